What follows belongs to an exercise in optimizing a design on an open flow for small area and few clock cycles; a production flow would make more cautious choices. The RTL was checked by simulation tests, not by an equivalence proof against the original design. Runs are listed by start time; runs that overlapped did not see each other's results, and the first one shown may already differ from the original design. The series may have gaps, and a smaller design here may also do less where the tests do not look.

==> design/flow/config.mk <==
export PLATFORM = sky130hd
export DESIGN_NAME = CHIP
export DESIGN_NICKNAME = CHIP
export VERILOG_FILES = /design/flow/design.v
export SDC_FILE = /design/flow/constraint.sdc
export NUM_CORES = 4
export LEC_CHECK = 0
export CAP_MARGIN = 20
export CORE_MARGIN = 2
export CORE_UTILIZATION = 40
export SLEW_MARGIN = 20
==> design/flow/constraint.sdc <==
create_clock -name core_clock -period 11.0 [get_ports {clk}]
set_input_delay 2.2000 -clock core_clock [delete_from_list [all_inputs] [get_ports {clk}]]
set_output_delay 2.2000 -clock core_clock [all_outputs]
set_load 0.01 [all_outputs]
==> design/flow/design.v <==
module CHIP (	clk,
				rst_n,
				mem_read_D,
				mem_write_D,
				mem_addr_D,
				mem_wdata_D,
				mem_rdata_D,
				mem_ready_D,
				mem_read_I,
				mem_write_I,
				mem_addr_I,
				mem_wdata_I,
				mem_rdata_I,
				mem_ready_I,
				DCACHE_addr, 
				DCACHE_wdata,
				DCACHE_wen,
				pipe_stall
			);
input			clk, rst_n;
output			mem_read_D;
output			mem_write_D;
output	[31:4]	mem_addr_D;
output	[127:0]	mem_wdata_D;
input	[127:0]	mem_rdata_D;
input			mem_ready_D;
output			mem_read_I;
output			mem_write_I;
output	[31:4]	mem_addr_I;
output	[127:0]	mem_wdata_I;
input	[127:0]	mem_rdata_I;
input			mem_ready_I;
output	[29:0]	DCACHE_addr;
output	[31:0]	DCACHE_wdata;
output			DCACHE_wen;
output			pipe_stall;
wire        ICACHE_ren;
wire        ICACHE_wen;
wire [29:0] ICACHE_addr;
wire [31:0] ICACHE_wdata;
wire        ICACHE_stall;
wire [31:0] ICACHE_rdata;
wire        DCACHE_ren;
wire        DCACHE_wen;
wire [29:0] DCACHE_addr;
wire [31:0] DCACHE_wdata;
wire        DCACHE_stall;
wire [31:0] DCACHE_rdata;
wire [127:0] ICACHE_mem_wdata;
assign pipe_stall = ICACHE_stall | DCACHE_stall;
	MIPS_Pipeline i_MIPS(
		clk, 
		rst_n,
		ICACHE_ren,
		ICACHE_wen,
		ICACHE_addr,
		ICACHE_wdata,
		ICACHE_stall,
		ICACHE_rdata,
		DCACHE_ren,
		DCACHE_wen,
		DCACHE_addr,
		DCACHE_wdata,
		DCACHE_stall,
		DCACHE_rdata
	);
	cache D_cache(
		clk,
		~rst_n,
		DCACHE_ren,
		DCACHE_wen,
		DCACHE_addr,
		DCACHE_wdata,
		DCACHE_stall,
		DCACHE_rdata,
		mem_read_D,
		mem_write_D,
		mem_addr_D,
		mem_rdata_D,
		mem_wdata_D,
		mem_ready_D
	);
	cache I_cache(
		clk,
		~rst_n,
		ICACHE_ren,
		ICACHE_wen,
		ICACHE_addr,
		ICACHE_wdata,
		ICACHE_stall,
		ICACHE_rdata,
		mem_read_I,
		mem_write_I,
		mem_addr_I,
		mem_rdata_I,
		ICACHE_mem_wdata,
		mem_ready_I
	);
	assign mem_wdata_I = 128'd0;
endmodule
module cache(
    clk,
    proc_reset,
    proc_read,
    proc_write,
    proc_addr,
    proc_wdata,
    proc_stall,
    proc_rdata,
    mem_read,
    mem_write,
    mem_addr,
    mem_rdata,
    mem_wdata,
    mem_ready
);
    input          clk;
    input          proc_reset;
    input          proc_read, proc_write;
    input   [29:0] proc_addr;
    input   [31:0] proc_wdata;
    output   reg   proc_stall;
    output  [31:0] proc_rdata;
    input  [127:0] mem_rdata;
    input          mem_ready;
    output   reg   mem_read, mem_write;
    output  reg [27:0] mem_addr;
    output [127:0] mem_wdata;
    parameter IDLE          = 2'b00;
    parameter WRITE_BACK    = 2'b01;
    parameter READ_FROM_MEM = 2'b10;
    reg [1:0] state, state_next;
    reg [153:0] blocks[7:0];
    reg [153:0] blocks_next[7:0];
    wire [24:0] proc_tag;
    wire [2:0]  proc_index;
    wire [1:0]  offset;
    wire [153:0] block_match;
    wire valid,hit;
    wire [24:0] cache_tag;
    integer i;
    assign proc_tag = proc_addr[29:5];
    assign proc_index = proc_addr[4:2];
    assign offset = proc_addr[1:0];
    assign block_match = blocks[proc_index];
    assign proc_rdata = (offset == 2'b00)? block_match[31:0]:
                        (offset == 2'b01)? block_match[63:32]:
                        (offset == 2'b10)? block_match[95:64]: block_match[127:96];
    assign valid  = block_match[153];
    assign hit = (proc_tag == cache_tag) ? 1'b1: 1'b0;
    assign cache_tag = block_match[152:128];
    assign mem_wdata = block_match[127:0];
    always@(*)begin    
        case(state)
            IDLE:
            begin
                mem_read = 1'b0;
                mem_write= 1'b0;
                mem_addr = 28'b0;
            end
            WRITE_BACK:
            begin
                mem_read = 1'b0;
                mem_write= 1'b1;
                mem_addr = {cache_tag,proc_index};
            end
            READ_FROM_MEM:
            begin
                mem_read = 1'b1;
                mem_write= 1'b0;
                mem_addr = {proc_tag,proc_index};
            end
            default:
            begin
                mem_read = 1'b0;
                mem_write= 1'b0;
                mem_addr = 28'b0;
            end
        endcase
    end
    always@(*)begin
        for(i = 0;i<8; i=i+1)begin
            blocks_next[i] = blocks[i];
        end
        proc_stall = 1'b0;
        case(state)
            IDLE:
            begin
                if(proc_read && ~proc_write)begin                
                    if(hit) begin
                        proc_stall = 1'b0;
                        state_next = IDLE;
                    end else begin
                        proc_stall = 1'b1;
                        if(valid) state_next = READ_FROM_MEM;
                        else      state_next = WRITE_BACK;
                    end
                end else if(~proc_read && proc_write)begin       
                    if(hit)begin
                        proc_stall = 1'b0;
                        state_next = IDLE;
                        blocks_next[proc_index][153] = 1'b0;     
                        if     (offset == 2'b00)blocks_next[proc_index][31:0] = proc_wdata;
                        else if(offset == 2'b01)blocks_next[proc_index][63:32] = proc_wdata;
                        else if(offset == 2'b10)blocks_next[proc_index][95:64] = proc_wdata;
                        else                    blocks_next[proc_index][127:96] = proc_wdata;
                    end else begin
                        proc_stall = 1'b1;
                        if(valid) state_next = READ_FROM_MEM;
                        else      state_next = WRITE_BACK;
                    end
                end else state_next = IDLE;
            end
            WRITE_BACK:
            begin
                proc_stall = 1'b1;
                if(~mem_ready) state_next = WRITE_BACK;
                else           state_next = READ_FROM_MEM;
            end
            READ_FROM_MEM:
            begin
                proc_stall = 1'b1;
                if(~mem_ready) state_next = READ_FROM_MEM;
                else begin
                    blocks_next[proc_index] = {1'b1,proc_tag,mem_rdata};
                    state_next = IDLE;
                end
            end
            default:
            begin
                state_next = IDLE;
            end
        endcase
    end
always@( posedge clk or posedge proc_reset ) begin
    if( proc_reset ) begin
        state <= 2'b00;
        for(i = 0;i<8;i=i+1)begin
            blocks[i] <= {1'b1,{153{1'b1}}};
        end 
    end
    else begin
        state <= state_next;
        for (i = 0; i<8; i=i+1)begin
            blocks[i] <= blocks_next[i];
        end
    end
end
endmodule
module MIPS_Pipeline(
		clk, 
		rst_n,
		ICACHE_ren,
		ICACHE_wen,
		ICACHE_addr,
		ICACHE_wdata,
		ICACHE_stall,
		ICACHE_rdata,
		DCACHE_ren,
		DCACHE_wen,
		DCACHE_addr,
		DCACHE_wdata,
		DCACHE_stall,
		DCACHE_rdata
	);
	input clk, rst_n;
	output ICACHE_ren, ICACHE_wen;
	output [29:0] ICACHE_addr;
	output [31:0] ICACHE_wdata;	 
	input  ICACHE_stall;
	input  [31:0] ICACHE_rdata;
	output DCACHE_ren, DCACHE_wen;
	output [29:0] DCACHE_addr;
	output [31:0] DCACHE_wdata;
	input  DCACHE_stall;
	input  [31:0] DCACHE_rdata;
	wire Zero;
	wire mem_stall;
	wire stall;
	wire [31:0] PC4;
	wire [31:0] PC_w;
	reg  [31:0] PC_r;
	wire [31:0] IFID_PC4_w;
	wire [31:0] IFID_instruction_w;
	reg  [31:0] IFID_PC4_r;
	reg  [31:0] IFID_instruction_r;
	wire  [5:0] instruction;
	wire  [4:0] if_id_rs_r,if_id_rt_r,id_ex_rt_r; 
	wire  [5:0] func_ctrl;
	wire	jump_out;			 
	wire	jr_pcaddr_out;		 
	wire	branch_out;			 
	wire	flush_out;			 
	wire    [1:0]aluop_out;		 
	wire	alusrc_out;			 
	wire	regwrite_ex_out;	 
	wire	stall_for_lw_out;	
	wire	jal_addr_ex_out;   
	wire	jal_data_ex_out;
	wire	memread_out;		 
	wire	memwrite_out;		 
	wire	regwrite_mem_out;	 
	wire	jal_addr_mem_out;  
	wire  jal_data_mem_out;
	wire	memtoreg_out;		 
	wire	regwrite_wb_out;	 
	wire	jal_addr_out;		 
	wire	jal_data_out;		 
	wire	regdst_out;  		 
	reg [2:0] id_ex_ex_r,id_ex_ex_w;		 
	reg [1:0]id_ex_m_r,id_ex_m_w;
	reg [4:0]id_ex_wb_r,id_ex_wb_w;
	reg [1:0]ex_mem_m_r,ex_mem_m_w;		 
	reg [4:0]ex_mem_wb_r,ex_mem_wb_w;
	reg [4:0]mem_wb_wb_r,mem_wb_wb_w;	 
	reg	[1:0] ForwardC,ForwardD;
	wire [4:0] wb_addr_alu_true;
	wire [4:0] wb_addr_mem_true;
	wire [4:0] wb_addr_wb_true;
	wire [5:0] IFID_inst_31_26;
	wire [31:0] IFID_Rs_data;
	wire [31:0] IFID_Rt_data;
	wire [15:0] IFID_inst_15_0;
	wire [4:0] IFID_Rs_addr;
	wire [4:0] IFID_Rt_addr;
	wire [4:0] IFID_Rd_addr;
	reg [31:0] register_w[31:0];
	reg [31:0] register_r[31:0];
	wire [31:0] ReadData_Rs, ReadData_Rt;
	integer i ;
	wire [4:0] Reg_Write_addr;
	wire [31:0] Reg_Write_data;
	wire [31:0] inst_sign_extend;
	wire [31:0] beq_addr;
	wire [31:0] jump_addr;
	wire [31:0] jr_addr;
	wire [31:0] IDEX_PC4_w;
	wire [5:0]  IDEX_inst31_26_w;
	wire [31:0] IDEX_Rs_data_w;
	wire [31:0] IDEX_Rt_data_w;
	wire [15:0] IDEX_inst15_0_w;
	wire [4:0]  IDEX_Rt_addr_w;
	wire [4:0]  IDEX_Rd_addr_w;
	reg [31:0] IDEX_PC4_r;
	reg [5:0]  IDEX_inst31_26_r;
	reg [31:0] IDEX_Rs_data_r;
	reg [31:0] IDEX_Rt_data_r;
	reg [15:0] IDEX_inst15_0_r;
	reg [4:0]  IDEX_Rt_addr_r;
	reg [4:0]  IDEX_Rd_addr_r;
	wire  [31:0] ALUin1;
	reg   [31:0] ALUin2;
	wire  [31:0] ALUadd;
	wire  [31:0] ALUsub;
	wire  [31:0] ALUand;
	wire  [31:0] ALUor;
	wire  [31:0] ALUxor;
	wire  [31:0] data2_forward;
	wire [31:0] addr_in_zero;
	wire [31:0] addr_in_sign;
	wire [4:0] shamt;
	wire [5:0] func;
	reg [31:0] ALUout;
	wire [4:0] IDEX_R;
	wire [31:0] EXMEM_data_w;	 
	wire [31:0] EXMEM_Rt_data_w;
	wire [4:0] EXMEM_R_w;
	reg  [31:0] EXMEM_data_r;
	reg  [31:0] EXMEM_Rt_data_r;
	reg  [4:0] EXMEM_R_r;
	wire [31:0] MEMWB_data_w;
	wire [4:0]  MEMWB_R_w;
	reg  [31:0] MEMWB_data_r;
	reg  [4:0]  MEMWB_R_r;
		wire [31:0] EXMEM_memout;
	assign ICACHE_ren=1'b1;
	assign ICACHE_wen=1'b0;
	assign ICACHE_wdata=32'd0;
	assign mem_stall = ICACHE_stall | DCACHE_stall;
	assign PC4 = PC_r+32'd4;
	assign ICACHE_addr = PC_r[31:2];
	assign jump_addr = {IFID_PC4_w[31:28], IFID_instruction_w[25:0],2'b0 };
	assign jump_out = (IFID_instruction_w[31:26]==6'b000010 || IFID_instruction_w[31:26]==6'b000011);
	assign PC_w = (stall) ? PC_r :
		   (jump_out==1'b1 && jr_pcaddr_out==1'b0 && branch_out==1'b0) ? jump_addr : 
		   (jump_out==1'b0 && jr_pcaddr_out==1'b1 && branch_out==1'b0) ? jr_addr :
		   (jump_out==1'b0 && jr_pcaddr_out==1'b0 && branch_out==1'b1) ? beq_addr : PC4;
	assign IFID_instruction_w = (stall) ? IFID_instruction_r : 
								(flush_out) ? 32'd0 : ICACHE_rdata;
	assign IFID_PC4_w = (stall) ? IFID_PC4_r :
						(flush_out) ? 32'd0 : PC4;
	assign  instruction = IFID_instruction_r[31:26];
	assign  if_id_rs_r = IFID_instruction_r[25:21];
	assign  if_id_rt_r = IFID_instruction_r[20:16];
	assign  id_ex_rt_r = IDEX_Rt_addr_r;
	assign  func_ctrl = IFID_instruction_r[5:0];
	assign	jr_pcaddr_out=(instruction==6'b000000)&&(func_ctrl==6'b001000 || func_ctrl==6'b001001);		 
	assign	branch_out=(instruction==6'b000100)&&(Zero);									 
	assign	flush_out=   ((instruction==6'b000000)&&(func_ctrl==6'b001000 || func_ctrl==6'b001001))||
						 ((instruction==6'b000100)&&(Zero));									 
	assign aluop_out=id_ex_ex_r[2:1];																								 
	assign alusrc_out=id_ex_ex_r[0];																									 
	assign regwrite_ex_out=id_ex_wb_r[3];																							 
	assign stall_for_lw_out=id_ex_m_r[1] &&(if_id_rs_r==id_ex_rt_r || if_id_rt_r==id_ex_rt_r)&& (id_ex_rt_r!=5'b00000); 
	assign jal_addr_ex_out=id_ex_wb_r[2];																							 
	assign jal_data_ex_out=id_ex_wb_r[1];
	assign memread_out=ex_mem_m_r[1];			 
	assign memwrite_out=	ex_mem_m_r[0];			 
	assign regwrite_mem_out=ex_mem_wb_r[3]; 	 
	assign jal_addr_mem_out=ex_mem_wb_r[2];	 
	assign jal_data_mem_out=ex_mem_wb_r[1];
	assign memtoreg_out=ex_mem_wb_r[4];		 
	assign regwrite_wb_out=mem_wb_wb_r[3];		 
	assign jal_addr_out=mem_wb_wb_r[2];			 
	assign jal_data_out=mem_wb_wb_r[1];			 
	assign regdst_out=id_ex_wb_r[0];  			 
	always@(*)begin
		if (mem_stall)begin																				 
			id_ex_ex_w=id_ex_ex_r;
			id_ex_m_w=id_ex_m_r;
			id_ex_wb_w=id_ex_wb_r;
			ex_mem_m_w=ex_mem_m_r;
			ex_mem_wb_w=ex_mem_wb_r;
			mem_wb_wb_w=mem_wb_wb_r;
		end
		else if (id_ex_m_r[1] &&(if_id_rs_r==id_ex_rt_r || if_id_rt_r==id_ex_rt_r)&& (id_ex_rt_r!=5'b00000))begin 		 
			id_ex_ex_w=3'b110;
			id_ex_m_w=2'b00;
			id_ex_wb_w=5'b00000;
			ex_mem_m_w=id_ex_m_r;
			ex_mem_wb_w=id_ex_wb_r;
			mem_wb_wb_w=ex_mem_wb_r;
		end
		else begin
			if(instruction==6'b000000)begin						 
				id_ex_ex_w=3'b100;
				id_ex_m_w=2'b00;
				id_ex_wb_w=(func_ctrl==6'b001001)?5'b01011:5'b01001;		 
			end
			else if(instruction==6'b001000 || 					 
					instruction==6'b001100 || 					 
					instruction==6'b001101 || 					 
					instruction==6'b001110 ||					 
					instruction==6'b001010)begin				 
				id_ex_ex_w=3'b001;
				id_ex_m_w=2'b00;
				id_ex_wb_w=5'b01000;
			end
			else if(instruction==6'b100011)begin				 
				id_ex_ex_w=3'b001;
				id_ex_m_w=2'b10;
				id_ex_wb_w=5'b11000;
			end
			else if(instruction==6'b101011)begin				 
				id_ex_ex_w=3'b001;
				id_ex_m_w=2'b01;
				id_ex_wb_w=5'b00000;
			end
			else if(instruction==6'b000100)begin				 
				id_ex_ex_w=3'b010;
				id_ex_m_w=2'b00;
				id_ex_wb_w=5'b00000;
			end
			else if(instruction==6'b000010)begin				 
				id_ex_ex_w=3'b110;
				id_ex_m_w=2'b00;
				id_ex_wb_w=5'b00000;
			end
			else if(instruction==6'b000011)begin				 
				id_ex_ex_w=3'b110;
				id_ex_m_w=2'b00;
				id_ex_wb_w=5'b01110;
			end
			else begin			 
				id_ex_ex_w=3'b110;
				id_ex_m_w=2'b00;
				id_ex_wb_w=5'b00000;
			end
			ex_mem_m_w=id_ex_m_r;
			ex_mem_wb_w=id_ex_wb_r;
			mem_wb_wb_w=ex_mem_wb_r;
		end
	end
	assign DCACHE_ren=memread_out;
	assign DCACHE_wen=memwrite_out;
	assign DCACHE_addr=EXMEM_data_r[31:2];
	assign DCACHE_wdata=EXMEM_Rt_data_r;
	assign stall = mem_stall | stall_for_lw_out;
	assign wb_addr_alu_true=jal_addr_ex_out?5'b11111:IDEX_R;
	assign wb_addr_mem_true=jal_addr_mem_out?5'b11111:EXMEM_R_r;
	assign wb_addr_wb_true=jal_addr_out?5'b11111:MEMWB_R_r;
	always@(*)begin
		if(wb_addr_alu_true==IFID_Rs_addr && regwrite_ex_out && wb_addr_alu_true!=5'b00000)begin
			ForwardC=2'b01;
		end
		else if(wb_addr_mem_true==IFID_Rs_addr && regwrite_mem_out && wb_addr_mem_true!=5'b00000)begin
			ForwardC=2'b10;
		end
		else if(wb_addr_wb_true==IFID_Rs_addr && regwrite_wb_out && wb_addr_wb_true!=5'b00000)begin
			ForwardC=2'b11;
		end
		else begin
			ForwardC=2'b00;
		end
	end
	always@(*)begin
		if(wb_addr_alu_true==IFID_Rt_addr && regwrite_ex_out && wb_addr_alu_true!=5'b00000)begin
			ForwardD=2'b01;
		end
		else if(wb_addr_mem_true==IFID_Rt_addr && regwrite_mem_out && wb_addr_mem_true!=5'b00000)begin
			ForwardD=2'b10;
		end
		else if(wb_addr_wb_true==IFID_Rt_addr && regwrite_wb_out && wb_addr_wb_true!=5'b00000)begin
			ForwardD=2'b11;
		end
		else begin
			ForwardD=2'b00;
		end
	end
	assign IFID_inst_31_26 = IFID_instruction_r[31:26];
	assign IFID_inst_15_0 = IFID_instruction_r[15:0];
	assign Reg_Write_addr = (jal_addr_out) ? 5'd31 : MEMWB_R_r;
	assign Reg_Write_data = MEMWB_data_r;
	assign ReadData_Rs = register_r[IFID_instruction_r[25:21]];
	assign ReadData_Rt = register_r[IFID_instruction_r[20:16]];
	assign IFID_Rs_data = (ForwardC==2'b01) ? EXMEM_data_w : 
						  (ForwardC==2'b10) ? MEMWB_data_w :
						  (ForwardC==2'b11) ? MEMWB_data_r : ReadData_Rs;
	assign IFID_Rt_data = (ForwardD==2'b01) ? EXMEM_data_w :
						  (ForwardD==2'b10) ? MEMWB_data_w :
						  (ForwardD==2'b11) ? MEMWB_data_r : ReadData_Rt;			  
	assign Zero = (IFID_Rs_data==IFID_Rt_data) ? 1'b1 : 1'b0;
	assign IFID_Rs_addr = IFID_instruction_r[25:21];
	assign IFID_Rt_addr = IFID_instruction_r[20:16];
	assign IFID_Rd_addr = IFID_instruction_r[15:11];
	assign inst_sign_extend = {{16{IFID_instruction_r[15]}}, IFID_inst_15_0};
	assign beq_addr = (inst_sign_extend << 2) + IFID_PC4_r;
	always @(*) begin
		register_w[0]=32'd0;
		for (i=1; i<32; i=i+1) begin
			register_w[i] = register_r[i];
		end
		if(regwrite_wb_out && Reg_Write_addr!=5'b00000) begin
			register_w[Reg_Write_addr] = Reg_Write_data;
		end
		else ;
	end
	assign jr_addr = IFID_Rs_data;
	assign IDEX_PC4_w = (mem_stall) ? IDEX_PC4_r : IFID_PC4_r;
	assign IDEX_inst31_26_w = (mem_stall) ? IDEX_inst31_26_r : IFID_inst_31_26;
	assign IDEX_Rs_data_w = (mem_stall) ? IDEX_Rs_data_r : IFID_Rs_data;
	assign IDEX_Rt_data_w = (mem_stall) ? IDEX_Rt_data_r : IFID_Rt_data;
	assign IDEX_inst15_0_w = (mem_stall) ? IDEX_inst15_0_r : IFID_inst_15_0;
	assign IDEX_Rt_addr_w = (mem_stall) ? IDEX_Rt_addr_r : IFID_Rt_addr;
	assign IDEX_Rd_addr_w = (mem_stall) ? IDEX_Rd_addr_r : IFID_Rd_addr;
	assign addr_in_zero = {16'b0, IDEX_inst15_0_r};
	assign addr_in_sign = {{16{IDEX_inst15_0_r[15]}}, IDEX_inst15_0_r};
	assign shamt = IDEX_inst15_0_r[10:6];
	assign func = IDEX_inst15_0_r[5:0];
	assign IDEX_R = (regdst_out) ? IDEX_Rd_addr_r : IDEX_Rt_addr_r ;
	assign ALUin1=IDEX_Rs_data_r;
	assign data2_forward=IDEX_Rt_data_r;
	always@(*)begin
		case(aluop_out)
		2'b00: begin	 
			if((IDEX_inst31_26_r==6'b001100)||(IDEX_inst31_26_r==6'b001101)||(IDEX_inst31_26_r==6'b001110)) begin	 
				ALUin2 = addr_in_zero;
			end
			else begin	 
				ALUin2 = addr_in_sign;
			end
		end
		2'b10: begin	 
			if((func==6'b100000)||(func==6'b100010)||(func==6'b100100)||(func==6'b100101)||(func==6'b100110)||(func==6'b101010))	begin	 
				ALUin2 = data2_forward;
			end
			else begin	 
				ALUin2 = data2_forward;
			end
		end
		default : begin 
				ALUin2 = 32'd0;	
		end
		endcase	
	end
	assign	ALUadd = ALUin1 + ALUin2;
	assign	ALUsub = ALUin1 - ALUin2;
	assign	ALUand = ALUin1 & ALUin2;
	assign	ALUor  = ALUin1 | ALUin2;
	assign	ALUxor = ALUin1 ^ ALUin2;
	always@(*) begin
		case(aluop_out)
		2'b00: begin	 
			if(IDEX_inst31_26_r==6'b001000) begin	 
				ALUout = ALUadd;
				end
			else if(IDEX_inst31_26_r==6'b001100) begin	 
				ALUout = ALUand;
				end
			else if(IDEX_inst31_26_r==6'b001101) begin	 
				ALUout = ALUor;
				end
			else if(IDEX_inst31_26_r==6'b001110) begin	 
				ALUout = ALUxor;
				end
			else if(IDEX_inst31_26_r==6'b001010) begin	 
				ALUout = ALUsub[31] ? 32'd1 : 32'd0;
				end
			else if(IDEX_inst31_26_r==6'b100011) begin	 
				ALUout = ALUadd;
				end
			else if(IDEX_inst31_26_r==6'b101011) begin	 
				ALUout = ALUadd;
				end
			else begin
				ALUout = 32'd0;	 
				end
			end
		2'b10: begin	 
			if(func==6'b100000)	begin	 
				ALUout = ALUadd;
				end
			else if(func==6'b100010) begin	 
				ALUout = ALUsub;
				end
			else if(func==6'b100100) begin	 
				ALUout = ALUand;
				end
			else if(func==6'b100101) begin	 
				ALUout = ALUor;
				end
			else if(func==6'b100110) begin	 
				ALUout = ALUxor;
				end
			else if(func==6'b100111) begin	 
				ALUout = ~ALUor;
				end
			else if(func==6'b000000) begin	 
				ALUout = ALUin1 << shamt;		 
				end
			else if(func==6'b000011) begin	 
				ALUout = ALUin1 >>> shamt;
				end
			else if(func==6'b00010)	begin	 
				ALUout = ALUin1 >> shamt;
				end
			else if(func==6'b101010) begin	 
				ALUout = ALUsub[31] ? 32'd1 : 32'd0;
				end
			else if(func==6'b001000) begin	 
				ALUout = 32'd0;
				end
			else if(func==6'b001001) begin	 
				ALUout = 32'd0;
				end
			else begin
				ALUout = 32'd0;
				end
			end
		default : begin 
				ALUout = 32'd0; 	
			end
		endcase	
	end
	assign EXMEM_data_w = (mem_stall) ? EXMEM_data_r : 
						  (jal_data_ex_out) ? IDEX_PC4_r : ALUout;
	assign EXMEM_Rt_data_w = (mem_stall) ? EXMEM_Rt_data_r : IDEX_Rt_data_r;
	assign EXMEM_R_w = (mem_stall) ? EXMEM_R_r : IDEX_R;
	assign EXMEM_memout=DCACHE_rdata;
	assign MEMWB_data_w = (mem_stall) ? MEMWB_data_r : 
						  (memtoreg_out) ? EXMEM_memout : EXMEM_data_r;
	assign MEMWB_R_w = (mem_stall) ? MEMWB_R_r : EXMEM_R_r;
	always @(posedge clk or negedge rst_n) begin
		if(~rst_n) begin
			PC_r <=32'd0;
			id_ex_ex_r<=3'b110;
			id_ex_m_r<=2'b00;
			id_ex_wb_r<=5'b00000;
			ex_mem_m_r<=2'b00;
			ex_mem_wb_r<=5'b00000;
			mem_wb_wb_r<=5'b00000;
			for (i=0; i<32; i=i+1) begin   
			register_r[i]<=32'd0;
			end
			IFID_PC4_r <= 32'd0;
			IFID_instruction_r <= 32'd0;
			IDEX_PC4_r <= 32'd0;
			IDEX_inst31_26_r <= 6'd0;
			IDEX_Rs_data_r <= 32'd0;
			IDEX_Rt_data_r <= 32'd0;
			IDEX_inst15_0_r <= 16'd0;
			IDEX_Rt_addr_r <= 5'd0;
			IDEX_Rd_addr_r <= 5'd0;
			EXMEM_data_r <= 32'd0;
			EXMEM_Rt_data_r <= 32'd0;
			EXMEM_R_r <= 5'd0;
			MEMWB_data_r <= 32'd0;
			MEMWB_R_r <= 5'd0;
		end
		else begin
			PC_r <= PC_w;
			id_ex_ex_r<=id_ex_ex_w;
			id_ex_m_r<=id_ex_m_w;
			id_ex_wb_r<=id_ex_wb_w;
			ex_mem_m_r<=ex_mem_m_w;
			ex_mem_wb_r<=ex_mem_wb_w;
			mem_wb_wb_r<=mem_wb_wb_w;
			for (i=0; i<32; i=i+1) begin   
				register_r[i]<=register_w[i];
			end
			IFID_PC4_r <= IFID_PC4_w;
			IFID_instruction_r <= IFID_instruction_w;
			IDEX_PC4_r <= IDEX_PC4_w;
			IDEX_inst31_26_r <= IDEX_inst31_26_w;
			IDEX_Rs_data_r <= IDEX_Rs_data_w;
			IDEX_Rt_data_r <= IDEX_Rt_data_w;
			IDEX_inst15_0_r <= IDEX_inst15_0_w;
			IDEX_Rt_addr_r <= IDEX_Rt_addr_w;
			IDEX_Rd_addr_r <= IDEX_Rd_addr_w;
			EXMEM_data_r <= EXMEM_data_w;
			EXMEM_Rt_data_r <= EXMEM_Rt_data_w;
			EXMEM_R_r <= EXMEM_R_w;
			MEMWB_data_r <= MEMWB_data_w;
			MEMWB_R_r <= MEMWB_R_w;
		end
	end
endmodule
==> design/flow/run.sh <==
#!/bin/bash
# synth_recipe.tcl (not shown) runs the flow's synth.tcl, then flattens the netlist and writes it again
# the make line also repeats each setting of config.mk as NAME=value (left out here)
make -C /OpenROAD-flow-scripts/flow DESIGN_CONFIG=/design/flow/config.mk WORK_HOME=/design/flow/orfs CLKGATE_MAP_FILE= SYNTH_SCRIPT=/design/flow/synth_recipe.tcl finish
==> results.yml, run 1 <==
critical_path:
  cp_top_family: "simple AND/OR/NAND/NOR gates"
  worst_path_most_repeated_cell: "buf_4"
  crit_fanout: 22
  critPathMaxStageDelay_ns: 0.83
  critPathKind: "flip-flop to flip-flop"
  slowest_stage: "nor2_1"
  cp.arrival_ns: 10.95
  crit_cells: 27
  critPathLaunchType: "flip-flop"
  cp-end-kind: "flip-flop"
  crit_required_ns: 11.88
  rr_worst_depth: 27
  critPathBufInv: 5
synthesis:
  synth-main-ff-cell: "dfstp_2"
  syn_area_per_cell_sq_um: 10.6
  synth-async-reset-ratio_pct: 100
  post_synth_instance_area_sq_um: 196000
  synth_edf_count: 0
  yosysUniqueCellTypes: 98
  seq_area_frac_synth_pct: 50.3
  yosys_register_bits: 3823
  synth.yosys.warnings: 6
  netlist_top_cells_area: "dfstp_2 33%, dfrtp_1 17%, mux2_2 14%, nand2_1 4.3%, a22oi_1 4.0%"
  synth.top_cells.by_count: "2,463 x mux2_2, 2,458 x dfstp_2, 2,253 x nand2_1"
  yosysMostFrequentCell: "mux2_2"
  netlist.area_leader.share_pct: 32.9
  postSynthCellCount: 18400
  synth_top_cell_by_area: "dfstp_2"
clocking:
  path_clk_slew_ns: 0.06
  cts.sinks: 3823
  cts_resized: 0
  holdBufCountCts: 0
  clk_path_buf_depth: 4
  cts_buffers: 423
  postCtsSetupBuffers: 0
  root_buffer: "clkbuf_16"
  cts_tree: "yes"
  insertion_delay_ns: 1.06
  htreeDepth: 5
floorplan:
  start_util_pct: 40.1
  die_w_microns: 705
  io_pins: 640
  die_h_microns: 705
  rows: 257
  die_area_sq_um: 496000
  core-area_sq_um: 489000
placed_design:
  post-place-ws_ns: 1.27
  place_area_sq_um: 209000
  place_congestion: 1.03
  dp_hpwl_microns: 578000
  port_buffers: 511
sta:
  skew_ns: 0.0942
  tns_ns: 0
  fin_crit_ns: 10.06
  grt_setup_unrepaired: "no"
  slew_headroom_pct: 12.0
  drv_slew: 0
  worstMarginPinSlew_ns: 1.32
  setup_viol: 0
  finalHoldViolCount: 0
  clock.fmax_ghz: 0.0994
  setup_ws_ns: 0.936
  post-route-period-util_pct: 91.5
final_layout:
  final_nets: 18800
  drive_gt1_share_pct: 35.7
  area_delta_synth_final_pct: 14.0
  finalInstanceArea_sq_um: 224000
  utilization_pct: 45.7
routing:
  wl_per_cell_microns: 35.3
  drt_iter0_drc: 22100
  drtAntennaViolNets: 0
  via_per_inst: 6.46
  vias: 163000
  drc_errors: 0
  dr.pass1.iters: 8
  routed_wl_microns: 894000
outcome:
  outcome: "no timing/DRC/antenna violations"
grt:
  gr-usage-all-layers_pct: 34.8
  gr-usage-met3_pct: 10.4
  first_global_vias: 157000
  grt.busiest_layer: "met2"
  grt_pass1_wl_microns: 1250000
  groute.layer.met2.usage_pct: 50.9
  met1_usage_pct: 45.7
  grt_max_degree: 192
  antenna_found_initial: 95
  overflow: 0
flow_run:
  cap_violations: 0
min_path:
  min_path_type: "flip-flop to flip-flop"
  hold-path-cell-count: 2
==> registers in the layout, summed over array words and instances (netlist names), 3 cells and up <==
register and cells:
i_MIPS.IDEX_Rt_data_r 32, I_cache.blocks 1224, i_MIPS.IDEX_Rt_addr_r 5, i_MIPS.PC_r 32, i_MIPS.register_r 1024, D_cache.blocks 1232, i_MIPS.IFID_instruction_r 32, i_MIPS.MEMWB_data_r 32
i_MIPS.IDEX_Rd_addr_r 4, i_MIPS.EXMEM_R_r 5, i_MIPS.id_ex_wb_r 4, i_MIPS.IFID_PC4_r 32, i_MIPS.IDEX_Rs_data_r 32, i_MIPS.MEMWB_R_r 5, i_MIPS.IDEX_PC4_r 32, i_MIPS.EXMEM_Rt_data_r 32
i_MIPS.EXMEM_data_r 32, i_MIPS.ex_mem_wb_r 3, i_MIPS.IDEX_inst31_26_r 6, i_MIPS.IDEX_inst15_0_r 12
==> layer usage <==
metal | share of wire (%) | up-vias | wire length (microns)
met5 | 0.050 | - | 444
met4 | 7.3 | 68 | 65600
met3 | 11 | 2846 | 102000
met2 | 42 | 10300 | 376000
met1 | 39 | 83300 | 350000
li1 | - | 66800 | -
==> worst register-to-register path: stages, from the launching register on <==
cell and delay [ns]:
dfstp_2 0.59, buf_4 0.34, nor2_1 0.84, nand2_1 0.12
a21oi_1 0.16, buf_4 0.28, a21oi_1 0.14, ha_1 0.45
inv_1 0.51, nand2_1 0.28, o22ai_1 0.58, o211ai_1 0.32
and3_1 0.28, o21ai_0 0.28, a22oi_1 0.16, o21a_1 0.33
nor4b_1 0.34, o221ai_1 0.16, or4b_1 0.56, or4_1 0.54
nor4_2 0.66, buf_4 0.42, nor3_4 0.20, a221o_1 0.42
nor3_4 0.18, buf_4 0.25, nor2_1 0.18, a221o_1 0.38
==> final timing paths <==
path / slack (ns) / from / end
max: 0.94 / i_MIPS.id_ex_ex_r[2]$_DFFE_PN1N_ / i_MIPS.PC_r[11]$_DFFE_PN0N_
min: 0.48 / D_cache.blocks[2][37]$_DFFE_PN1P_ / D_cache.blocks[2][37]$_DFFE_PN1P_
max reg2reg: 0.94 / i_MIPS.id_ex_ex_r[2]$_DFFE_PN1N_ / i_MIPS.PC_r[11]$_DFFE_PN0N_
min reg2reg: 0.48 / D_cache.blocks[2][37]$_DFFE_PN1P_ / D_cache.blocks[2][37]$_DFFE_PN1P_
max in group asynchronous: 7.17 / rst_n / i_MIPS.register_r[27][5]$_DFFE_PN0P_
min in group asynchronous: 1.28 / rst_n / i_MIPS.EXMEM_Rt_data_r[13]$_DFFE_PN0N_
==> per-stage QoR <==
step | std cells | hold slack (ns)
floorplan | 18600 | 0.439
global placement | 24500 | 0.458
detailed placement | 24500 | 0.471
CTS | 25300 | 0.480
global route | 25300 | 0.489
finish | 25300 | 0.477
==> cell families (layout without fill, tap and decap cells) <==
group                    count (synthesis)  in the layout  synth area share [%]
multiplexers                          2971           2971                  17.7
XOR/XNOR                               161            161                 0.718
flip-flops                            3823           3823                  50.3
adder cells (fa/ha/maj)                139            139                 0.897
AO/OA/AOI/OAI                         5056           5056                  16.8
other                                    1            210               0.00191
AND/OR/NAND/NOR                       4314           4314                  9.40
buffers and inverters                 1973           2151                  4.18
==> cell type report <==
type | instances | area (sq um)
Fill cell | 45700 | 266000
Sequential cell | 3823 | 98800
Multi-Input combinational cell | 12800 | 91300
Clock buffer | 631 | 12400
Timing Repair Buffer | 1122 | 10300
Tap cell | 6475 | 8100
Clock inverter | 154 | 1870
Inverter | 244 | 941
Antenna cell | 50 | 125
==> cells in the final DEF (no fill, tap or decap), types with 110 or more instances in the layout <==
cell             count
mux2_2            2463
dfstp_2           2458
nand2_1           2229
o21ai_0           1491
dfrtp_1           1343
a22oi_1           1053
nor2_1             975
a21oi_1            942
buf_4              567
clkdlybuf4s50_1    509
clkbuf_16          429
mux2i_1            345
a221oi_1           261
inv_1              227
conb_1             160
mux4_2             156
a22o_1             153
nor2b_1            153
nor3_1             147
nand3_1            145
ha_1               132
o221ai_1           125
o22ai_1            124
a211oi_1           124
nor4_1             114
clkbuf_1           110
Testbench counts, summed over its fixed seeds: cycles 52,195.
Power of run 1 is not shown: the default activity estimate is doubtful for this run.
==> run 2, diff against run 1 <==
==> design/flow/design.v (replaced) <==
module CHIP (
    clk, rst_n,
    mem_read_D, mem_write_D, mem_addr_D, mem_wdata_D, mem_rdata_D, mem_ready_D,
    mem_read_I, mem_write_I, mem_addr_I, mem_wdata_I, mem_rdata_I, mem_ready_I,
    DCACHE_addr, DCACHE_wdata, DCACHE_wen, pipe_stall
);
input          clk, rst_n;
output         mem_read_D;
output         mem_write_D;
output [31:4]  mem_addr_D;
output [127:0] mem_wdata_D;
input  [127:0] mem_rdata_D;
input          mem_ready_D;
output         mem_read_I;
output         mem_write_I;
output [31:4]  mem_addr_I;
output [127:0] mem_wdata_I;
input  [127:0] mem_rdata_I;
input          mem_ready_I;
output [29:0]  DCACHE_addr;
output [31:0]  DCACHE_wdata;
output         DCACHE_wen;
output         pipe_stall;
localparam LNI = 2;               
localparam NI  = 1 << LNI;
localparam PF  = 2;               
localparam LND = 1;               
localparam ND  = 1 << LND;
localparam ITW = 8 - LNI;
integer k;
genvar g, w;
reg  [29:0] pc;                   
wire [27:0] pcblk = pc[29:2];
wire [LNI-1:0] pidx = pcblk[LNI-1:0];
reg  [NI*128-1:0] idata;
reg  [NI*ITW-1:0] itag;           
reg  [19:0]       ireg;           
reg  [NI-1:0]     ival;
reg               imr;
reg  [27:0]       ima;
wire         iregok = ireg == pcblk[27:8];
wire [127:0] iline = idata[pidx*128 +: 128];
wire         ihit  = iregok && ival[pidx] && itag[pidx*ITW +: ITW] == pcblk[7:LNI];
wire [31:0]  inst  = iline[pc[1:0]*32 +: 32];
wire [5:0]  op  = inst[31:26];
wire [5:0]  fn  = inst[5:0];
wire [4:0]  rs  = inst[25:21];
wire [4:0]  rt  = inst[20:16];
wire [4:0]  rd  = inst[15:11];
wire [4:0]  sh  = inst[10:6];
wire [15:0] imm = inst[15:0];
wire isR    = op == 6'h00;
wire isJR   = isR && (fn == 6'h08 || fn == 6'h09);
wire isJALR = isR && fn == 6'h09;
wire isJ    = op == 6'h02;
wire isJAL  = op == 6'h03;
wire isBEQ  = op == 6'h04;
wire isLW   = op == 6'h23;
wire isSW   = op == 6'h2b;
wire isADDI = op == 6'h08;
wire isANDI = op == 6'h0c;
wire isORI  = op == 6'h0d;
wire isXORI = op == 6'h0e;
wire isSLTI = op == 6'h0a;
wire isImm  = isADDI | isANDI | isORI | isXORI | isSLTI;
reg  [32*32-1:32] rfr;            
wire [32*32-1:0]  rf = {rfr, 32'd0};
reg  [31:0]      rv;              
wire [31:0] rsv = rv[rs] ? rf[rs*32 +: 32] : 32'd0;
wire [31:0] rtv = rv[rt] ? rf[rt*32 +: 32] : 32'd0;
wire [31:0] simm = {{16{imm[15]}}, imm};
wire [31:0] zimm = {16'd0, imm};
wire        dosub = isSLTI | (isR & (fn == 6'h22 || fn == 6'h2a));
wire [31:0] opb  = isR ? rtv : (isANDI | isORI | isXORI) ? zimm : simm;
wire [31:0] sum  = rsv + (dosub ? ~opb : opb) + {31'd0, dosub};
wire [31:0] land = rsv & opb;
wire [31:0] lor  = rsv | opb;
wire [31:0] lxor = rsv ^ opb;
function [31:0] rev32(input [31:0] x);
    integer j;
    for (j = 0; j < 32; j = j + 1) rev32[j] = x[31 - j];
endfunction
wire [31:0] shr = (fn[1] ? rsv : rev32(rsv)) >> sh;
wire [31:0] shl = rev32(shr);
reg [31:0] alu;
always @(*) begin
    alu = 32'd0;
    if (isR) begin
        case (fn)
            6'h20, 6'h22: alu = sum;
            6'h24: alu = land;
            6'h25: alu = lor;
            6'h26: alu = lxor;
            6'h27: alu = ~lor;
            6'h2a: alu = {31'd0, sum[31]};
            6'h00: alu = shl;
            6'h02, 6'h03: alu = shr;
            default: alu = 32'd0;
        endcase
    end else if (isADDI) alu = sum;
    else if (isANDI) alu = land;
    else if (isORI)  alu = lor;
    else if (isXORI) alu = lxor;
    else if (isSLTI) alu = {31'd0, sum[31]};
end
wire [29:0] pc1  = pc + 30'd1;
wire [29:0] btgt = pc1 + simm[29:0];
wire        eq   = rsv == rtv;
reg  [ND*128-1:0] ddata;
reg  [ND*28-1:0]  dtag;           
reg  [ND-1:0]     dlv;            
reg  [ND*4-1:0]   dmask;          
reg  [ND-1:0]     ddirty;
reg               dmr, dmw;       
reg               dkw;            
reg               wbv;            
reg  [27:0]       wba;
reg  [3:0]        wbm;            
reg  [127:0]      wbd;
reg               pend;           
reg  [4:0]        preg;
reg  [1:0]        pwo;
wire [27:0]    ablk  = sum[31:4];
wire [1:0]     wo    = sum[3:2];
wire [3:0]     wbit  = 4'b0001 << wo;
wire [4:0] lowsum = {1'b0, rsv[3:0]} + {1'b0, simm[3:0]};
function blkeq(input [27:0] a, input [27:0] b, input [27:0] t, input c4);
    reg [27:0] x, kk;
    begin
        x     = a ^ b ^ t;
        kk    = (a & b) | ((a | b) & ~t);
        blkeq = x == {kk[26:0], c4};
    end
endfunction
reg            dlru;              
reg            dfl;               
wire           lrdone = mem_ready_D & dmr & ~dkw;       
wire           wrdone = mem_ready_D & dmr &  dkw;       
wire           wwdone = mem_ready_D & dmw;              
wire [LND-1:0] fidx   = dfl;
wire           mfree  = ~(dmr | dmw) | mem_ready_D;
wire           wbv_e  = wbv & ~wwdone;
wire [3:0]     wbm_e  = wrdone ? 4'hf : wbm;
wire           pend_e = pend & ~lrdone;
wire           lfill0 = dmr & ~dkw & ~dfl;
wire           lfill1 = dmr & ~dkw &  dfl;
wire [3:0]     m0     = dmask[3:0];
wire [3:0]     m1     = dmask[7:4];
wire [3:0]     m0e    = (lfill0 & lrdone) ? 4'hf : m0;
wire [3:0]     m1e    = (lfill1 & lrdone) ? 4'hf : m1;
wire           hit0   = dlv[0] && blkeq(rsv[31:4], simm[31:4], dtag[27:0],  lowsum[4]);
wire           hit1   = dlv[1] && blkeq(rsv[31:4], simm[31:4], dtag[55:28], lowsum[4]);
wire           taghit = hit0 | hit1;
wire           wbhit  = wbv_e && blkeq(rsv[31:4], simm[31:4], wba, lowsum[4]);
wire           vfill0 = dlru ? lfill1 : lfill0;
wire           ofill  = dlru ? lfill0 : lfill1;
wire           alt    = vfill0 | (ddirty[dlru] & wbv & ~ddirty[~dlru] & ~ofill);
wire           v      = dlru ^ alt;
wire           vfill  = v ? lfill1 : lfill0;
wire           vdirty = ddirty[v];
wire [3:0]     vmask  = v ? m1 : m0;
wire           vevok  = ~vdirty | ~wbv_e;
wire [27:0]    vtag   = v ? dtag[55:28] : dtag[27:0];
wire [LND-1:0] s      = hit1 ? 1'b1 : hit0 ? 1'b0 : v;
wire [3:0]     smask  = hit1 ? m1e : m0e;               
wire [31:0]    lw0    = ddata[wo*32 +: 32];
wire [31:0]    lw1    = ddata[128 + wo*32 +: 32];
wire           fr0    = lfill0 & lrdone & ~m0[wo];
wire           fr1    = lfill1 & lrdone & ~m1[wo];
wire [31:0]    lword  = (hit1 ? fr1 : fr0) ? mem_rdata_D[wo*32 +: 32] : hit1 ? lw1 : lw0;
wire           hitnf  = (hit0 & ~(lfill0 & ~lrdone)) | (hit1 & ~(lfill1 & ~lrdone));
wire [4:0]  wa_c;
wire        wr_c;
wire        rdrs  = ~(isJ | isJAL);
wire        rdrt  = isR | isBEQ | isSW;
wire        haz   = pend && ((rdrs && rs == preg) || (rdrt && rt == preg) || (wr_c && wa_c == preg));
wire        fillw = lrdone & pend;                       
wire        block = haz | (fillw & wr_c);
wire ld_hit  = (hit0 & m0e[wo]) | (hit1 & m1e[wo]);
wire ld_go   = ~ld_hit & mfree & ~pend_e & ~wbhit & (hitnf | (~taghit & ~vfill & vevok));    
wire st_go   = ~lrdone & (taghit | (~vfill & vevok));
wire dready  = isLW ? (ld_hit | ld_go) : isSW ? st_go : 1'b1;
wire retire  = ihit & ~block & dready;
wire d_ld    = retire & isLW & ~ld_hit;                  
wire d_evict = retire & ~taghit & vdirty & (isLW | isSW);
wire d_st    = retire & isSW;
wire d_retag = retire & ~taghit & (isLW | isSW);
wire need_wb = ihit & ~block & (isLW | isSW) & ~dready & mfree & wbv_e &
               (isLW ? (wbhit | (~taghit & vdirty)) : (~taghit & vdirty & ~vfill));
wire wb_go   = mfree & wbv_e & ~d_ld & ((isLW | isSW) ? (need_wb | dready) : 1'b1);
wire        wen = retire & ~d_ld & wr_c;
assign wr_c = (isR & ~(fn == 6'h08)) | isImm | isLW | isJAL;
assign wa_c = isJAL ? 5'd31 : isR ? rd : rt;
wire [4:0]  wa  = fillw ? preg : wa_c;
wire [31:0] wd  = fillw ? mem_rdata_D[pwo*32 +: 32] :
                  isLW ? lword : (isJAL | isJALR) ? {pc1, 2'b00} : alu;
wire        we  = fillw | wen;
generate for (g = 1; g < 32; g = g + 1) begin : RFW
    always @(posedge clk)
        if (we && wa == g) rfr[g*32 +: 32] <= wd;
end endgenerate
always @(posedge clk or negedge rst_n)
    if (!rst_n) rv <= 32'd0;
    else if (we && wa != 5'd0) rv[wa] <= 1'b1;
wire [29:0] npc = (isJ | isJAL) ? {pc1[29:26], inst[25:0]} :
                  isJR          ? rsv[31:2] :
                  (isBEQ & eq)  ? btgt : pc1;
always @(posedge clk or negedge rst_n)
    if (!rst_n) pc <= 30'd0;
    else if (retire) pc <= npc;
reg srep;                         
always @(posedge clk or negedge rst_n)
    if (!rst_n) srep <= 1'b0;
    else if (retire) srep <= 1'b0;
    else if (ihit & isSW & ~haz) srep <= 1'b1;
assign DCACHE_wen   = isSW;
assign DCACHE_addr  = sum[31:2];
assign DCACHE_wdata = rtv;
assign pipe_stall   = ~(ihit & ~haz & ~srep);
always @(posedge clk or negedge rst_n) begin
    if (!rst_n) begin
        dmr <= 1'b0; dmw <= 1'b0; dkw <= 1'b0;
        dlv <= {ND{1'b0}}; dmask <= {ND*4{1'b0}}; ddirty <= {ND{1'b0}};
        wbv <= 1'b0; wbm <= 4'd0; pend <= 1'b0; preg <= 5'd0; pwo <= 2'd0;
        dlru <= 1'b0; dfl <= 1'b0;
    end else begin
        if (mem_ready_D) begin
            dmr <= 1'b0; dmw <= 1'b0;
        end
        if (lrdone) begin
            dmask[fidx*4 +: 4] <= 4'hf;
            pend <= 1'b0;
        end
        if (wrdone) wbm <= 4'hf;
        if (wwdone) wbv <= 1'b0;
        if (retire && (isLW || isSW)) dlru <= ~s;
        if (d_ld) begin
            dmr <= 1'b1; dkw <= 1'b0; dfl <= s;
            pend <= wr_c & (rt != 5'd0); preg <= rt; pwo <= wo;
        end else if (wb_go) begin
            dkw <= 1'b1;
            if (wbm_e == 4'hf) dmw <= 1'b1; else dmr <= 1'b1;
        end
        if (d_evict) begin
            wbv <= 1'b1; wbm <= vmask;
        end
        if (d_retag) begin
            dlv[s] <= 1'b1;
            ddirty[s] <= isSW;
            dmask[s*4 +: 4] <= isSW ? wbit : 4'h0;
        end else if (d_st) begin
            ddirty[s] <= 1'b1;
            dmask[s*4 +: 4] <= smask | wbit;
        end
    end
end
generate for (g = 0; g < ND; g = g + 1) begin : DL
    always @(posedge clk)
        if (d_retag && s == g) dtag[g*28 +: 28] <= ablk;
    for (w = 0; w < 4; w = w + 1) begin : W
        always @(posedge clk)
            if ((d_st && s == g && wo == w) || (lrdone && fidx == g && !dmask[g*4 + w]))
                ddata[g*128 + w*32 +: 32] <= lrdone ? mem_rdata_D[w*32 +: 32] : rtv;
    end
end endgenerate
always @(posedge clk)
    if (d_evict) wba <= vtag;
generate for (w = 0; w < 4; w = w + 1) begin : WB
    always @(posedge clk)
        if (d_evict)
            wbd[w*32 +: 32] <= v ? ddata[128 + w*32 +: 32] : ddata[w*32 +: 32];
        else if (wrdone && !wbm[w])
            wbd[w*32 +: 32] <= mem_rdata_D[w*32 +: 32];
end endgenerate
assign mem_read_D  = dmr;
assign mem_write_D = dmw;
assign mem_addr_D  = dkw ? wba : dfl ? dtag[55:28] : dtag[27:0];
assign mem_wdata_D = wbd;
wire [LNI-1:0] iidx = ima[LNI-1:0];
reg  [7:0]     loopb;             
reg            ireq;
reg  [27:0]    inext;
reg  [8:0]     cb;
reg  [LNI-1:0] ci;
wire           inloop = pcblk[7:0] == loopb;
always @(*) begin
    ireq  = 1'b0;
    inext = pcblk;
    for (k = PF; k >= 1; k = k - 1) begin
        cb = {1'b0, pcblk[7:0]} + k;
        ci = cb[LNI-1:0];
        if (iregok && !cb[8] && !(k > 1 && inloop) &&
            !(ival[ci] && itag[ci*ITW +: ITW] == cb[7:LNI]) && !(mem_ready_I && iidx == ci)) begin
            ireq  = 1'b1;
            inext = {pcblk[27:8], cb[7:0]};
        end
    end
    if (!ihit && !(mem_ready_I && iidx == pidx)) begin
        ireq  = 1'b1;
        inext = pcblk;
    end
end
always @(posedge clk or negedge rst_n) begin
    if (!rst_n) begin
        imr <= 1'b0; ima <= 28'd0; ival <= {NI{1'b0}}; loopb <= 8'd0;
    end else begin
        if (mem_ready_I) begin
            imr <= 1'b0;
            if (ima[27:8] == ireg) ival[iidx] <= 1'b1;
            else ival <= {{NI-1{1'b0}}, 1'b1} << iidx;
        end
        if ((!imr || mem_ready_I) && ireq) begin
            imr <= 1'b1;
            ima <= inext;
        end
        if (retire && isJ && inst[25:0] < pc[25:0]) loopb <= pcblk[7:0];
    end
end
always @(posedge clk)
    if (mem_ready_I) ireg <= ima[27:8];
generate for (g = 0; g < NI; g = g + 1) begin : IL
    always @(posedge clk)
        if (mem_ready_I && iidx == g) begin
            idata[g*128 +: 128] <= mem_rdata_I;
            itag[g*ITW +: ITW]  <= ima[7:LNI];
        end
end endgenerate
assign mem_read_I  = imr | (ireq & rst_n);
assign mem_addr_I  = imr ? ima : inext;
assign mem_write_I = 1'b0;
assign mem_wdata_I = 128'd0;
endmodule
==> run 2 against run 1 <==
Effect of this change: non-clock buffer count is 25 higher; fmax fell by 6.1%; still clean on timing, DRC and antenna; worst hold slack improved by 0.014 ns; worst setup slack lost 0.66 ns.
==> results.yml, run 2 <==
outcome:
  outcome: "no timing/DRC/antenna violations"
sta:
  finalHoldViolCount: 0
  skew_ns: 0.0777
  post-route-period-util_pct: 97.5
  drv_slew: 0
  setup_viol: 0
  holdWs_ns: 0.491
  fin_crit_ns: 10.72
  clock.fmax_ghz: 0.0933
  worstMarginPinSlew_ns: 1.32
  slew_headroom_pct: 11.5
grt:
  grt_pass1_wl_microns: 729000
  first_global_vias: 92200
  gr-usage-all-layers_pct: 34.2
  grt_max_degree: 136
  overflow: 0
  antenna_found_initial: 56
critical_path:
  critPathLaunch: "pc[0]$_DFFE_PN0N_"
  crit_required_ns: 8.80
  cp.arrival_ns: 8.52
  cp-end-kind: "output pin"
  rr_worst_depth: 31
  critPathKind: "flip-flop to output pin"
  critPathMaxStageDelay_ns: 0.72
  critPathLaunchType: "flip-flop"
  crit_fanout: 29
  reg2reg_from: "pc[2]$_DFFE_PN0N_"
  slowest_stage: "clkdlybuf4s50_1"
floorplan:
  die_h_microns: 548
  die_area_sq_um: 300000
  start_util_pct: 40.2
  core-area_sq_um: 294000
  rows: 199
  die_w_microns: 548
  io_pins: 640
routing:
  dr.pass1.iters: 11
  vias: 98000
  drt_iter0_drc: 14800
  drtAntennaViolNets: 0
  via_per_inst: 6.33
  wl_per_cell_microns: 34.2
  routed_wl_microns: 530000
  drc_errors: 0
final_layout:
  final_common_cell: "nand2_1"
  area_delta_synth_final_pct: 18.2
  largest_registers: "rfr x992, idata x512, ddata x256"
  top_register: "rfr"
  drive_gt1_share_pct: 13.3
  largest_register_ffs: 992
  layoutNonFillerInstCount: 15500
  finalInstanceArea_sq_um: 140000
  final_nets: 11800
  utilization_pct: 47.6
  final_cell_mix: "2,156 x nand2_1, 2,016 x edfxtp_1, 691 x nand3_1"
placed_design:
  dp_cells: 15000
  place_congestion: 1.04
  port_buffers: 510
  dp_hpwl_microns: 367000
  place_area_sq_um: 131000
synthesis:
  synth.top_cells.by_count: "2,160 x nand2_1, 2,016 x edfxtp_1, 693 x nand3_1"
  yosysUniqueCellTypes: 103
  synth_edf_count: 2016
  netlist.area_leader.share_pct: 51.2
  postSynthCellCount: 10700
  synth-async-reset-ratio_pct: 6.23
  synth.yosys.warnings: 1
  yosysMostFrequentCell: "nand2_1"
  netlist_top_cells_area: "edfxtp_1 51%, nand2_1 6.9%, mux2i_1 5.2%, mux4_2 4.5%, nand3_1 2.9%"
  synth-main-ff-cell: "edfxtp_1"
  post_synth_instance_area_sq_um: 118000
  syn_area_per_cell_sq_um: 11.1
  seq_area_frac_synth_pct: 54.0
  synth_top_cell_by_area: "edfxtp_1"
  yosys_register_bits: 2150
clocking:
  clk_path_buf_depth: 4
  cts_tree: "yes"
  htreeDepth: 4
  path_clk_slew_ns: 0.06
  cts.sinks: 2150
  insertion_delay_ns: 0.95
  holdBufCountCts: 0
  root_buffer: "clkbuf_16"
  cts_buffers: 237
min_path:
  hold-path-cell-count: 2
  min_path_type: "flip-flop to flip-flop"
  min_from: "rv[11]$_DFFE_PN0P_"
flow_run:
  cap_violations: 0
## run 2: cell count changes in the layout (fill, tap and decap cells not counted), moves of 943 or more
cell,change
a22oi_1,-995
o21ai_0,-943
dfstp_2,-2458
edfxtp_1,+2016
dfrtp_1,-1217
mux2_2,-2401
## run 2: repair_timing
action | CTS | global route
buffers inserted | 23 | 5
pin swaps | 5 | 6
endpoints found under the setup margin | 16 | 14
cloned | 4 | 0
gates resized for setup | 63 | 46
## run 2: final timing paths
| kind | to | slack (ns) |
|---|---|---|
| max reg2reg | rfr[945]$_DFFE_PP_ | 0.34 |
| min reg2reg | rv[11]$_DFFE_PN0P_ | 0.49 |
| max | DCACHE_addr[21] | 0.28 |
| min | rv[11]$_DFFE_PN0P_ | 0.49 |
| min in group asynchronous | dlv[1]$_DFFE_PN0N_ | 1.25 |
| max in group asynchronous | pc[0]$_DFFE_PN0N_ | 8.56 |
## run 2: final cells by class
class / instances / area, sq um
fillers: 26400 / 154000
well taps: 3919 / 4900
clock inverters: 147 / 1480
flip-flops and latches: 2150 / 63900
clock buffers: 293 / 6260
inverters: 271 / 1060
diodes: 32 / 80.1
repair buffers: 1147 / 11300
multi-input cells: 7526 / 50900
## run 2: metrics by stage
stage                     TNS (ns)  worst slack [ns]
final                            0             0.280
after global routing      -0.00855          -0.00855
after CTS                        0           0.00259
after detailed placement    -0.467            -0.280
after global placement      -0.742            -0.413
after floorplan                  0             0.628
## run 2: cells by family after synthesis
| kind of cell | synth area share (%) |
|---|---|
| other | 0.00317 |
| buffers and inverters | 4.38 |
| and+or+nand+nor | 14.2 |
| adders and majority gates | 3.11 |
| xor gates and xnor gates | 2.69 |
| AOI/OAI and AO/OA | 11.2 |
| DFF | 54.0 |
| muxes | 10.4 |
## run 2: per-layer routing
metal,global-route usage (%),routed length [microns],part of all wire (%),vias up
li1,-,-,-,40900
met1,45.6,205000,39,48800
met2,50.9,228000,43,6924
met3,8.99,62500,12,1335
met4,18.2,33200,6.3,44
met5,0,280,0.053,-
## run 2: critical path: cells and delay by family (launching register included)
kind            cells  cell delay (ns)
buf+inv             7             2.28
compound gates     10             1.84
simple gates        9             1.57
flops               1             0.56
mux                 1             0.54
fa+ha+maj           1             0.48
xor+xnor            1             0.28
Testbench counts for the RTL of run 2, summed over its fixed seeds: cycles 33,638.
Power of run 2 is not shown: the default activity estimate is doubtful for this run.
==> run 3, diff against run 2 <==
--- a/design/flow/design.v
+++ b/design/flow/design.v
@@ -39,9 +39,15 @@
 reg               imr;
 reg  [27:0]       ima;
 wire         iregok = ireg == pcblk[27:8];
-wire [127:0] iline = idata[pidx*128 +: 128];
 wire         ihit  = iregok && ival[pidx] && itag[pidx*ITW +: ITW] == pcblk[7:LNI];
-wire [31:0]  inst  = iline[pc[1:0]*32 +: 32];
+wire [4*NI-1:0] isel = {{4*NI-1{1'b0}}, 1'b1} << {pidx, pc[1:0]};
+reg  [31:0]  inst;
+integer q;
+always @(*) begin
+    inst = 32'd0;
+    for (q = 0; q < 4*NI; q = q + 1)
+        inst = inst | (idata[q*32 +: 32] & {32{isel[q]}});
+end
 wire [5:0]  op  = inst[31:26];
 wire [5:0]  fn  = inst[5:0];
 wire [4:0]  rs  = inst[25:21];
@@ -66,8 +72,18 @@
 reg  [32*32-1:32] rfr;            
 wire [32*32-1:0]  rf = {rfr, 32'd0};
 reg  [31:0]      rv;              
-wire [31:0] rsv = rv[rs] ? rf[rs*32 +: 32] : 32'd0;
-wire [31:0] rtv = rv[rt] ? rf[rt*32 +: 32] : 32'd0;
+wire [31:0] rssel = (32'd1 << rs) & rv;
+wire [31:0] rtsel = (32'd1 << rt) & rv;
+reg  [31:0] rsv, rtv;
+integer r;
+always @(*) begin
+    rsv = 32'd0;
+    rtv = 32'd0;
+    for (r = 1; r < 32; r = r + 1) begin
+        rsv = rsv | (rf[r*32 +: 32] & {32{rssel[r]}});
+        rtv = rtv | (rf[r*32 +: 32] & {32{rtsel[r]}});
+    end
+end
 wire [31:0] simm = {{16{imm[15]}}, imm};
 wire [31:0] zimm = {16'd0, imm};
 wire        dosub = isSLTI | (isR & (fn == 6'h22 || fn == 6'h2a));
@@ -120,8 +136,9 @@
 reg               pend;           
 reg  [4:0]        preg;
 reg  [1:0]        pwo;
-wire [27:0]    ablk  = sum[31:4];
-wire [1:0]     wo    = sum[3:2];
+wire [31:0]    maddr = rsv + simm;
+wire [27:0]    ablk  = maddr[31:4];
+wire [1:0]     wo    = maddr[3:2];
 wire [3:0]     wbit  = 4'b0001 << wo;
 wire [4:0] lowsum = {1'b0, rsv[3:0]} + {1'b0, simm[3:0]};
 function blkeq(input [27:0] a, input [27:0] b, input [27:0] t, input c4);
@@ -214,7 +231,7 @@
     else if (retire) srep <= 1'b0;
     else if (ihit & isSW & ~haz) srep <= 1'b1;
 assign DCACHE_wen   = isSW;
-assign DCACHE_addr  = sum[31:2];
+assign DCACHE_addr  = maddr[31:2];
 assign DCACHE_wdata = rtv;
 assign pipe_stall   = ~(ihit & ~haz & ~srep);
 always @(posedge clk or negedge rst_n) begin
--- a/design/flow/config.mk
+++ b/design/flow/config.mk
@@ -8,4 +8,6 @@
 export CAP_MARGIN = 20
 export CORE_MARGIN = 2
 export CORE_UTILIZATION = 40
+export CTS_CLUSTER_DIAMETER = 100
+export CTS_CLUSTER_SIZE = 22
 export SLEW_MARGIN = 20
==> run 3 against run 2 <==
Effect of this change: synthesized cell count decreased by 16%; largest cell class unchanged; via count shrank 1.8%; synthesized area fell by 5.1%; core utilization is 0.79 points lower; worst setup slack got worse by 0.050 ns; sequential cell count is 1 lower.
==> results.yml, run 3 <==
final_layout:
  final_common_cell: "edfxtp_1"
  drive_gt1_share_pct: 14.8
  largest_registers: "rfr x992, idata x512, ddata x256"
  area_delta_synth_final_pct: 16.4
  final_nets: 10300
  top_register: "rfr"
  layoutNonFillerInstCount: 13600
  final_cell_mix: "2,016 x edfxtp_1, 604 x nand2_1, 586 x buf_4"
  utilization_pct: 46.8
  largest_register_ffs: 992
floorplan:
  rows: 194
  io_pins: 640
  start_util_pct: 40.2
  core-area_sq_um: 279000
  die_h_microns: 534
  die_area_sq_um: 285000
  die_w_microns: 534
clocking:
  root_buffer: "clkbuf_16"
  cts_buffers: 134
  path_clk_slew_ns: 0.10
  holdBufCountCts: 0
  htreeDepth: 4
  cts_tree: "yes"
  insertion_delay_ns: 0.92
  clk_path_buf_depth: 4
  cts.sinks: 2149
placed_design:
  dp_hpwl_microns: 461000
  port_buffers: 510
  dp_cells: 13300
  place_congestion: 1.03
routing:
  drc_errors: 0
  dr.pass1.iters: 10
  drtAntennaViolNets: 0
  wl_per_cell_microns: 48.4
  routed_wl_microns: 658000
  vias: 96200
  drt_iter0_drc: 17800
  via_per_inst: 7.08
synthesis:
  synth.yosys.warnings: 1
  synth_top_cell_by_area: "edfxtp_1"
  syn_area_per_cell_sq_um: 12.4
  netlist.area_leader.share_pct: 53.9
  post_synth_instance_area_sq_um: 112000
  netlist_top_cells_area: "edfxtp_1 54%, dfrtp_1 3.0%, a22oi_1 2.9%, mux2i_1 2.9%, mux4_2 2.6%"
  yosys_register_bits: 2149
  synth-main-ff-cell: "edfxtp_1"
  yosysMostFrequentCell: "edfxtp_1"
  synth-async-reset-ratio_pct: 6.19
  synth_edf_count: 2016
  yosysUniqueCellTypes: 119
  synth.top_cells.by_count: "2,016 x edfxtp_1, 606 x nand2_1, 486 x nor2_1"
  seq_area_frac_synth_pct: 56.9
  postSynthCellCount: 9028
critical_path:
  worst_path_most_repeated_cell: "buf_4"
  slowest_stage: "or4_4"
  critPathKind: "flip-flop to output pin"
  crit_required_ns: 8.80
  crit_fanout: 16
  cp-end-kind: "output pin"
  cp.arrival_ns: 8.57
  critPathLaunchType: "flip-flop"
  critPathMaxStageDelay_ns: 0.57
sta:
  grt_setup_unrepaired: "no"
  worstMarginPinSlew_ns: 1.32
  setup_viol: 0
  slew_headroom_pct: 9.52
  skew_ns: 0.0785
  post-route-period-util_pct: 97.9
  drv_slew: 0
  fin_crit_ns: 10.77
  finalHoldViolCount: 0
  clock.fmax_ghz: 0.0929
  holdWs_ns: 0.508
grt:
  grt_max_degree: 137
  grt_pass1_wl_microns: 855000
  overflow: 0
  first_global_vias: 90000
  gr-usage-all-layers_pct: 44.8
  antenna_found_initial: 61
min_path:
  min_path_type: "flip-flop to flip-flop"
flow_run:
  cap_violations: 0
outcome:
  outcome: "no timing/DRC/antenna violations"
## run 3: cell types whose count changed after synthesis, moves of 137 or more
cell / change
mux2i_1: -293
a22oi_1: +380
nand2_1: -1554
o21ai_0: -252
a22o_1: +137
nand3_1: -472
## run 3: worst max-delay path: cells and delay by family, from the launching register on
family | cells | cell delay [ns]
AO/OA/AOI/OAI | 9 | 2.00
adder cells (fa/ha/maj) | 2 | 0.56
buffers and inverters | 10 | 2.78
flip-flops | 1 | 0.44
AND/OR/NAND/NOR | 8 | 1.75
## run 3: final cells by class
type	instances	area [sq um]
well taps	3724	4660
multi-input cells	5976	45200
clock buffers	169	3550
repair buffers	1208	11700
flip-flops and latches	2149	63900
clock inverters	46	614
fillers	24900	149000
diodes	40	100
inverters	275	1040
## run 3: per-layer routing
metal | GRT usage, % | routed length [microns]
met3 | 12.1 | 76700
met4 | 29.8 | 54100
met2 | 67.4 | 285000
met1 | 56.6 | 242000
met5 | 0 | 227
## run 3: per-stage QoR
step	setup TNS, ns	area, sq um	worst slack (ns)
after global placement	-0.244	126000	-0.171
after CTS	0	130000	0.0157
after global routing	0	131000	0.0119
after detailed placement	0	126000	0.0371
after floorplan	-308.67	113000	-1.15
final	0	131000	0.230
## run 3: worst paths after layout
path                                     start  slack (ns)                    to  cells past startpoint
min in group asynchronous                rst_n        1.35  loopb[0]$_DFFE_PN0P_                      1
max in group asynchronous                rst_n        8.08     pc[3]$_DFFE_PN0N_                      2
setup reg to reg             pc[0]$_DFFE_PN0N_        0.33    rfr[542]$_DFFE_PP_                     38
hold reg to reg            ima[24]$_DFFE_PN0P_        0.51    ireg[16]$_DFFE_PP_                      0
hold / removal             ima[24]$_DFFE_PN0P_        0.51    ireg[16]$_DFFE_PP_                      0
setup / recovery             pc[1]$_DFFE_PN0N_        0.23       DCACHE_addr[23]                     29
## run 3: cell families after synthesis
kind of cell / after synthesis / share of synthesized area [%]
flip-flops: 2149 / 56.9
AO/OA/AOI/OAI: 2572 / 16.7
AND/OR/NAND/NOR: 2086 / 9.21
other: 1 / 0.00334
adder cells (fa/ha/maj): 276 / 3.63
buffers and inverters: 1031 / 4.26
multiplexers: 568 / 6.65
XOR/XNOR: 345 / 2.70
## run 3: timing repair
| item | in CTS | in global routing |
|---|---|---|
| endpoints found under the hold margin | 0 | 0 |
| gates cloned | 0 | 1 |
| endpoints found under the setup margin | 15 | 14 |
| pin swaps | 4 | 11 |
| buffers inserted | 3 | 9 |
| resized for setup | 30 | 38 |
Testbench counts for the RTL of run 3, summed over its fixed seeds: cycles 33,638.
Power of run 3 is not shown: the default activity estimate is doubtful for this run.
==> run 4, diff against run 3 <==
==> design/flow/flow/run.sh (new file) <==
#!/bin/bash
# The standard layout (standard.sh, unchanged synthesis and steps), except that
# the buffer placed on every input and output port is a buf_1 cell instead of
# the delay cell the resizer picks by default. Make's full output goes to
# standard.log in this folder; the ORFS step logs stay under orfs/logs.
set -euo pipefail
export BUFFER_PORTS_ARGS="-buffer_cell sky130_fd_sc_hd__buf_1"
bash standard.sh > standard.log 2>&1
==> design/flow/standard.sh (new file) <==
#!/bin/bash
# synth_recipe.tcl (not shown) runs the flow's synth.tcl, then flattens the netlist and writes it again
# the make line also repeats each setting of config.mk as NAME=value (left out here)
make -C /OpenROAD-flow-scripts/flow DESIGN_CONFIG=/design/flow/config.mk WORK_HOME=/design/flow/orfs CLKGATE_MAP_FILE= SYNTH_SCRIPT=/design/flow/synth_recipe.tcl "${@:-finish}"
removed: design/flow/run.sh
==> run 4 against run 3 <==
Effect of this change: the layout now fails its checks (setup timing); routed wire length up 0.56%; worst setup slack worse by 0.25 ns; clock skew increased by 0.00095 ns; critical path depth rose by 1; die area unchanged; fmax decreased by 2.2%; first-iteration DRC count up 1.8%; via count is 0.77% higher; non-clock buffer count increased by 33; final area fell by 1.9%; critical path type unchanged; largest cell class unchanged.
==> results.yml, run 4 <==
synthesis:
  yosysUniqueCellTypes: 119
  synth-async-reset-ratio_pct: 6.19
  synth.top_cells.by_count: "2,016 x edfxtp_1, 606 x nand2_1, 486 x nor2_1"
  netlist.area_leader.share_pct: 53.9
  synth_edf_count: 2016
  synth_top_cell_by_area: "edfxtp_1"
  syn_area_per_cell_sq_um: 12.4
  synth-main-ff-cell: "edfxtp_1"
  yosysMostFrequentCell: "edfxtp_1"
  yosys_register_bits: 2149
  postSynthCellCount: 9028
  netlist_top_cells_area: "edfxtp_1 54%, dfrtp_1 3.0%, a22oi_1 2.9%, mux2i_1 2.9%, mux4_2 2.6%"
  post_synth_instance_area_sq_um: 112000
  seq_area_frac_synth_pct: 56.9
  synth.yosys.warnings: 1
final_layout:
  final_cell_mix: "2,016 x edfxtp_1, 604 x nand2_1, 584 x buf_4"
  drive_gt1_share_pct: 15.3
  largest_register_ffs: 992
  layoutNonFillerInstCount: 13600
  final_nets: 10300
  top_register: "rfr"
  final_common_cell: "edfxtp_1"
  largest_registers: "rfr x992, idata x512, ddata x256"
  area_delta_synth_final_pct: 14.2
  nFillCells: 25300
placed_design:
  port_buffers: 510
  dp_hpwl_microns: 471000
  dp_cells: 13300
  post-place-ws_ns: 0.202
  place_congestion: 1.07
floorplan:
  die_h_microns: 534
  die_w_microns: 534
  io_pins: 640
  core-area_sq_um: 279000
  start_util_pct: 40.2
  rows: 194
  die_area_sq_um: 285000
critical_path:
  critPathKind: "flip-flop to output pin"
  slowest_stage: "a2111o_2"
  cp-end-kind: "output pin"
  crit_fanout: 15
  worst_path_most_repeated_cell: "buf_4"
  critPathMaxStageDelay_ns: 0.58
  critPathLaunchType: "flip-flop"
  cp.arrival_ns: 8.82
  cp_top_family: "compound AO/OA/AOI/OAI gates"
  critPathBufInv: 9
  crit_required_ns: 8.80
routing:
  drc_errors: 0
  dr.pass1.iters: 12
  drtAntennaViolNets: 0
  via_per_inst: 7.12
  routed_wl_microns: 661000
  vias: 97000
  drt_iter0_drc: 18100
  wl_per_cell_microns: 48.5
sta:
  post-route-period-util_pct: 100
  fin_crit_ns: 11.02
  tns_ns: -0.0167
  skew_ns: 0.0795
  finalHoldViolCount: 0
  setup_viol: 1
  clock.fmax_ghz: 0.0908
  worstMarginPinSlew_ns: 1.28
  slew_headroom_pct: 14.4
  drv_slew: 0
  setup_ws_ns: -0.0167
clocking:
  htreeDepth: 4
  clk_path_buf_depth: 4
  root_buffer: "clkbuf_16"
  path_clk_slew_ns: 0.09
  cts.sinks: 2149
  cts_buffers: 136
  insertion_delay_ns: 0.93
  cts_tree: "yes"
outcome:
  outcome: "finished with violations"
  violations: "setup timing"
flow_run:
  cap_violations: 0
grt:
  grt_max_degree: 128
  gr-usage-all-layers_pct: 45.0
  grt_pass1_wl_microns: 861000
  first_global_vias: 90300
  antenna_found_initial: 73
  overflow: 0
min_path:
  min_path_type: "flip-flop to flip-flop"
## run 4: cell counts after synthesis
No cell type changed its count.
## run 4: worst paths after layout
check	end	startpoint	slack (ns)	cells after the start
worst max-delay path	DCACHE_addr[29]	pc[1]$_DFFE_PN0N_	-0.02	30
worst min-delay path	srep$_DFFE_PN0P_	srep$_DFFE_PN0P_	0.51	2
worst max register to register	rfr[838]$_DFFE_PP_	pc[1]$_DFFE_PN0N_	0.78	30
worst min register to register	srep$_DFFE_PN0P_	srep$_DFFE_PN0P_	0.51	2
max in group asynchronous	pc[3]$_DFFE_PN0N_	rst_n	7.61	3
min in group asynchronous	loopb[4]$_DFFE_PN0P_	rst_n	1.42	1
## run 4: stage by stage
| step | hold WS [ns] | area [sq um] | util [%] |
|---|---|---|---|
| finish | 0.511 | 128000 | 45.9 |
| global route | 0.531 | 128000 | 45.9 |
| CTS | 0.505 | 128000 | 45.7 |
| detailed placement | 0.486 | 123000 | 44.2 |
| global placement | 0.473 | 123000 | 44.2 |
| floorplan | 0.459 | 113000 | - |
## run 4: repair_timing
action	4_1_cts	5_1_grt
pin swaps	8	14
hold buffers	0	0
gates resized for setup	36	41
cloned	0	1
buffers inserted	6	16
setup endpoints to repair	16	9
## run 4: per-layer routing
metal  track usage (%)  up-vias  routed length, microns
met5                 0        -                     292
met4              30.6       42                   55100
met3              12.6     2139                   77500
met2              67.0     8307                  284000
met1              57.0    49600                  245000
li1                  -    36900                       -
## run 4: layout make-up
type                    count  area [sq um]  area share [%]
diodes                     53           133           0.103
flip-flops and latches   2149         63900            49.8
multi-input cells        5976         45200            35.3
inverters                 275          1050           0.818
well taps                3724          4660            3.63
clock inverters            45           594           0.463
clock buffers             162          3540            2.76
repair buffers           1241          9140            7.13
## run 4: tightest hold or removal path, cell delays in order (launching register included)
cell     delay, ns
dfrtp_1       0.35
nor2_1        0.05
nor2_1        0.07
## run 4: cells by family (layout without fill, tap and decap cells)
kind of cell	count (synthesis)	count (layout)	synth area share, %
adders and majority gates	276	276	3.63
DFF	2149	2149	56.9
other	1	182	0.00334
buffers and inverters	1031	1723	4.26
and+or+nand+nor	2086	2086	9.21
muxes	568	568	6.65
AOI/OAI and AO/OA	2572	2572	16.7
xor gates and xnor gates	345	345	2.70
Power of run 4 is not shown: the default activity estimate is doubtful for this run.
==> run 5, diff against run 4 <==
==> design/flow/flow/run.sh (replaced) <==
#!/bin/bash
# The standard layout (standard.sh: unchanged synthesis and steps), except that
# the buffer placed on every input and output port is a buf_2 cell instead of
# the delay cell the resizer picks by default. Make's full output goes to
# standard.log in this folder; the ORFS step logs stay under orfs/logs.
set -euo pipefail
export BUFFER_PORTS_ARGS="-buffer_cell sky130_fd_sc_hd__buf_2"
bash standard.sh > standard.log 2>&1
--- a/design/flow/config.mk
+++ b/design/flow/config.mk
@@ -7,7 +7,7 @@
 export LEC_CHECK = 0
 export CAP_MARGIN = 20
 export CORE_MARGIN = 2
-export CORE_UTILIZATION = 40
+export CORE_UTILIZATION = 55
 export CTS_CLUSTER_DIAMETER = 100
 export CTS_CLUSTER_SIZE = 22
 export SLEW_MARGIN = 20
==> run 5 against run 4 <==
Effect of this change: still fails the layout checks on setup timing; worst hold slack better by 0.015 ns; critical path depth rose by 1; non-clock buffer count fell by 175; worst setup slack got worse by 0.016 ns; via count up 3.2%; clock skew hardly changed; routed wire length decreased by 11%; sequential cell count stayed put; synthesized area did not move; final cell count is 8.9% lower; final area shrank 2.9%; critical endpoint unchanged; highest routed layer unchanged.
==> results.yml, run 5 <==
outcome:
  outcome: "finished with violations"
  violations: "setup timing"
final_layout:
  largest_registers: "rfr x992, idata x512, ddata x256"
  utilization_pct: 61.5
  area_delta_synth_final_pct: 10.9
  final_cell_mix: "2,016 x edfxtp_1, 604 x nand2_1, 509 x buf_2"
  finalInstanceArea_sq_um: 124000
  final_nets: 10100
  final_common_cell: "edfxtp_1"
  largest_register_ffs: 992
  drive_gt1_share_pct: 18.3
  top_register: "rfr"
clocking:
  cts_tree: "yes"
  insertion_delay_ns: 0.90
  cts.sinks: 2149
  htreeDepth: 3
  path_clk_slew_ns: 0.10
  root_buffer: "clkbuf_16"
  holdBufCountCts: 0
  clk_path_buf_depth: 3
  cts_buffers: 112
synthesis:
  synth_edf_count: 2016
  synth.top_cells.by_count: "2,016 x edfxtp_1, 606 x nand2_1, 486 x nor2_1"
  yosys_register_bits: 2149
  post_synth_instance_area_sq_um: 112000
  netlist.area_leader.share_pct: 53.9
  synth-main-ff-cell: "edfxtp_1"
  netlist_top_cells_area: "edfxtp_1 54%, dfrtp_1 3.0%, a22oi_1 2.9%, mux2i_1 2.9%, mux4_2 2.6%"
  synth.yosys.warnings: 1
  synth_top_cell_by_area: "edfxtp_1"
  yosysUniqueCellTypes: 119
  yosysMostFrequentCell: "edfxtp_1"
  seq_area_frac_synth_pct: 56.9
  syn_area_per_cell_sq_um: 12.4
  synth-async-reset-ratio_pct: 6.19
  postSynthCellCount: 9028
grt:
  first_global_vias: 91600
  grt_pass1_wl_microns: 781000
  overflow: 0
  grt_max_degree: 131
  gr-usage-all-layers_pct: 54.9
  antenna_found_initial: 82
critical_path:
  crit_required_ns: 8.80
  slowest_stage: "nand4_1"
  regToRegSetupSlack_ns: 0.33
  cp-end-kind: "output pin"
  critPathMaxStageDelay_ns: 0.53
  reg2reg_from: "pc[3]$_DFFE_PN0N_"
  critPathLaunchType: "flip-flop"
  crit_fanout: 19
  timing.rr.end: "rfr[862]$_DFFE_PP_"
  cp.arrival_ns: 8.83
  critPathKind: "flip-flop to output pin"
  rr_worst_depth: 32
routing:
  routed_wl_microns: 589000
  vias: 100000
  drtAntennaViolNets: 0
  drc_errors: 0
  wl_per_cell_microns: 47.5
  via_per_inst: 8.07
  drt_iter0_drc: 22300
  dr.pass1.iters: 17
floorplan:
  io_pins: 640
  start_util_pct: 55.4
  die_h_microns: 456
  die_area_sq_um: 208000
  core-area_sq_um: 203000
  die_w_microns: 456
  rows: 165
min_path:
  min_from: "ima[17]$_DFFE_PN0P_"
  hold-path-cell-count: 0
  min_path_type: "flip-flop to flip-flop"
  hold_end: "ireg[9]$_DFFE_PP_"
sta:
  clock.fmax_ghz: 0.0906
  finalHoldViolCount: 0
  worstMarginPinSlew_ns: 1.29
  skew_ns: 0.0794
  post-route-period-util_pct: 100
  drv_slew: 0
  fin_crit_ns: 11.03
  setup_viol: 1
  setup_ws_ns: -0.0323
  slew_headroom_pct: 13.1
  holdWs_ns: 0.526
flow_run:
  cap_violations: 0
placed_design:
  port_buffers: 510
  dp_hpwl_microns: 398000
  place_congestion: 1.11
  place_area_sq_um: 121000
-- run 5: cell counts after synthesis --
No cell type changed its count.
-- run 5: critical path: cells and delay by family, from the launching register on --
kind	cells	cell delay, ns
flops	1	0.44
compound gates	12	3.14
buf+inv	9	1.70
xor+xnor	1	0.19
simple gates	7	1.76
fa+ha+maj	2	0.61
-- run 5: stage by stage --
| step | setup slack (ns) | TNS [ns] | instances |
|---|---|---|---|
| floorplan | -1.15 | -308.67 | 9156 |
| global placement | 0.00452 | 0 | 12100 |
| detailed placement | -0.0385 | -0.0385 | 12100 |
| CTS | 0.0173 | 0 | 12300 |
| global route | -0.0341 | -0.0341 | 12300 |
| finish | -0.0323 | -0.0323 | 12400 |
-- run 5: how the worst max path moves through the flow --
stage	depth (start not counted)	end	slack [ns]	from
CTS	31	DCACHE_addr[29]	0.02	pc[1]$_DFFE_PN0N_
global route	28	DCACHE_addr[29]	-0.03	pc[1]$_DFFE_PN0N_
finish	31	DCACHE_addr[29]	-0.03	pc[1]$_DFFE_PN0N_
floorplan	2	idata[256]$_DFFE_PP_	-1.15	mem_ready_I
detailed placement	30	DCACHE_addr[29]	-0.04	pc[1]$_DFFE_PN0N_
global placement	30	DCACHE_addr[29]	0.005	pc[1]$_DFFE_PN0N_
-- run 5: layout make-up --
type | count | area (sq um)
inverters | 275 | 1040
multi-input cells | 5976 | 45100
clock inverters | 20 | 329
flip-flops and latches | 2149 | 63900
diodes | 100 | 250
clock buffers | 152 | 2960
fillers | 15200 | 78000
repair buffers | 1066 | 7540
well taps | 2672 | 3340
-- run 5: routing by layer --
metal | vias up | GRT usage [%] | share of wire, %
li1 | 36500 | - | -
met2 | 11500 | 76.0 | 40
met1 | 48600 | 65.0 | 32
met3 | 3406 | 25.5 | 17
met5 | - | 2.14 | 0.13
met4 | 49 | 44.7 | 11
-- run 5: logic make-up (layout without fill, tap and decap cells) --
logic type | after synthesis | count (layout) | share of synthesized area (%)
xor gates and xnor gates | 345 | 345 | 2.70
AOI/OAI and AO/OA | 2572 | 2572 | 16.7
DFF | 2149 | 2149 | 56.9
buffers and inverters | 1031 | 1513 | 4.26
and+or+nand+nor | 2086 | 2086 | 9.21
adders and majority gates | 276 | 276 | 3.63
other | 1 | 229 | 0.00334
muxes | 568 | 568 | 6.65
-- run 5: what timing repair did --
item / CTS / global route
setup buffers: 5 / 3
gates resized for setup: 28 / 20
setup endpoints to repair: 15 / 6
hold endpoints to repair: 0 / 0
pin swaps: 3 / 4
gates cloned: 1 / 0
Power of run 5 is not shown: the default activity estimate is doubtful for this run.

port drivers added, routing unchanged:
In the flow no input, the clock included, has a driving cell. The finished layouts below were timed again as built, in two steps.
Step 1 sets driving cells, clkbuf_16 on the clock port and buf_2 on the other inputs (assumed; they add their load-dependent delay and slew).
Step 2 times the ports against the registers' clock, not the clock port: input delays grow and output delays shrink by t, the midpoint of the rising clock arrivals with the driver on.
a / b / c = no drivers / after step 1 / after step 2; a / b = the first two.
| run | shift t [ns] | slack for setup (ns) | latest minus earliest clock arrival (ns) | slew at the worst register clock pin (ns) | worst slew at a driven data input, ns |
|---|---|---|---|---|---|
| run 1 | 1.135 | 0.936 / 0.936 / 0.936 | 0.095 / 0.094 | 0.08 / 0.08 | 0.20 |
| run 2 | 1.012 | 0.280 / 0.180 / 0.339 | 0.078 / 0.078 | 0.07 / 0.07 | 0.17 |
| run 3 | 0.999 | 0.230 / 0.115 / 0.331 | 0.079 / 0.078 | 0.11 / 0.11 | 0.16 |
| run 4 | 0.986 | -0.017 / -0.116 / 0.780 | 0.079 / 0.079 | 0.11 / 0.11 | 0.18 |
| run 5 | 0.951 | -0.032 / -0.125 / 0.328 | 0.079 / 0.079 | 0.11 / 0.11 | 0.23 |
